From an optimization exercise on the open Yosys and OpenROAD flow, aimed at small area, a short achievable clock period and few clock cycles; shortcuts taken in it are not production practice. In this exercise RTL edits were held to simulation tests only and were not proved equivalent to the original. Runs are listed by start time; runs that overlapped did not see each other's results, and the first one shown may already differ from the original design. Not every run is shown, and edits may drop behaviour that the tests do not exercise. Power and IR drop assume default switching activity.

[design/flow/config.mk]
export PLATFORM = sky130hd
export DESIGN_NAME = ysyx_040066_Div
export DESIGN_NICKNAME = ysyx_040066_Div
export VERILOG_FILES = /design/flow/design.v
export SDC_FILE = /design/flow/constraint.sdc
export NUM_CORES = 4
export LEC_CHECK = 0
export CAP_MARGIN = 20
export CORE_MARGIN = 2
export CORE_UTILIZATION = 45
export SLEW_MARGIN = 20
[design/flow/constraint.sdc]
create_clock -name core_clock -period 7.5 [get_ports {clk}]
set_input_delay 1.5000 -clock core_clock [delete_from_list [all_inputs] [get_ports {clk}]]
set_output_delay 1.5000 -clock core_clock [all_outputs]
set_load 0.01 [all_outputs]
[design/flow/design.v]
module ysyx_040066_Div(
    input clk,rst,
    input [63:0] src1_in,
    input [63:0] src2_in,
    input is_w,
    input [1:0] ALUctr_in,
    input in_valid,
    output reg in_ready,
    output out_valid,
    output [63:0] result
);
    wire [63:0] src1,src2,x_abs,y_abs;
    wire div_signed,x_sign,y_sign;
    assign div_signed=~ALUctr_in[0];
    assign src1={is_w?{32{src1_in[31]&&div_signed}}:src1_in[63:32],src1_in[31:0]};
    assign src2={is_w?{32{src2_in[31]&&div_signed}}:src2_in[63:32],src2_in[31:0]};
    assign x_sign=src1[63]&&div_signed;
    assign y_sign=src2[63]&&div_signed;
    assign x_abs=x_sign?(~src1+64'b1):src1;
    assign y_abs=y_sign?(~src2+64'b1):src2;
    reg doing;
    reg [5:0] count; 
    assign out_valid = doing && in_ready;
    wire ready_to_doing;
    assign ready_to_doing = in_ready&&in_valid;
    always @(posedge clk) begin
        if(rst||(&count)) in_ready<=1;
        else if(ready_to_doing) in_ready<=0;
    end
    always @(posedge clk) begin
        if(rst) doing<=0;
        else if(ready_to_doing) doing<=1;
        else if(out_valid) doing<=0;
    end
    always @(posedge clk) begin
        if(rst||ready_to_doing) count<=6'b0;
        else if(doing) count<=count+6'b1;
    end
    reg dividend_s,divisor_s,aluctr;
    always @(posedge clk) if(ready_to_doing) begin
        dividend_s<=x_sign;
        divisor_s<=y_sign;
        aluctr<=ALUctr_in[1];
    end
    reg [127:0] dividend;
    reg [63:0] divisor;
    wire sub_cout;
    wire [63:0] sub_result;
    assign {sub_cout,sub_result}=dividend[127:63]-{1'b0,divisor};
    always @(posedge clk) begin
        if(ready_to_doing) begin
            dividend <= {64'b0,x_abs};
            divisor <= y_abs;
        end else if(doing) begin
            dividend <= {sub_cout?dividend[126:63]:sub_result[63:0],dividend[62:0],~sub_cout};
        end
    end
    wire [63:0] qutient,remain,qutient_real,remain_real;
    assign {remain,qutient}=dividend;
    assign qutient_real=(dividend_s^divisor_s)?-qutient:qutient;
    assign remain_real=dividend_s?-remain:remain;
    assign result=aluctr?remain_real:qutient_real;
endmodule
[design/flow/run.sh]
#!/bin/bash
# synth_recipe.tcl (not shown) runs the flow's synth.tcl, then flattens the netlist and writes it again
# the make line also repeats each setting of config.mk as NAME=value (left out here)
make -C /OpenROAD-flow-scripts/flow DESIGN_CONFIG=/design/flow/config.mk WORK_HOME=/design/flow/orfs CLKGATE_MAP_FILE= SYNTH_SCRIPT=/design/flow/synth_recipe.tcl finish
==> metrics.md, run 1 <==
| Metric | Value |
|---|---|
| Status | timing/DRC/antenna clean |
| Max Cap Viol | 0 |
| Avg Cell Area, Syn | 7.61 um2 |
| Die Height | a little over 200 um |
| Synth Warn # | 1 |
| Global-route met2 utilization | a little under 50% |
| Post-layout min period | between 6000 and 7000 ps |
| Inst Count DP | 3016 |
| Final nets | 2721 |
| Most frequent cells in the layout | 298 x nand2_1, 247 x a21oi_1, 239 x o21ai_0 |
| Starting Density | 45.8% |
| Power density cells | approximately 200 mW/mm2 |
| Clock Skews | 8.91 ps |
| Setup Buffers After CTS | 0 |
| CTS clk-pin slew, worst paths | about 60 ps |
| Fmax | around 150 MHz |
| Die width | around 210 um |
| Layout cells sized above 1 | between 3 and 4% |
| Placer Congestion | about 0.95 |
| Starting DRT DRC Count | 1329 |
| Post-CTS Resized | 0 |
| Multi-input gate area | approximately 0.012 mm2 |
| CTS Buf Count | 24 |
| Final setup violation count | 0 |
| Core Rows | between 70 and 80 |
| Worst path arrival time | slightly below 5000 ps |
| Grt peak-use layer | met2 |
| Area of the core | 0.0399 mm2 |
| Max H-tree Level | 1 |
| Critical path startpoint category | register |
| Post-synth top flop | edfxtp_1 |
| Post-DP HPWL | approximately 46000 um |
| Tightest Pin Transition | 1080 ps |
| Worst path slowest cell | clkdlybuf4s50_1 |
| Avg WL per Cell | around 19 um |
| Port bufs | between 150 and 200 |
| Fin cells | between 3000 and 4000 |
| Critical path cell sequence | or3_1 -> or4_1 -> nor4b_1 -> nand4_1 -> or3_1 -> nand2b_1 -> or4_1 -> o21ai_0 -> xor2_1 -> mux2i_1 -> clkdlybuf4s50_1 |
| DIE AREA | 0.0423 mm2 |
| Fin Hold WS | ~500 ps |
| Syn_nets | ~2600 |
| Worst slew margin | 28.2% |
| M3 GR Usage | under 10% |
| Clock sink total | approximately 200 |
| Critical Path Fanout Max | 7 |
| Commonest non-fill, non-tap cell in the layout | nand2_1 |
| Synthesized instance count | roughly 2400 |
| Worst slack at placement | around 1700 ps |
| Slew Limit Fails | 0 |
| Synth unique cells | 73 |
| DR vias/cell | 5.94 |
| Pin count of the biggest net entering global routing | 120 |
| Tcrit/Tclk final | a little under nine tenths |
| TNS Setup | 0 ps |
| Crit. End Element | primary output |
| EDFF count, synth | about 130 |
| Fin. Hold Viols | 0 |
| Leakage power | slightly above 8 nW |
| Async set-reset flop share out of synthesis | 0% |
| Worst path required time | ~6000 ps |
| Routed Antenna Nets | 0 |
| Hold_buf cts | 0 |
| GRT met1 Usage | 33.9% |
| RSZ-0062 raised after global routing | no |
| Final WL | a little under 60000 um |
| Sequential area share after synthesis | between 20% and 30% |
| Initial antenna violation count | 1 |
| TritonCTS clock tree | yes |
| GR Util All Layers | 27.3% |
| Drt pass-1 iters | 6 |
| Synth Cell Area | between 0.015 and 0.02 mm2 |
| Area growth, synth to finish | 17.1% |
| Via count | ~18000 |
| Critical path's largest stage delay | between 500 and 600 ps |
| Register area | ~0.0054 mm2 |
| Top-level I/O count | 200 |
| Fillers | slightly below 4000 |
| Worst Hold Class | reg2reg |
| Critical path class | reg2out |
| Setup ws final | about 1000 ps |
| Ant. Diodes | 0 |
| Clock root cell | clkbuf_16 |
| Number of remaining DRC errors | 0 |
| Global route overflow | 0 |
| First-pass GRT wire length | about 92000 um |
| Vias in the first global route | 17025 |
| Skew-Pair Late Insertion Delay | ~540 ps |
| Yosys reg bits | 203 |
| Clock Tree Buf Depth | 3 |
| VDD IR-drop max | approximately 190 uV |
logic make-up after synthesis:
group	count (synthesis)	synth area share [%]
xor gates and xnor gates	288	13.8
DFF	203	29.4
and+or+nand+nor	823	21.3
AOI/OAI and AO/OA	765	24.8
muxes	17	0.930
adders and majority gates	70	4.83
buffers and inverters	240	4.93
flip-flops by register name, summed over array words and instances, names as in the netlist:
name        flops
divisor        64
count           6
dividend      128
dividend_s      1
doing           1
in_ready        1
aluctr          1
divisor_s       1
worst max-delay path: cells and delay by family (launching register included):
kind / cells / cell delay (ps)
DFF: 1 / 370
buffers and inverters: 1 / 570
AOI/OAI and AO/OA: 1 / 250
muxes: 1 / 140
and+or+nand+nor: 7 / 2940
xor gates and xnor gates: 1 / 120
per-layer routing:
layer  share of wire, %  vias up
met3                4.9       86
li1                   -     8935
met2                 50      514
met1                 42     8629
met5                  0        -
met4                3.3        0
worst paths after layout:
kind           startpoint           to  slack, ps  cells after the start
max          dividend[92]   result[58]       1040                     11
min              count[5]     count[5]        500                      2
max reg2reg  dividend[63]  dividend[0]       2590                     13
min reg2reg      count[5]     count[5]        500                      2
layout make-up:
type / instances / share of cell area [%]
clock inverters: 13 / 0.596
inverters: 106 / 1.86
flip-flops and latches: 203 / 25.1
repair buffers: 219 / 9.99
clock buffers: 31 / 3.03
multi-input cells: 1963 / 56.4
well taps: 525 / 3.07
synth_stat cells, drive strengths merged (5+ instances only):
cell,number,share of area (%)
clkbuf,128,2.6
nor4,31,1.1
nand4,35,1.2
nand2b,19,0.65
a21oi,247,6.8
xnor2,152,7.3
o21ai,240,6.6
or2,10,0.36
o31ai,61,2.5
xor2,136,6.5
nand3b,5,0.21
ha,69,4.7
o21bai,11,0.45
mux2i,17,0.93
edfxtp,131,21
o41ai,19,0.95
nor2b,16,0.55
dfxtp,72,7.9
a21o,34,1.4
and2,12,0.41
and3,9,0.31
nor2,204,4.2
o211ai,7,0.29
o31a,5,0.24
nor3,55,1.5
a21boi,5,0.21
buf,6,0.13
nor3b,9,0.43
nand2,299,6.1
or3,32,1.1
o311ai,5,0.24
a211oi,10,0.41
or4,25,1.1
a221oi,5,0.24
nand3,46,1.3
inv,105,2.2
a31oi,66,2.3
o21a,8,0.33
a32oi,8,0.38
through the flow:
stage | utilization [%] | instance area [um2] | total power [mW]
2_1_floorplan | - | 18300 | 2.50
3_3_place_gp | 51.7 | 20600 | 3.09
3_5_place_dp | 51.7 | 20600 | 3.10
4_1_cts | 53.7 | 21400 | 4.28
5_1_grt | 53.7 | 21400 | 4.50
6_report | 53.7 | 21400 | 4.26
where the power goes:
part | total, mW | internal, mW | switching [mW]
Clock | 1.17 | 0.681 | 0.493
Combinational | 1.61 | 0.674 | 0.935
Sequential | 1.48 | 1.33 | 0.152
Total | 4.26 | 2.68 | 1.58
Testbench counts, summed over its fixed seeds: cycles 156,000.
==> inputs of run 2 (changes only) <==
==> design/flow/design.v (replaced) <==
module ysyx_040066_Div(
    input clk,rst,
    input [63:0] src1_in,
    input [63:0] src2_in,
    input is_w,
    input [1:0] ALUctr_in,
    input in_valid,
    output reg in_ready,
    output reg out_valid,
    output [63:0] result
);
    localparam S_IDLE=3'd0, S_CLZ=3'd1, S_SHIFT=3'd2, S_ITER=3'd3, S_POST=3'd4;
    wire div_signed = ~ALUctr_in[0];
    wire [63:0] src1 = {is_w ? {32{src1_in[31] & div_signed}} : src1_in[63:32], src1_in[31:0]};
    wire [63:0] src2 = {is_w ? {32{src2_in[31] & div_signed}} : src2_in[63:32], src2_in[31:0]};
    reg [2:0] state;
    reg [63:0] R;       
    reg [63:0] Q;       
    reg [64:0] D;       
    reg [6:0] count;
    reg xs, ys, aluctr;
    wire accept = in_ready & in_valid;
    function [6:0] bitlen;
        input [63:0] v;
        integer k;
        begin
            bitlen = 7'd0;
            for (k = 0; k < 64; k = k + 1)
                if (v[k]) bitlen = k + 1;
        end
    endfunction
    wire [6:0] la = bitlen(R ^ {64{xs}});
    wire [6:0] lb = bitlen(D[63:0] ^ {64{ys}});
    wire [6:0] la_est = la + {6'b0, xs};         
    wire d_zero = ~ys & (lb == 7'd0);
    wire [7:0] s_diff = {1'b0, la_est} - {1'b0, lb};    
    wire [63:0] neg_in = (state == S_POST && !aluctr) ? Q : R;
    wire [63:0] neg_out = -neg_in;
    wire [64:0] d_sh = {ys, D[63:0]} << count;
    wire [65:0] sum = {2'b00, R} + {D[64], D} + {65'b0, ~ys};
    wire qbit = ~sum[65];
    wire [63:0] sel = aluctr ? R : Q;
    wire do_neg = aluctr ? xs : (xs ^ ys);
    reg [2:0] nstate;
    always @(*) begin
        nstate = state;
        case (state)
            S_IDLE, S_POST: nstate = accept ? S_CLZ : S_IDLE;
            S_CLZ: nstate = (d_zero | ~s_diff[7]) ? S_SHIFT : S_POST;
            S_SHIFT: nstate = S_ITER;
            S_ITER: nstate = (count == 7'd0) ? S_POST : S_ITER;
            default: nstate = S_IDLE;
        endcase
    end
    always @(posedge clk) begin
        if (rst) begin
            state <= S_IDLE;
            in_ready <= 1'b1;
            out_valid <= 1'b0;
        end else begin
            state <= nstate;
            in_ready <= (nstate == S_IDLE) | (nstate == S_POST);
            out_valid <= (state == S_POST);
        end
    end
    always @(posedge clk) begin
        if (accept) begin
            R <= src1;
            D <= {1'b0, src2};
            xs <= src1[63] & div_signed;
            ys <= src2[63] & div_signed;
            aluctr <= ALUctr_in[1];
        end else if (state == S_CLZ) begin
            if (xs) R <= neg_out;
            count <= d_zero ? 7'd63 : s_diff[6:0];
        end else if (state == S_SHIFT) begin
            D <= d_sh ^ {65{~ys}};
        end else if (state == S_ITER) begin
            if (qbit) R <= sum[63:0];
            D <= {1'b1, D[64:1]};
            count <= count - 7'd1;
        end
    end
    always @(posedge clk) begin
        if (state == S_CLZ) Q <= 64'b0;
        else if (state == S_ITER) Q <= {Q[62:0], qbit};
        else if (state == S_POST) Q <= do_neg ? neg_out : sel;
    end
    assign result = Q;
endmodule
==> run 2 against run 1 <==
  * Non-clock buffer count up 21
  * Synthesized area up 38%
  * Critical path depth up 15
  * Global-route usage up 6.7 points
  * Die area up 37%
  * Register-to-register slack worse by 1500 ps
  * Count of clock-buffer cells in the layout up 4
  * Cell count up 40%
  * Hold slack better by 9.2 ps
  * Critical endpoint is now state[2]
  * Highest routed layer unchanged
==> metrics.md, run 2 <==
| Metric | Value |
|---|---|
| Commonest non-fill, non-tap cell in the layout | a21oi_1 |
| Vias in the first global route | 25067 |
| Number of flip-flops in the largest register | 65 |
| Synth area leaders | edfxtp_1 16%, a21oi_1 9.6%, nor2_1 6.8%, nand2_1 6.1%, dfxtp_1 5.6% |
| Routed Antenna Nets | 0 |
| Port bufs | 199 |
| Critical path class | reg2reg |
| DIE AREA | 0.0579 mm2 |
| Syn_nets | between 3000 and 4000 |
| Most common cell in the netlist | a21oi_1 |
| Tightest Pin Transition | about 1000 ps |
| Clock root cell | clkbuf_16 |
| Inst Count DP | roughly 4200 |
| Critical path's largest stage delay | between 600 and 700 ps |
| EDFF count, synth | around 140 |
| Avg Cell Area, Syn | between 7 and 8 um2 |
| Sequential area share after synthesis | about 22% |
| Synth Warn # | 1 |
| Core Rows | 86 |
| Critical Path Fanout Max | 67 |
| TNS Setup | 0 ps |
| Max Cap Viol | 0 |
| Post-DP HPWL | roughly 74000 um |
| Reg with most FFs | D |
| Fin. Hold Viols | 0 |
| CTS Buf Count | 29 |
| Clock Skews | 17.9 ps |
| Initial antenna violation count | 2 |
| Status | timing/DRC/antenna clean |
| Crit. End Element | register |
| Area growth, synth to finish | 11.8% |
| Final setup violation count | 0 |
| Clock Tree Buf Depth | 3 |
| Synth cell count leaders | 482 x a21oi_1, 460 x nor2_1, 409 x nand2_1 |
| Starting DRT DRC Count | ~3000 |
| Crit path buffers/inverters | 1 |
| RSZ-0062 raised after global routing | no |
| Final WL | 102000 um |
| Worst path arrival time | 6870 ps |
| Final nets | ~3700 |
| Post-synth top flop | edfxtp_1 |
| Hold_buf cts | 0 |
| Cell family with most CP delay | compound AO/OA/AOI/OAI gates |
| Via count | ~27000 |
| Worst slew margin | around a third |
| Die width | 241 um |
| First-pass GRT wire length | 152000 um |
| Critical path's most frequent cell | a21oi_1 |
| Die Height | ~240 um |
| Synth unique cells | 95 |
| Async set-reset flop share out of synthesis | 0% |
| Global route overflow | 0 |
| Number of remaining DRC errors | 0 |
| Starting Density | 45.7% |
| Top-level I/O count | 200 |
| Slew Limit Fails | 0 |
| DR vias/cell | 6.38 |
| TritonCTS clock tree | yes |
| Worst R2R Setup Slack | roughly 1100 ps |
| Regs by FF count | D x65, Q x64, R x64 |
| Worst path required time | around 8000 ps |
| Max H-tree Level | 1 |
| Fin cells | between 4000 and 5000 |
| Worst Hold Class | reg2reg |
| Clock sink total | approximately 210 |
| Final core occ | 51.0% |
| Synth Cell Area | between 0.02 and 0.03 mm2 |
| Setup Buffers After CTS | 0 |
| GR Util All Layers | about a third |
| Layout cells sized above 1 | 5.68% |
| Placer Congestion | between 0.9 and 1 |
| Yosys reg bits | about 210 |
| Synth top area share | roughly 16% |
| Pin count of the biggest net entering global routing | ~110 |
| Avg WL per Cell | about 24 um |
| Post-CTS Resized | 0 |
| Yosys top cell by area | edfxtp_1 |
| CTS clk-pin slew, worst paths | ~60 ps |
| Fmax | roughly 160 MHz |
| Tcrit/Tclk final | ~85% |
| Most frequent cells in the layout | 482 x a21oi_1, 456 x nor2_1, 407 x nand2_1 |
| Area of the core | around 0.055 mm2 |
| Post-layout min period | around 6400 ps |
| Worst path slowest cell | buf_4 |
| Skew-Pair Late Insertion Delay | ~600 ps |
| Drt pass-1 iters | 8 |
| Critical path startpoint category | register |
| Synthesized instance count | about 3600 |
-- run 2: cell type report --
type | count | area (um2)
multi-input cells | 2981 | 18200
repair buffers | 240 | 2320
flip-flops and latches | 208 | 5550
clock buffers | 35 | 782
clock inverters | 17 | 121
fillers | 5604 | 27000
well taps | 748 | 936
inverters | 60 | 226
diodes | 1 | 2.50
-- run 2: worst min-delay path, cell delays in order (launching register included) --
cell,delay [ps]
dfxtp_1,330
nand3_1,70
o21ai_0,60
-- run 2: cells by family after synthesis --
| kind of cell | synth area share (%) |
|---|---|
| simple gates | 24.7 |
| flops | 22.0 |
| buf+inv | 6.01 |
| compound gates | 28.8 |
| fa+ha+maj | 3.91 |
| mux | 8.21 |
| xor+xnor | 6.39 |
-- run 2: final timing paths --
kind	endpoint	from	depth (start not counted)
worst min register to register	Q[58]	Q[57]	2
worst max register to register	state[2]	xs	26
worst max-delay path	state[2]	xs	26
worst min-delay path	Q[58]	Q[57]	2
-- run 2: layer usage --
layer | track usage, % | vias up | routed length [um]
met5 | 0 | - | 0
met3 | 4.96 | 184 | 8240
li1 | - | 12886 | -
met4 | 12.8 | 0 | 3920
met2 | 54.8 | 1266 | 46400
met1 | 46.0 | 13054 | 43200
-- run 2: through the flow --
stage	hold WS (ps)	area (um2)	worst slack [ps]
2_1_floorplan	503	25200	731
3_3_place_gp	504	27300	1490
3_5_place_dp	506	27300	1420
4_1_cts	514	28200	1340
5_1_grt	564	28200	658
6_report	512	28200	1130
Testbench counts for the RTL of run 2, summed over its fixed seeds: cycles 43,191.
Power of run 2 is not shown: the default activity estimate is doubtful for this run.
==> inputs of run 3 (changes only) <==
==> design/flow/design.v (replaced) <==
module lzc64(input [63:0] x, output [6:0] z);
    wire [31:0] v1, p1;
    wire [15:0] v2; wire [31:0] p2;
    wire [7:0]  v3; wire [23:0] p3;
    wire [3:0]  v4; wire [15:0] p4;
    wire [1:0]  v5; wire [9:0]  p5;
    wire v6; wire [5:0] p6;
    genvar j;
    generate
        for (j = 0; j < 32; j = j + 1) begin : l1
            assign v1[j] = x[2*j+1] | x[2*j];
            assign p1[j] = ~x[2*j+1];
        end
        for (j = 0; j < 16; j = j + 1) begin : l2
            assign v2[j] = v1[2*j+1] | v1[2*j];
            assign p2[2*j+1:2*j] = v1[2*j+1] ? {1'b0, p1[2*j+1]} : {1'b1, p1[2*j]};
        end
        for (j = 0; j < 8; j = j + 1) begin : l3
            assign v3[j] = v2[2*j+1] | v2[2*j];
            assign p3[3*j+2:3*j] = v2[2*j+1] ? {1'b0, p2[4*j+3:4*j+2]} : {1'b1, p2[4*j+1:4*j]};
        end
        for (j = 0; j < 4; j = j + 1) begin : l4
            assign v4[j] = v3[2*j+1] | v3[2*j];
            assign p4[4*j+3:4*j] = v3[2*j+1] ? {1'b0, p3[6*j+5:6*j+3]} : {1'b1, p3[6*j+2:6*j]};
        end
        for (j = 0; j < 2; j = j + 1) begin : l5
            assign v5[j] = v4[2*j+1] | v4[2*j];
            assign p5[5*j+4:5*j] = v4[2*j+1] ? {1'b0, p4[8*j+7:8*j+4]} : {1'b1, p4[8*j+3:8*j]};
        end
    endgenerate
    assign v6 = v5[1] | v5[0];
    assign p6 = v5[1] ? {1'b0, p5[9:5]} : {1'b1, p5[4:0]};
    assign z = v6 ? {1'b0, p6} : 7'd64;
endmodule
module ks64(input [63:0] a, input [63:0] b, input cin, output [63:0] s, output cout);
    wire [64:0] g0 = {a & b, cin};
    wire [64:0] p0 = {a ^ b, 1'b0};
    wire [64:0] g1, p1, g2, p2, g3, p3, g4, p4, g5, p5, g6, p6, g7;
    genvar i;
    generate
        for (i = 0; i < 65; i = i + 1) begin : lv
            if (i >= 1) begin : a1 assign g1[i] = g0[i] | p0[i] & g0[i-1]; assign p1[i] = p0[i] & p0[i-1]; end
            else begin : b1 assign g1[i] = g0[i]; assign p1[i] = p0[i]; end
            if (i >= 2) begin : a2 assign g2[i] = g1[i] | p1[i] & g1[i-2]; assign p2[i] = p1[i] & p1[i-2]; end
            else begin : b2 assign g2[i] = g1[i]; assign p2[i] = p1[i]; end
            if (i >= 4) begin : a3 assign g3[i] = g2[i] | p2[i] & g2[i-4]; assign p3[i] = p2[i] & p2[i-4]; end
            else begin : b3 assign g3[i] = g2[i]; assign p3[i] = p2[i]; end
            if (i >= 8) begin : a4 assign g4[i] = g3[i] | p3[i] & g3[i-8]; assign p4[i] = p3[i] & p3[i-8]; end
            else begin : b4 assign g4[i] = g3[i]; assign p4[i] = p3[i]; end
            if (i >= 16) begin : a5 assign g5[i] = g4[i] | p4[i] & g4[i-16]; assign p5[i] = p4[i] & p4[i-16]; end
            else begin : b5 assign g5[i] = g4[i]; assign p5[i] = p4[i]; end
            if (i >= 32) begin : a6 assign g6[i] = g5[i] | p5[i] & g5[i-32]; assign p6[i] = p5[i] & p5[i-32]; end
            else begin : b6 assign g6[i] = g5[i]; assign p6[i] = p5[i]; end
            if (i >= 64) begin : a7 assign g7[i] = g6[i] | p6[i] & g6[i-64]; end
            else begin : b7 assign g7[i] = g6[i]; end
        end
    endgenerate
    assign s = p0[64:1] ^ g7[63:0];
    assign cout = g7[64];
endmodule
module ysyx_040066_Div(
    input clk,rst,
    input [63:0] src1_in,
    input [63:0] src2_in,
    input is_w,
    input [1:0] ALUctr_in,
    input in_valid,
    output reg in_ready,
    output reg out_valid,
    output [63:0] result
);
    wire div_signed = ~ALUctr_in[0];
    wire [63:0] src1 = {is_w ? {32{src1_in[31] & div_signed}} : src1_in[63:32], src1_in[31:0]};
    wire [63:0] src2 = {is_w ? {32{src2_in[31] & div_signed}} : src2_in[63:32], src2_in[31:0]};
    wire sx = src1[63] & div_signed;
    wire sy = src2[63] & div_signed;
    reg st_clz, st_shift, st_iter, st_post;
    reg [63:0] R;       
    reg [63:0] Q;       
    reg [63:0] D;       
    reg [5:0] count;
    reg xs, ys, aluctr;
    wire accept = in_ready & in_valid;
    wire [6:0] za, zb;
    lzc64 u_lza(.x(R), .z(za));
    lzc64 u_lzb(.x(D), .z(zb));
    wire [7:0] s_diff = {1'b0, zb} - {1'b0, za} + {7'b0, xs};
    wire b_zero = zb[6] & ~ys;            
    wire q_zero = s_diff[7];              
    wire do_neg = aluctr ? xs : (xs ^ ys);
    wire [63:0] inc_in = ((st_post & ~aluctr) ? Q : R) ^ {64{st_post & do_neg}};
    wire inc_c = st_post ? do_neg : xs;
    wire [63:0] inc_out = inc_in + {63'b0, inc_c};
    wire [63:0] d_sh = ~((D << count) | ({64{ys}} >> (7'd64 - {1'b0, count})));
    wire [63:0] sum;
    wire qbit;
    ks64 u_add(.a(R), .b(D), .cin(~ys), .s(sum), .cout(qbit));
    wire last = st_iter & (count == 6'd0);
    wire to_post = (st_clz & q_zero) | last;
    always @(posedge clk) begin
        if (rst) begin
            st_clz <= 1'b0; st_shift <= 1'b0; st_iter <= 1'b0; st_post <= 1'b0;
            in_ready <= 1'b1;
            out_valid <= 1'b0;
        end else begin
            st_clz <= accept;
            st_shift <= st_clz & ~q_zero;
            st_iter <= st_shift | (st_iter & ~last);
            st_post <= to_post;
            in_ready <= to_post | (in_ready & ~in_valid);
            out_valid <= st_post;
        end
    end
    always @(posedge clk) begin
        if (accept) begin
            R <= src1 ^ {64{sx}};
            D <= src2 ^ {64{sy}};
            xs <= sx;
            ys <= sy;
            aluctr <= ALUctr_in[1];
        end else begin
            if (st_clz) R <= inc_out;
            if (st_iter & qbit) R <= sum;
            if (st_shift) D <= d_sh;
            if (st_iter) D <= {1'b1, D[63:1]};
        end
        if (st_clz) count <= (b_zero | s_diff[6]) ? 6'd63 : s_diff[5:0];
        if (st_iter) count <= count - 6'd1;
    end
    always @(posedge clk) begin
        if (st_clz) Q <= 64'b0;
        if (st_iter) Q <= {Q[62:0], qbit};
        if (st_post) Q <= inc_out;
    end
    assign result = Q;
endmodule
--- a/design/flow/config.mk
+++ b/design/flow/config.mk
@@ -8,4 +8,5 @@
 export CAP_MARGIN = 20
 export CORE_MARGIN = 2
 export CORE_UTILIZATION = 45
+export SETUP_SLACK_MARGIN = 4
 export SLEW_MARGIN = 20
==> run 3 against run 2 <==
  * Die area fell by 6.2%
  * Still clean on timing, DRC and antenna
  * First-iteration DRC count increased by 31%
  * Worst setup slack improved by 2000 ps
  * Critical endpoint is now count[3]
  * Core utilization grew 14 points
==> metrics.md, run 3 <==
| Metric | Value |
|---|---|
| Worst R2R Setup Slack | roughly 3100 ps |
| Via count | roughly 28000 |
| Routed Antenna Nets | 0 |
| Die width | around 230 um |
| TritonCTS clock tree | yes |
| First-pass GRT wire length | 171000 um |
| Fin. Hold Viols | 0 |
| Cell family with most CP delay | compound AO/OA/AOI/OAI gates |
| Multi-input gate area | a little under 0.02 mm2 |
| TNS Setup | 0 ps |
| Avg Cell Area, Syn | a little over 8 um2 |
| Tcrit/Tclk final | approximately 58% |
| Die Height | ~230 um |
| Synth cell count leaders | 318 x nor2_1, 311 x nand2_1, 236 x a21oi_1 |
| Fillers | 4125 |
| Worst Hold Class | reg2reg |
| Leakage power | 12.7 nW |
| Core Rows | 83 |
| Commonest non-fill, non-tap cell in the layout | buf_4 |
| CP Depth | 20 |
| Port bufs | between 150 and 200 |
| Clock Tree Buf Depth | 3 |
| Tightest Pin Transition | between 1000 and 1500 ps |
| Post-layout min period | 4370 ps |
| Fin Hold WS | 629 ps |
| Critical path's largest stage delay | 560 ps |
| Starting Density | between 40% and 50% |
| Most common cell in the netlist | nor2_1 |
| DIE AREA | approximately 0.054 mm2 |
| Critical path startpoint category | register |
| Yosys reg bits | 207 |
| Regs by FF count | D x64, Q x64, R x64 |
| Post-synth top flop | edfxtp_1 |
| Critical path cell sequence | nor2_1 -> nand2_1 -> or4b_4 -> o311a_1 -> nor3_2 -> o21ai_1 -> ha_1 -> inv_1 -> ha_2 -> inv_2 -> fa_2 -> inv_1 -> a21oi_1 -> o21bai_1 -> a21o_1 -> a21oi_2 -> xnor2_1 -> a211oi_2 -> buf_4 -> a22oi_1 |
| Synth unique cells | 83 |
| Synth area leaders | edfxtp_1 26%, xnor2_1 7.8%, mux4_2 5.2%, nor2_1 5.1%, a21oi_1 5.0% |
| Worst slew margin | 17.3% |
| Clock root cell | clkbuf_16 |
| Worst reg-to-reg path cell count | 20 |
| Vias in the first global route | around 26000 |
| Synth Warn # | 1 |
| Final nets | roughly 3600 |
| FF-to-FF Start | D[44] |
| Clock Skews | around 47 ps |
| Design Area, Final | approximately 0.033 mm2 |
| Clock sink total | 207 |
| Global route overflow | 0 |
| Synthesized instance count | between 2000 and 3000 |
| Layout cells sized above 1 | between 20% and 30% |
| GR Util All Layers | 42.3% |
| CTS Buf Count | 26 |
| End point of the critical path | count[3] |
| Skew-Pair Late Insertion Delay | between 600 and 700 ps |
| DR vias/cell | between 6 and 7 |
| Power density cells | approximately 460 mW/mm2 |
| Sequential area share after synthesis | between 20% and 30% |
| VDD IR-drop max | between 200 and 250 uV |
| Most frequent cells in the layout | 298 x buf_4, 288 x nor2_1, 284 x nand2_1 |
| Avg WL per Cell | a little over 30 um |
| Critical Path Fanout Max | 6 |
| Async set-reset flop share out of synthesis | 0% |
| EDFF count, synth | roughly 200 |
| Top-level I/O count | 200 |
| Status | timing/DRC/antenna clean |
| Register area | a little over 0.006 mm2 |
| Final setup violation count | 0 |
| Final WL | 122000 um |
| Worst path required time | between 7000 and 8000 ps |
| Worst path arrival time | between 4000 and 5000 ps |
| Post-DP HPWL | 77700 um |
| Number of remaining DRC errors | 0 |
| Crit. End Element | register |
| Crit. Startpoint | D[44] |
| Drt pass-1 iters | 7 |
| RSZ-0062 raised after global routing | yes |
| Fmax | 229 MHz |
| Hold_buf cts | 0 |
| Max H-tree Level | 1 |
| Worst path slowest cell | or4b_4 |
| Critical path class | reg2reg |
| Area growth, synth to finish | 41.4% |
| Slew Limit Fails | 0 |
| Critical path's most frequent cell | inv_1 |
| Yosys top cell by area | edfxtp_1 |
| Area of the core | 0.0516 mm2 |
| Syn_nets | about 3100 |
| Placer Congestion | between 1 and 1.5 |
| Starting DRT DRC Count | 3923 |
| Crit path buffers/inverters | 4 |
| Placed instance area | approximately 0.026 mm2 |
| Synth top area share | approximately 26% |
| Initial antenna violation count | 5 |
| Max Cap Viol | 0 |
| RR Endpoint | count[3] |
| Synth Cell Area | 0.0236 mm2 |
| Pin count of the biggest net entering global routing | 74 |
| Total Power | roughly 15 mW |
| CTS clk-pin slew, worst paths | about 60 ps |
-- run 3: how the worst min path moves through the flow --
| stage | start | endpoint | slack (ps) | depth (start not counted) |
|---|---|---|---|---|
| floorplan | st_shift | st_iter | 430 | 2 |
| global placement | st_shift | st_iter | 470 | 2 |
| detailed placement | st_shift | st_iter | 460 | 2 |
| CTS | Q[12] | Q[13] | 630 | 1 |
| global route | Q[9] | Q[10] | 660 | 1 |
| finish | Q[8] | Q[9] | 630 | 1 |
-- run 3: worst reg2reg max path, delay by kind of cell, from the launching register on --
family | cells | cell delay (ps)
flip-flops | 1 | 510
XOR/XNOR | 1 | 130
adder cells (fa/ha/maj) | 3 | 810
AO/OA/AOI/OAI | 8 | 1160
AND/OR/NAND/NOR | 4 | 1130
buffers and inverters | 4 | 340
-- run 3: through the flow --
stage          setup slack, ps  util (%)  std cells
2_1_floorplan             3500         -       2916
3_3_place_gp              2530      50.7       3614
4_1_cts                   3220      60.6       3918
5_1_grt                   3020      64.7       4037
3_5_place_dp              2410      50.7       3614
6_report                  3130      64.7       4038
-- run 3: cells by family (layout without fill, tap and decap cells) --
group	after synthesis	after routing	synth area share (%)
simple gates	993	1002	19.1
compound gates	881	881	24.4
xor+xnor	323	323	12.1
buf+inv	282	714	4.70
flops	207	207	26.1
mux	147	147	9.21
fa+ha+maj	83	83	4.46
other cells	0	1	0
-- run 3: area by class of cell --
cell class / count / share of cell area (%)
antenna: 1 / 0.00749
clock buffer: 30 / 1.99
clock inverter: 18 / 0.570
inverter: 58 / 0.719
multi-input combinational: 2436 / 57.9
sequential: 207 / 18.5
tap: 680 / 2.55
timing repair buffer: 608 / 17.8
-- run 3: power breakdown --
part | switching (mW) | internal, mW | total [mW]
registers | 0.720 | 1.88 | 2.60
clock network | 0.597 | 0.745 | 1.34
logic | 6.88 | 4.48 | 11.4
total | 8.20 | 7.10 | 15.3
-- run 3: layer usage --
| metal | part of all wire [%] | up-vias | GRT usage (%) |
|---|---|---|---|
| met1 | 36 | 13423 | 54.4 |
| met2 | 43 | 2332 | 64.7 |
| met4 | 7.9 | 4 | 24.5 |
| met5 | 0.018 | - | 0 |
| li1 | - | 11826 | - |
| met3 | 12 | 638 | 10.0 |
-- run 3: what timing repair did --
action	CTS	global route
resized for setup	415	236
pin swaps	169	152
setup endpoints to repair	286	243
setup buffers	240	114
gates cloned	16	5
Testbench counts for the RTL of run 3, summed over its fixed seeds: cycles 43,191.
==> inputs of run 4 (changes only) <==
--- a/design/flow/config.mk
+++ b/design/flow/config.mk
@@ -7,6 +7,6 @@
 export LEC_CHECK = 0
 export CAP_MARGIN = 20
 export CORE_MARGIN = 2
-export CORE_UTILIZATION = 45
-export SETUP_SLACK_MARGIN = 4
+export CORE_UTILIZATION = 55
+export SETUP_SLACK_MARGIN = 5
 export SLEW_MARGIN = 20
==> run 4 against run 3 <==
  * The flow now stops in global routing (5_1_grt)
  * Synthesized area unchanged
  * Synthesized cell count unchanged
==> metrics.md, run 4 <==
| Metric | Value |
|---|---|
| WEP type | register data pin |
| XOR/XNOR share of the synthesized area | 12.1% |
| Synth Warn # | 1 |
| Most common cell in the netlist | nor2_1 |
| Adder-Cell Fraction of Synth Area | around 4.5% |
| Pin count of the biggest net entering global routing | between 90 and 100 |
| GRT repair_timing worst endpoint | st_post$_SDFF_PP0_/D |
| Largest family of logic cells by synthesized area | compound AO/OA/AOI/OAI gates |
| Die width | around 210 um |
| Synth Cell Area | about 0.024 mm2 |
| Clock sink total | 207 |
| Placer Congestion | 1.05 |
| Max H-tree Level | 1 |
| Sequential area share after synthesis | a little over a quarter |
| Post-synth top flop | edfxtp_1 |
| Synth top area share | approximately 26% |
| Port bufs | roughly 200 |
| Synth area leaders | edfxtp_1 26%, xnor2_1 7.8%, mux4_2 5.2%, nor2_1 5.1%, a21oi_1 5.0% |
| Syn_nets | 3133 |
| Post-Synth Simple-Gate Area | a little under a fifth |
| Synth unique cells | between 80 and 90 |
| Async set-reset flop share out of synthesis | 0% |
| Yosys top cell by area | edfxtp_1 |
| Die Height | about 210 um |
| Synth Area in Compound Gates | 24.4% |
| EDFF count, synth | 201 |
| Post-DP HPWL | between 70000 and 80000 um |
| Clock Tree Buf Depth | 3 |
| CTS Buf Count | 26 |
| Core Rows | 75 |
| GR Util All Layers | about nine tenths |
| Avg Cell Area, Syn | about 8.1 um2 |
| Yosys reg bits | just over 200 |
| Top-level I/O count | 200 |
| Err | [ERROR GRT-0232] Routing congestion too high. Check the congestion heatmap in the GUI. |
| Synthesized instance count | 2916 |
| Starting Density | 56.1% |
| Synth cell count leaders | 318 x nor2_1, 311 x nand2_1, 236 x a21oi_1 |
| Failed at | global routing (5_1_grt) |
| Clock root cell | clkbuf_16 |
| Global route overflow | roughly 650 |
| Mux cell area share after synthesis | under 10% |
| Status | stopped before the end |
-- run 4: cell counts after synthesis --
No cell type changed its count.
-- run 4: metal layers --
metal | GRT overflow | global-route usage [%]
met4 | 238 | 92.2
met5 | 3 | 54.5
met1 | 21 | 86.3
met3 | 46 | 79.3
met2 | 340 | 100
-- run 4: cell families after synthesis --
logic type / after synthesis
simple gates: 993
compound gates: 881
xor+xnor: 323
buf+inv: 282
flops: 207
mux: 147
fa+ha+maj: 83
-- run 4: stage by stage --
stage	setup slack, ps	cell area (um2)	util, %	instances
floorplan	3500	25000	-	2916
global placement	2180	26600	63.0	3464
detailed placement	2060	26600	63.0	3464
CTS	3200	35100	83.3	3953
-- run 4: how the worst max path moves through the flow --
stage | slack (ps) | depth (start not counted) | endpoint
floorplan | 3500 | 14 | R[57]
detailed placement | 2060 | 12 | R[56]
global placement | 2180 | 12 | R[56]
CTS | 3200 | 20 | count[2]
-- run 4: repair_timing --
| item | 4_1_cts |
|---|---|
| gates resized for setup | 1108 |
| hold buffers | 0 |
| pin swaps | 234 |
| gates cloned | 34 |
| buffers inserted | 408 |
| hold endpoints to repair | 0 |
| endpoints found under the setup margin | 400 |
==> inputs of run 5 (changes only) <==
--- a/design/flow/design.v
+++ b/design/flow/design.v
@@ -92,10 +92,21 @@
     wire inc_c = st_post ? do_neg : xs;
     wire [63:0] inc_out = inc_in + {63'b0, inc_c};
     wire [63:0] d_sh = ~((D << count) | ({64{ys}} >> (7'd64 - {1'b0, count})));
-    wire [63:0] sum;
-    wire qbit;
-    ks64 u_add(.a(R), .b(D), .cin(~ys), .s(sum), .cout(qbit));
-    wire last = st_iter & (count == 6'd0);
+    wire [63:0] Dh = {1'b1, D[63:1]};
+    wire [63:0] t1, t2, t3;
+    wire c1, c2, c3o;
+    ks64 u_add1(.a(R), .b(D), .cin(~ys), .s(t1), .cout(c1));
+    ks64 u_add2(.a(R), .b(Dh), .cin(~ys), .s(t2), .cout(c2));
+    wire [63:0] cs_s = R ^ D ^ Dh;
+    wire [64:0] cs_c = {(R & D) | (R & Dh) | (D & Dh), ~ys};
+    ks64 u_add3(.a(cs_s), .b(cs_c[63:0]), .cin(~ys), .s(t3), .cout(c3o));
+    wire c3 = cs_c[64] & c3o;
+    wire q1 = c1;
+    wire q0 = c1 ? c3 : c2;
+    wire last = st_iter & (count[5:1] == 5'd0);
+    wire single = last & ~count[0];
+    wire [63:0] r_next = single ? (c1 ? t1 : R) :
+                         q1 ? (q0 ? t3 : t1) : (q0 ? t2 : R);
     wire to_post = (st_clz & q_zero) | last;
     always @(posedge clk) begin
         if (rst) begin
@@ -120,16 +131,16 @@
             aluctr <= ALUctr_in[1];
         end else begin
             if (st_clz) R <= inc_out;
-            if (st_iter & qbit) R <= sum;
+            if (st_iter) R <= r_next;
             if (st_shift) D <= d_sh;
-            if (st_iter) D <= {1'b1, D[63:1]};
+            if (st_iter) D <= {2'b11, D[63:2]};
         end
         if (st_clz) count <= (b_zero | s_diff[6]) ? 6'd63 : s_diff[5:0];
-        if (st_iter) count <= count - 6'd1;
+        if (st_iter) count <= count - 6'd2;
     end
     always @(posedge clk) begin
         if (st_clz) Q <= 64'b0;
-        if (st_iter) Q <= {Q[62:0], qbit};
+        if (st_iter) Q <= single ? {Q[62:0], c1} : {Q[61:0], q1, q0};
         if (st_post) Q <= inc_out;
     end
     assign result = Q;
--- a/design/flow/config.mk
+++ b/design/flow/config.mk
@@ -7,6 +7,6 @@
 export LEC_CHECK = 0
 export CAP_MARGIN = 20
 export CORE_MARGIN = 2
-export CORE_UTILIZATION = 55
-export SETUP_SLACK_MARGIN = 5
+export CORE_UTILIZATION = 45
+export SETUP_SLACK_MARGIN = 4
 export SLEW_MARGIN = 20
==> run 5 against run 4 <==
  * The run now finishes clean
  * Synthesized area grew 47%
  * Synthesized cell count grew 56%
==> metrics.md, run 5 <==
| Metric | Value |
|---|---|
| Status | timing/DRC/antenna clean |
| Hold_buf cts | 0 |
| Critical Path Fanout Max | 6 |
| Clock root cell | clkbuf_16 |
| TritonCTS clock tree | yes |
| Drt pass-1 iters | 8 |
| Placed instance area | 0.0383 mm2 |
| Register area | 0.00616 mm2 |
| Design Area, Final | 0.0493 mm2 |
| Die width | around 280 um |
| Final setup violation count | 0 |
| EDFF count, synth | 201 |
| Worst path arrival time | just under 5000 ps |
| Async set-reset flop share out of synthesis | 0% |
| Tightest Pin Transition | around 1200 ps |
| Regs by FF count | D x64, Q x64, R x64 |
| Fmax | 216 MHz |
| Number of remaining DRC errors | 0 |
| RSZ-0062 raised after global routing | yes |
| Synth Warn # | 1 |
| Worst path slowest cell | edfxtp_1 |
| Most frequent cells in the layout | 488 x nand2_1, 445 x buf_4, 362 x a21oi_1 |
| Final WL | between 200000 and 250000 um |
| Starting DRT DRC Count | roughly 7000 |
| Setup ws final | 2880 ps |
| DIE AREA | between 0.07 and 0.08 mm2 |
| Synth Cell Area | 0.0347 mm2 |
| Avg WL per Cell | about 34 um |
| Critical path cell sequence | buf_4 -> nor4_1 -> nor2b_2 -> nand2_2 -> nor3_4 -> nand2_2 -> nor4_4 -> nor2_1 -> ha_1 -> inv_2 -> fa_2 -> inv_1 -> a21oi_1 -> o21bai_1 -> a21o_1 -> a21oi_2 -> xor2_2 -> o21ai_4 -> nor3b_2 -> a21oi_1 |
| Initial antenna violation count | 9 |
| Fillers | approximately 6500 |
| CTS Buf Count | 34 |
| Port bufs | between 150 and 200 |
| Crit. End Element | register |
| Critical path startpoint category | register |
| Slew Limit Fails | 0 |
| TNS Setup | 0 ps |
| Worst path required time | about 7800 ps |
| Hold depth | 2 |
| Critical path's largest stage delay | 560 ps |
| RR Endpoint | count[1] |
| Critical hold path startpoint | st_shift |
| Layout cells sized above 1 | a little over a quarter |
| Starting Density | between 40% and 50% |
| Clock Tree Buf Depth | 3 |
| Avg Cell Area, Syn | between 7 and 8 um2 |
| Post-layout min period | between 4000 and 5000 ps |
| Yosys top cell by area | edfxtp_1 |
| CTS clk-pin slew, worst paths | around 70 ps |
| Clock Skews | 25.2 ps |
| Syn_nets | about 5000 |
| Worst slack at placement | between 1500 and 2000 ps |
| Synth top area share | ~17% |
| Area growth, synth to finish | 41.8% |
| Synthesized instance count | 4552 |
| End point of the critical path | count[1] |
| FF-to-FF Start | R[57] |
| Worst slew margin | 16.7% |
| First-pass GRT wire length | ~290000 um |
| GR Util All Layers | 50.2% |
| Tcrit/Tclk final | between 60% and 70% |
| Via count | approximately 44000 |
| DR vias/cell | between 7 and 8 |
| Routed Antenna Nets | 0 |
| Die Height | between 200 and 300 um |
| Worst reg-to-reg path cell count | 20 |
| Clock sink total | 207 |
| Synth area leaders | edfxtp_1 17%, ha_1 7.6%, xnor2_1 7.2%, a21oi_1 6.1%, o21ai_0 6.1% |
| Fin cells | between 6000 and 7000 |
| Crit. Startpoint | R[57] |
| Synth unique cells | 93 |
| Post-synth top flop | edfxtp_1 |
| Synth cell count leaders | 524 x nand2_1, 425 x a21oi_1, 423 x o21ai_0 |
| Sequential area share after synthesis | between 10% and 20% |
| Placer Congestion | 1.07 |
| Critical path class | reg2reg |
| Most common cell in the netlist | nand2_1 |
| Max Cap Viol | 0 |
| Final nets | between 5000 and 6000 |
| Worst Hold Class | reg2reg |
| Yosys reg bits | slightly above 200 |
| Vias in the first global route | around 40000 |
| Commonest non-fill, non-tap cell in the layout | nand2_1 |
| Core Rows | 101 |
| Skew-Pair Late Insertion Delay | around 580 ps |
| Multi-input gate area | ~0.032 mm2 |
| Post-DP HPWL | between 100000 and 150000 um |
| Global route overflow | 0 |
| Area of the core | between 0.07 and 0.08 mm2 |
| Fin. Hold Viols | 0 |
| Pin count of the biggest net entering global routing | 73 |
| Max H-tree Level | 2 |
| Worst R2R Setup Slack | between 2000 and 3000 ps |
| Inst Count DP | 5618 |
| Top-level I/O count | 200 |
-- run 5: worst min path at each step --
stage and endpoint:
2_1_floorplan st_iter, 3_3_place_gp st_iter, 3_5_place_dp st_iter, 4_1_cts st_iter, 5_1_grt st_iter, 6_report st_iter
-- run 5: stage by stage --
stage | util (%) | hold WS (ps)
final | 64.6 | 476
after global routing | 64.6 | 494
after CTS | 60.5 | 472
after detailed placement | 50.3 | 444
after global placement | 50.3 | 440
after floorplan | - | 431
-- run 5: area by class of cell --
class,instances,share of cell area (%)
Clock inverter,23,0.549
Multi-Input combinational cell,3963,64.9
Inverter,121,0.958
Timing Repair Buffer,827,16.6
Clock buffer,39,1.81
Antenna cell,12,0.0610
Sequential cell,207,12.5
Tap cell,1030,2.62
-- run 5: logic make-up (layout without fill, tap and decap cells) --
kind of cell,after synthesis,count (layout),share of synthesized area [%]
AO/OA/AOI/OAI,1580,1581,28.7
AND/OR/NAND/NOR,1461,1474,19.4
XOR/XNOR,437,437,11.1
buffers and inverters,396,1010,4.45
adder cells (fa/ha/maj),278,278,11.4
flip-flops,207,207,17.7
multiplexers,193,193,7.23
other,0,12,0
-- run 5: metal layers --
metal | wire (um) | global-route usage (%)
met5 | 207 | 0
met4 | 21500 | 38.7
met3 | 32500 | 18.7
met2 | 83900 | 71.8
met1 | 73200 | 60.8
-- run 5: what timing repair did --
action,4_1_cts,5_1_grt
pin swaps,167,206
gates resized for setup,640,394
buffers inserted,368,136
hold endpoints to repair,0,0
setup endpoints to repair,327,246
gates cloned,17,9
-- run 5: critical path, delay by kind of cell, from the launching register on --
family / cells / cell delay (ps)
buf+inv: 3 / 340
simple gates: 8 / 1830
fa+ha+maj: 2 / 730
compound gates: 6 / 660
flops: 1 / 560
xor+xnor: 1 / 190
Testbench counts for the RTL of run 5, summed over its fixed seeds: cycles 25,698.
Power of run 5 is not shown: default switching activity piles up to over one toggle a cycle in this logic, so the estimate is an artifact.
==> inputs of run 6 (changes only) <==
--- a/design/flow/design.v
+++ b/design/flow/design.v
@@ -74,24 +74,28 @@
     wire [63:0] src2 = {is_w ? {32{src2_in[31] & div_signed}} : src2_in[63:32], src2_in[31:0]};
     wire sx = src1[63] & div_signed;
     wire sy = src2[63] & div_signed;
-    reg st_clz, st_shift, st_iter, st_post;
+    reg [63:0] Ain;     
+    reg [63:0] Bin;     
+    reg xs_i, ys_i, al_i;
+    reg iv;             
+    reg sv;             
+    reg [5:0] cnt_i;    
+    reg qz_i;           
+    wire [6:0] za, zb;
+    lzc64 u_lza(.x(Ain), .z(za));
+    lzc64 u_lzb(.x(Bin), .z(zb));
+    wire [7:0] s_diff = {1'b0, zb} - {1'b0, za} + {7'b0, xs_i};
+    wire b_zero = zb[6] & ~ys_i;          
+    reg st_iter, st_post, first;
     reg [63:0] R;       
     reg [63:0] Q;       
     reg [63:0] D;       
     reg [5:0] count;
-    reg xs, ys, aluctr;
+    reg xs, ys, aluctr, qz;
+    wire handoff = iv & sv & ~st_iter;
     wire accept = in_ready & in_valid;
-    wire [6:0] za, zb;
-    lzc64 u_lza(.x(R), .z(za));
-    lzc64 u_lzb(.x(D), .z(zb));
-    wire [7:0] s_diff = {1'b0, zb} - {1'b0, za} + {7'b0, xs};
-    wire b_zero = zb[6] & ~ys;            
-    wire q_zero = s_diff[7];              
-    wire do_neg = aluctr ? xs : (xs ^ ys);
-    wire [63:0] inc_in = ((st_post & ~aluctr) ? Q : R) ^ {64{st_post & do_neg}};
-    wire inc_c = st_post ? do_neg : xs;
-    wire [63:0] inc_out = inc_in + {63'b0, inc_c};
-    wire [63:0] d_sh = ~((D << count) | ({64{ys}} >> (7'd64 - {1'b0, count})));
+    wire [63:0] a_abs = Ain + {63'b0, xs_i};
+    wire [63:0] d_sh = ~((Bin << cnt_i) | ({64{ys_i}} >> (7'd64 - {1'b0, cnt_i})));
     wire [63:0] Dh = {1'b1, D[63:1]};
     wire [63:0] t1, t2, t3;
     wire c1, c2, c3o;
@@ -107,41 +111,57 @@
     wire single = last & ~count[0];
     wire [63:0] r_next = single ? (c1 ? t1 : R) :
                          q1 ? (q0 ? t3 : t1) : (q0 ? t2 : R);
-    wire to_post = (st_clz & q_zero) | last;
+    wire [63:0] q_base = first ? 64'b0 : Q;
+    wire [63:0] q_next = single ? {q_base[62:0], c1} : {q_base[61:0], q1, q0};
+    wire do_neg = aluctr ? xs : (xs ^ ys);
+    wire [63:0] sel = aluctr ? R : (Q & {64{~qz}});
+    wire [63:0] res = (sel ^ {64{do_neg}}) + {63'b0, do_neg};
+    wire iv_n = accept | (iv & ~handoff);
+    wire sv_n = iv & ~handoff;
+    wire st_iter_n = (st_iter & ~last) | (handoff & ~qz_i);
+    wire st_post_n = last | (handoff & qz_i);
     always @(posedge clk) begin
         if (rst) begin
-            st_clz <= 1'b0; st_shift <= 1'b0; st_iter <= 1'b0; st_post <= 1'b0;
+            iv <= 1'b0; sv <= 1'b0;
+            st_iter <= 1'b0; st_post <= 1'b0;
             in_ready <= 1'b1;
             out_valid <= 1'b0;
         end else begin
-            st_clz <= accept;
-            st_shift <= st_clz & ~q_zero;
-            st_iter <= st_shift | (st_iter & ~last);
-            st_post <= to_post;
-            in_ready <= to_post | (in_ready & ~in_valid);
+            iv <= iv_n; sv <= sv_n;
+            st_iter <= st_iter_n; st_post <= st_post_n;
+            in_ready <= ~iv_n | (sv_n & ~st_iter_n);
             out_valid <= st_post;
         end
     end
     always @(posedge clk) begin
         if (accept) begin
-            R <= src1 ^ {64{sx}};
-            D <= src2 ^ {64{sy}};
-            xs <= sx;
-            ys <= sy;
-            aluctr <= ALUctr_in[1];
-        end else begin
-            if (st_clz) R <= inc_out;
-            if (st_iter) R <= r_next;
-            if (st_shift) D <= d_sh;
-            if (st_iter) D <= {2'b11, D[63:2]};
+            Ain <= src1 ^ {64{sx}};
+            Bin <= src2 ^ {64{sy}};
+            xs_i <= sx;
+            ys_i <= sy;
+            al_i <= ALUctr_in[1];
         end
-        if (st_clz) count <= (b_zero | s_diff[6]) ? 6'd63 : s_diff[5:0];
-        if (st_iter) count <= count - 6'd2;
-    end
-    always @(posedge clk) begin
-        if (st_clz) Q <= 64'b0;
-        if (st_iter) Q <= single ? {Q[62:0], c1} : {Q[61:0], q1, q0};
-        if (st_post) Q <= inc_out;
+        if (iv & ~sv) begin
+            cnt_i <= (b_zero | s_diff[6]) ? 6'd63 : s_diff[5:0];
+            qz_i <= s_diff[7];
+        end
+        if (handoff) begin
+            R <= a_abs;
+            D <= d_sh;
+            count <= cnt_i;
+            xs <= xs_i;
+            ys <= ys_i;
+            aluctr <= al_i;
+            qz <= qz_i;
+            first <= 1'b1;
+        end else if (st_iter) begin
+            R <= r_next;
+            D <= {2'b11, D[63:2]};
+            count <= count - 6'd2;
+            first <= 1'b0;
+        end
+        if (st_iter) Q <= q_next;
+        else if (st_post) Q <= res;
     end
     assign result = Q;
 endmodule
==> run 6 against run 5 <==
  * Synthesized area is 11% higher
  * Worst setup slack better by 350 ps
  * Cell count is 0.23% lower
  * Count of clock-buffer cells in the layout up 9
  * Critical path depth is 2 lower
  * Hold slack lost 37 ps
  * Still clean
  * First-iteration DRC count is 48% lower
  * Wire length decreased by 25%
==> metrics.md, run 6 <==
| Metric | Value |
|---|---|
| Status | timing/DRC/antenna clean |
| Slew Limit Fails | 0 |
| Worst Hold Class | reg2reg |
| Via count | 38601 |
| Max H-tree Level | 2 |
| Synth cell count leaders | 543 x nand2_1, 395 x nor2_1, 383 x a21oi_1 |
| Final nets | roughly 5400 |
| Critical Path Fanout Max | 8 |
| Seq pwr share | about a quarter |
| Starting DRT DRC Count | about 3700 |
| Die width | around 300 um |
| Ant. Diodes | 0 |
| Most common cell in the netlist | nand2_1 |
| Async set-reset flop share out of synthesis | 0% |
| Worst reg-to-reg path cell count | 18 |
| Fillers | 7646 |
| Critical path's largest stage delay | ~530 ps |
| Top-level I/O count | 200 |
| Layout cells sized above 1 | between 20% and 30% |
| Synth top area share | a little over a quarter |
| Critical path cell sequence | fa_1 -> buf_4 -> ha_4 -> nor2_1 -> a21oi_4 -> o2111ai_4 -> nand4b_1 -> a31oi_4 -> o21bai_4 -> a21o_4 -> a22oi_4 -> a31o_4 -> buf_12 -> buf_16 -> buf_6 -> mux2i_1 -> a21oi_1 -> a21oi_1 |
| EDFF count, synth | 340 |
| Commonest non-fill, non-tap cell in the layout | nand2_1 |
| Final WL | 158000 um |
| CP Depth | 18 |
| Skew-Pair Late Insertion Delay | around 630 ps |
| Power density cells | between 150 and 200 mW/mm2 |
| Drt pass-1 iters | 7 |
| Total Power | around 9.7 mW |
| Clock root cell | clkbuf_16 |
| Area of the core | approximately 0.085 mm2 |
| Inst Count DP | 5715 |
| Sequential area share after synthesis | 26.8% |
| Synth Cell Area | roughly 0.039 mm2 |
| Die Height | 297 um |
| Register area | approximately 0.010 mm2 |
| Number of remaining DRC errors | 0 |
| GR Util All Layers | between 30 and 40% |
| Worst path required time | between 7000 and 8000 ps |
| Yosys top cell by area | edfxtp_1 |
| Hold_buf cts | 0 |
| VDD IR-drop max | a little under 200 uV |
| Fin cells | slightly above 6000 |
| Area growth, synth to finish | 30.0% |
| Critical path's most frequent cell | a21oi_1 |
| CTS Buf Count | 44 |
| Syn_nets | ~5000 |
| Worst path arrival time | between 4000 and 5000 ps |
| Fin. Hold Viols | 0 |
| Post-DP HPWL | around 120000 um |
| Yosys reg bits | 347 |
| Vias in the first global route | roughly 36000 |
| RSZ-0062 raised after global routing | yes |
| Sw Ratio | around two fifths |
| Synth Warn # | 1 |
| Clk pwr share | 23.6% |
| Synth unique cells | between 100 and 150 |
| Max Cap Viol | 0 |
| Pin count of the biggest net entering global routing | approximately 160 |
| CTS clk-pin slew, worst paths | around 60 ps |
| DIE AREA | roughly 0.088 mm2 |
| Crit. End Element | register |
| Core Rows | ~110 |
| Fmax | between 200 and 250 MHz |
| Comb pwr share | between 40 and 50% |
| TNS Setup | 0 ps |
| Global route overflow | 0 |
| TritonCTS clock tree | yes |
| Sw Pwr | approximately 4 mW |
| Multi-input gate area | 0.0297 mm2 |
| DR vias/cell | between 6 and 7 |
| Routed Antenna Nets | 0 |
| Critical path class | reg2reg |
| Synth area leaders | edfxtp_1 26%, xnor2_1 7.9%, ha_1 6.9%, nand2_1 5.3%, a21oi_1 5.0% |
| Post-layout min period | approximately 4300 ps |
| Cell family with most CP delay | compound AO/OA/AOI/OAI gates |
| First-pass GRT wire length | 230000 um |
| Post-synth top flop | edfxtp_1 |
| Tightest Pin Transition | between 1000 and 1500 ps |
| Initial antenna violation count | 1 |
| Final setup violation count | 0 |
| Leakage power | 18.9 nW |
| Int Pwr | approximately 5.7 mW |
| Placer Congestion | between 1 and 1.5 |
| Worst slew margin | approximately a quarter |
| Critical path startpoint category | register |
| Clock Skews | between 30 and 40 ps |
| Starting Density | between 40% and 50% |
| Clock Tree Buf Depth | 3 |
| Crit path buffers/inverters | 4 |
| Tcrit/Tclk final | between 50 and 60% |
| Most frequent cells in the layout | 522 x nand2_1, 360 x nor2_1, 340 x edfxtp_1 |
| Worst path slowest cell | fa_1 |
| Avg Cell Area, Syn | about 8.4 um2 |
| Avg WL per Cell | 25.4 um |
| Clock sink total | 347 |
| Port bufs | slightly below 200 |
| Synthesized instance count | around 4600 |
| Hold depth | 0 |
run 6: logic make-up (layout without fill, tap and decap cells):
| kind of cell | Yosys count | in the layout | synth area share (%) |
|---|---|---|---|
| AO/OA/AOI/OAI | 1412 | 1413 | 23.1 |
| XOR/XNOR | 545 | 545 | 12.4 |
| adder cells (fa/ha/maj) | 279 | 279 | 10.3 |
| buffers and inverters | 420 | 874 | 4.47 |
| flip-flops | 347 | 347 | 26.8 |
| multiplexers | 147 | 147 | 5.43 |
| AND/OR/NAND/NOR | 1458 | 1459 | 17.4 |
run 6: path summary, 6_finish.rpt:
path              slack, ps      to  from
hold / removal          440  aluctr  al_i
hold reg to reg         440  aluctr  al_i
setup reg to reg       3240   R[13]  D[1]
setup / recovery       3240   R[13]  D[1]
run 6: power by group through the flow:
| stage | Sequential (mW) | Clock (mW) | Combinational, mW |
|---|---|---|---|
| after CTS | 2.57 | 2.32 | 4.41 |
| after global routing | 2.59 | 2.38 | 5.11 |
| final | 2.57 | 2.29 | 4.81 |
| after floorplan | 2.53 | 0 | 2.70 |
| after global placement | 2.64 | 0 | 3.82 |
| after detailed placement | 2.65 | 0 | 3.79 |
run 6: cell type report:
class | instances | area share [%]
Multi-Input combinational cell | 3843 | 59.2
Sequential cell | 347 | 20.6
Timing Repair Buffer | 663 | 13.3
Tap cell | 1144 | 2.85
Clock buffer | 48 | 2.22
Inverter | 132 | 1.01
Clock inverter | 31 | 0.800
run 6: layer usage:
layer / GRT usage, % / part of all wire (%) / up-vias / wire, um
met4: 15.4 / 5.4 / 2 / 8540
met5: 0 / 0.0089 / - / 14
li1: - / - / 17802 / -
met3: 4.98 / 8.3 / 302 / 13100
met2: 54.0 / 45 / 1777 / 70800
met1: 46.1 / 41 / 18718 / 65300
run 6: timing repair:
| item | in CTS | in global routing |
|---|---|---|
| gates cloned | 17 | 3 |
| resized for setup | 436 | 280 |
| pin swaps | 161 | 165 |
| endpoints found under the setup margin | 223 | 235 |
| setup buffers | 279 | 114 |
run 6: stage by stage:
step	area, um2	utilization [%]	setup WS, ps	hold WS, ps
2_1_floorplan	39100	-	2860	400
3_3_place_gp	41700	48.9	2240	403
3_5_place_dp	41700	48.9	2200	426
4_1_cts	47900	56.2	3170	441
5_1_grt	50200	58.9	3140	451
6_report	50200	58.9	3240	438
run 6: worst reg2reg max path: cells and delay by family (launching register included):
| kind | cells | cell delay [ps] |
|---|---|---|
| flip-flops | 1 | 490 |
| multiplexers | 1 | 60 |
| AND/OR/NAND/NOR | 2 | 450 |
| adder cells (fa/ha/maj) | 2 | 690 |
| AO/OA/AOI/OAI | 9 | 1710 |
| buffers and inverters | 4 | 570 |
Testbench counts for the RTL of run 6, summed over its fixed seeds: cycles 21,173.
==> inputs of run 7 (changes only) <==
--- a/design/flow/design.v
+++ b/design/flow/design.v
@@ -80,7 +80,6 @@
     reg iv;             
     reg sv;             
     reg [5:0] cnt_i;    
-    reg qz_i;           
     wire [6:0] za, zb;
     lzc64 u_lza(.x(Ain), .z(za));
     lzc64 u_lzb(.x(Bin), .z(zb));
@@ -90,9 +89,12 @@
     reg [63:0] R;       
     reg [63:0] Q;       
     reg [63:0] D;       
+    reg [63:0] OUT;     
     reg [5:0] count;
-    reg xs, ys, aluctr, qz;
-    wire handoff = iv & sv & ~st_iter;
+    reg xs, ys, aluctr, neg_f;
+    wire last = st_iter & (count[5:1] == 5'd0);
+    wire single = last & ~count[0];
+    wire handoff = iv & sv & (~st_iter | last);
     wire accept = in_ready & in_valid;
     wire [63:0] a_abs = Ain + {63'b0, xs_i};
     wire [63:0] d_sh = ~((Bin << cnt_i) | ({64{ys_i}} >> (7'd64 - {1'b0, cnt_i})));
@@ -107,19 +109,17 @@
     wire c3 = cs_c[64] & c3o;
     wire q1 = c1;
     wire q0 = c1 ? c3 : c2;
-    wire last = st_iter & (count[5:1] == 5'd0);
-    wire single = last & ~count[0];
     wire [63:0] r_next = single ? (c1 ? t1 : R) :
                          q1 ? (q0 ? t3 : t1) : (q0 ? t2 : R);
     wire [63:0] q_base = first ? 64'b0 : Q;
     wire [63:0] q_next = single ? {q_base[62:0], c1} : {q_base[61:0], q1, q0};
     wire do_neg = aluctr ? xs : (xs ^ ys);
-    wire [63:0] sel = aluctr ? R : (Q & {64{~qz}});
-    wire [63:0] res = (sel ^ {64{do_neg}}) + {63'b0, do_neg};
+    wire [63:0] res = (Q ^ {64{neg_f}}) + {63'b0, neg_f};
     wire iv_n = accept | (iv & ~handoff);
     wire sv_n = iv & ~handoff;
-    wire st_iter_n = (st_iter & ~last) | (handoff & ~qz_i);
-    wire st_post_n = last | (handoff & qz_i);
+    wire st_iter_n = (st_iter & ~last) | handoff;
+    wire [5:0] count_n = handoff ? cnt_i : count - 6'd2;
+    wire last_n = st_iter_n & (count_n[5:1] == 5'd0);
     always @(posedge clk) begin
         if (rst) begin
             iv <= 1'b0; sv <= 1'b0;
@@ -128,8 +128,8 @@
             out_valid <= 1'b0;
         end else begin
             iv <= iv_n; sv <= sv_n;
-            st_iter <= st_iter_n; st_post <= st_post_n;
-            in_ready <= ~iv_n | (sv_n & ~st_iter_n);
+            st_iter <= st_iter_n; st_post <= last;
+            in_ready <= ~iv_n | (sv_n & (~st_iter_n | last_n));
             out_valid <= st_post;
         end
     end
@@ -141,27 +141,21 @@
             ys_i <= sy;
             al_i <= ALUctr_in[1];
         end
-        if (iv & ~sv) begin
-            cnt_i <= (b_zero | s_diff[6]) ? 6'd63 : s_diff[5:0];
-            qz_i <= s_diff[7];
-        end
+        if (iv & ~sv) cnt_i <= (s_diff[7] & ~b_zero) ? 6'd0 : (b_zero | s_diff[6]) ? 6'd63 : s_diff[5:0];
         if (handoff) begin
-            R <= a_abs;
-            D <= d_sh;
-            count <= cnt_i;
             xs <= xs_i;
             ys <= ys_i;
             aluctr <= al_i;
-            qz <= qz_i;
-            first <= 1'b1;
-        end else if (st_iter) begin
-            R <= r_next;
-            D <= {2'b11, D[63:2]};
-            count <= count - 6'd2;
-            first <= 1'b0;
         end
-        if (st_iter) Q <= q_next;
-        else if (st_post) Q <= res;
+        if (last) neg_f <= do_neg;
     end
-    assign result = Q;
+    always @(posedge clk) begin
+        R <= handoff ? a_abs : r_next;
+        D <= handoff ? d_sh : {2'b11, D[63:2]};
+        count <= count_n;
+        first <= handoff;
+        Q <= (last & aluctr) ? r_next : q_next;
+        OUT <= res;
+    end
+    assign result = OUT;
 endmodule
==> run 7 against run 6 <==
  * Sequential share of layout area down 0.84 points
  * Count of clock-buffer cells in the layout is 13 higher
  * Non-clock buffer count down 190
  * Via count up 4.0%
  * Still clean
  * Core utilization fell by 1.5 points
  * Cell count increased by 1.1%
  * Critical endpoint is now R[57]
  * Critical path type unchanged
  * Synthesized area rose by 1.4%
==> metrics.md, run 7 <==
| Metric | Value |
|---|---|
| Status | timing/DRC/antenna clean |
| Worst path slowest cell | fa_1 |
| Die Height | approximately 300 um |
| EDFF count, synth | approximately 140 |
| DIE AREA | 0.0894 mm2 |
| Synth top area share | 13.7% |
| Clock Tree Buf Depth | 3 |
| Initial antenna violation count | 10 |
| Inst Count DP | around 6000 |
| Core Rows | 108 |
| Post-synth top flop | dfxtp_1 |
| Pin count of the biggest net entering global routing | between 80 and 90 |
| Fmax | between 200 and 250 MHz |
| Starting Density | 45.3% |
| Number of remaining DRC errors | 0 |
| Yosys top cell by area | dfxtp_1 |
| Tcrit/Tclk final | just under 60% |
| Vias in the first global route | between 30000 and 40000 |
| Grt peak-use layer | met2 |
| CTS Buf Count | 49 |
| Final WL | 173000 um |
| TNS Setup | 0 ps |
| First-pass GRT wire length | 252000 um |
| Clock Skews | ~40 ps |
| Critical Path Fanout Max | 6 |
| Tightest Pin Transition | 1210 ps |
| Final setup violation count | 0 |
| Worst path arrival time | roughly 4900 ps |
| Critical path startpoint category | register |
| Post-layout min period | roughly 4300 ps |
| Most frequent cells in the layout | 544 x nand2_1, 496 x nor2_1, 305 x a21oi_1 |
| Synth Area in Compound Gates | around a fifth |
| Fin Hold WS | 425 ps |
| Final nets | 5492 |
| Fin cells | ~6300 |
| Worst path required time | ~8100 ps |
| Worst slew margin | 19.5% |
| Yosys reg bits | ~400 |
| Area of the core | around 0.086 mm2 |
| Avg Cell Area, Syn | 8.06 um2 |
| Async set-reset flop share out of synthesis | 0% |
| Worst slack at placement | 1190 ps |
| Syn_nets | roughly 5300 |
| Crit. End Element | register |
| Post-DP HPWL | 131000 um |
| Clock sink total | a little over 400 |
| Commonest non-fill, non-tap cell in the layout | nand2_1 |
| Skew-Pair Late Insertion Delay | roughly 650 ps |
| Drt pass-1 iters | 6 |
| Critical path's largest stage delay | approximately 580 ps |
| Largest family of logic cells by synthesized area | compound AO/OA/AOI/OAI gates |
| Worst Hold Class | reg2reg |
| Placer Congestion | around 1.0 |
| Top-level I/O count | 200 |
| Synthesized instance count | 4857 |
| Global-route met2 utilization | 59.2% |
| Synth Cell Area | 0.0392 mm2 |
| TritonCTS clock tree | yes |
| Synth cell count leaders | 554 x nand2_1, 522 x nor2_1, 349 x a21oi_1 |
| Post-Synth Simple-Gate Area | about a fifth |
| Most common cell in the netlist | nand2_1 |
| Sequential area share after synthesis | 24.6% |
| DR vias/cell | 6.40 |
| CTS clk-pin slew, worst paths | ~70 ps |
| Fin. Hold Viols | 0 |
| XOR/XNOR share of the synthesized area | about a tenth |
| Area growth, synth to finish | 26.9% |
| Max Cap Viol | 0 |
| Hold_buf cts | 0 |
| Via count | approximately 40000 |
| RSZ-0062 raised after global routing | yes |
| Synth area leaders | dfxtp_1 14%, edfxtp_1 11%, ha_1 6.8%, xnor2_1 6.0%, mux2i_1 5.9% |
| GRT met1 Usage | 46.4% |
| Critical path class | reg2reg |
| Critical path cell sequence | inv_2 -> fa_1 -> inv_2 -> ha_4 -> a21oi_2 -> o21ai_2 -> a32oi_2 -> a21oi_2 -> o211ai_1 -> buf_4 -> a21oi_4 -> a41oi_4 -> buf_4 -> buf_6 -> buf_6 -> a21o_4 -> a311o_1 -> a32o_2 -> o21ai_4 |
| Starting DRT DRC Count | around 4000 |
| M3 GR Usage | under 10% |
| Max H-tree Level | 2 |
| Port bufs | between 150 and 200 |
| Synth unique cells | 93 |
| Clock root cell | clkbuf_16 |
| Synth Warn # | 1 |
| Setup ws final | 3170 ps |
| Layout cells sized above 1 | approximately 20% |
| Avg WL per Cell | between 20 and 30 um |
| Die width | roughly 300 um |
| Mux cell area share after synthesis | 10.5% |
| Routed Antenna Nets | 0 |
| Global route overflow | 0 |
| Slew Limit Fails | 0 |
| GR Util All Layers | a little under two fifths |
| Adder-Cell Fraction of Synth Area | roughly 10% |
run 7: area by class of cell:
type                    count  area (um2)
fillers                  7858       36800
multi-input cells        4020       31100
flip-flops and latches    410        9830
repair buffers            473        5080
well taps                1155        1450
clock buffers              61        1310
inverters                 125         484
clock inverters            28         418
diodes                      4        10.0
run 7: through the flow:
step / utilization (%) / cell area (um2)
after floorplan: - / 39700
after global placement: 48.7 / 42100
after detailed placement: 48.7 / 42100
after CTS: 55.9 / 48400
after global routing: 57.4 / 49700
final: 57.4 / 49700
run 7: per-layer routing:
layer	routed length [um]	vias up
met4	14500	4
met2	76800	2062
li1	-	18162
met3	14700	582
met1	67300	19337
met5	28	-
run 7: cell families after synthesis:
group           Yosys count
mux                     341
fa+ha+maj               279
simple gates           1677
buf+inv                 432
flops                   410
xor+xnor                458
compound gates         1260
run 7: path summary, 6_finish.rpt:
kind	from	to	slack, ps	cells past startpoint
worst min register to register	al_i	aluctr	430	0
worst min-delay path	al_i	aluctr	430	0
worst max-delay path	D[10]	R[57]	3170	19
worst max register to register	D[10]	R[57]	3170	19
run 7: what timing repair did:
action,4_1_cts,5_1_grt
endpoints found under the setup margin,198,159
resized for setup,620,178
pin swaps,136,82
setup buffers,162,52
gates cloned,25,1
run 7: critical path, delay by kind of cell, from the launching register on:
| family | cells | cell delay, ps |
|---|---|---|
| compound gates | 11 | 2260 |
| fa+ha+maj | 2 | 880 |
| flops | 1 | 380 |
| buf+inv | 6 | 700 |
Testbench counts for the RTL of run 7, summed over its fixed seeds: cycles 19,182.
Power of run 7 is not shown: default switching activity piles up to over one toggle a cycle in this logic, so the estimate is an artifact.
==> inputs of run 8 (changes only) <==
--- a/design/flow/design.v
+++ b/design/flow/design.v
@@ -35,28 +35,52 @@
 module ks64(input [63:0] a, input [63:0] b, input cin, output [63:0] s, output cout);
     wire [64:0] g0 = {a & b, cin};
     wire [64:0] p0 = {a ^ b, 1'b0};
-    wire [64:0] g1, p1, g2, p2, g3, p3, g4, p4, g5, p5, g6, p6, g7;
-    genvar i;
+    wire [64:0] g [0:7];
+    wire [64:0] p [0:7];
+    assign g[0] = g0; assign p[0] = p0;
+    genvar l, i;
     generate
-        for (i = 0; i < 65; i = i + 1) begin : lv
-            if (i >= 1) begin : a1 assign g1[i] = g0[i] | p0[i] & g0[i-1]; assign p1[i] = p0[i] & p0[i-1]; end
-            else begin : b1 assign g1[i] = g0[i]; assign p1[i] = p0[i]; end
-            if (i >= 2) begin : a2 assign g2[i] = g1[i] | p1[i] & g1[i-2]; assign p2[i] = p1[i] & p1[i-2]; end
-            else begin : b2 assign g2[i] = g1[i]; assign p2[i] = p1[i]; end
-            if (i >= 4) begin : a3 assign g3[i] = g2[i] | p2[i] & g2[i-4]; assign p3[i] = p2[i] & p2[i-4]; end
-            else begin : b3 assign g3[i] = g2[i]; assign p3[i] = p2[i]; end
-            if (i >= 8) begin : a4 assign g4[i] = g3[i] | p3[i] & g3[i-8]; assign p4[i] = p3[i] & p3[i-8]; end
-            else begin : b4 assign g4[i] = g3[i]; assign p4[i] = p3[i]; end
-            if (i >= 16) begin : a5 assign g5[i] = g4[i] | p4[i] & g4[i-16]; assign p5[i] = p4[i] & p4[i-16]; end
-            else begin : b5 assign g5[i] = g4[i]; assign p5[i] = p4[i]; end
-            if (i >= 32) begin : a6 assign g6[i] = g5[i] | p5[i] & g5[i-32]; assign p6[i] = p5[i] & p5[i-32]; end
-            else begin : b6 assign g6[i] = g5[i]; assign p6[i] = p5[i]; end
-            if (i >= 64) begin : a7 assign g7[i] = g6[i] | p6[i] & g6[i-64]; end
-            else begin : b7 assign g7[i] = g6[i]; end
+        for (l = 0; l < 7; l = l + 1) begin : lv
+            for (i = 0; i < 65; i = i + 1) begin : bt
+                if ((i >> l) & 1) begin : m
+                    assign g[l+1][i] = g[l][i] | p[l][i] & g[l][((i >> l) << l) - 1];
+                    assign p[l+1][i] = p[l][i] & p[l][((i >> l) << l) - 1];
+                end else begin : n
+                    assign g[l+1][i] = g[l][i];
+                    assign p[l+1][i] = p[l][i];
+                end
+            end
         end
     endgenerate
-    assign s = p0[64:1] ^ g7[63:0];
-    assign cout = g7[64];
+    assign s = p0[64:1] ^ g[7][63:0];
+    wire [63:0] tg0 = a & b, tp0 = a ^ b;
+    wire [31:0] tg1, tp1; wire [15:0] tg2, tp2; wire [7:0] tg3, tp3;
+    wire [3:0] tg4, tp4; wire [1:0] tg5, tp5; wire tg6, tp6;
+    generate
+        for (i = 0; i < 32; i = i + 1) begin : c1
+            assign tg1[i] = tg0[2*i+1] | tp0[2*i+1] & tg0[2*i];
+            assign tp1[i] = tp0[2*i+1] & tp0[2*i];
+        end
+        for (i = 0; i < 16; i = i + 1) begin : c2
+            assign tg2[i] = tg1[2*i+1] | tp1[2*i+1] & tg1[2*i];
+            assign tp2[i] = tp1[2*i+1] & tp1[2*i];
+        end
+        for (i = 0; i < 8; i = i + 1) begin : c3
+            assign tg3[i] = tg2[2*i+1] | tp2[2*i+1] & tg2[2*i];
+            assign tp3[i] = tp2[2*i+1] & tp2[2*i];
+        end
+        for (i = 0; i < 4; i = i + 1) begin : c4
+            assign tg4[i] = tg3[2*i+1] | tp3[2*i+1] & tg3[2*i];
+            assign tp4[i] = tp3[2*i+1] & tp3[2*i];
+        end
+        for (i = 0; i < 2; i = i + 1) begin : c5
+            assign tg5[i] = tg4[2*i+1] | tp4[2*i+1] & tg4[2*i];
+            assign tp5[i] = tp4[2*i+1] & tp4[2*i];
+        end
+    endgenerate
+    assign tg6 = tg5[1] | tp5[1] & tg5[0];
+    assign tp6 = tp5[1] & tp5[0];
+    assign cout = tg6 | tp6 & cin;
 endmodule
 module ysyx_040066_Div(
     input clk,rst,
@@ -80,9 +104,12 @@
     reg iv;             
     reg sv;             
     reg [5:0] cnt_i;    
-    wire [6:0] za, zb;
-    lzc64 u_lza(.x(Ain), .z(za));
-    lzc64 u_lzb(.x(Bin), .z(zb));
+    wire [63:0] a_x = src1 ^ {64{sx}};
+    wire [63:0] b_x = src2 ^ {64{sy}};
+    wire [6:0] za_w, zb_w;
+    lzc64 u_lza(.x(a_x), .z(za_w));
+    lzc64 u_lzb(.x(b_x), .z(zb_w));
+    reg [6:0] za, zb;
     wire [7:0] s_diff = {1'b0, zb} - {1'b0, za} + {7'b0, xs_i};
     wire b_zero = zb[6] & ~ys_i;          
     reg st_iter, st_post, first;
@@ -135,8 +162,10 @@
     end
     always @(posedge clk) begin
         if (accept) begin
-            Ain <= src1 ^ {64{sx}};
-            Bin <= src2 ^ {64{sy}};
+            Ain <= a_x;
+            Bin <= b_x;
+            za <= za_w;
+            zb <= zb_w;
             xs_i <= sx;
             ys_i <= sy;
             al_i <= ALUctr_in[1];
==> run 8 against run 7 <==
  * Critical path type unchanged
  * Still clean on timing, DRC and antenna
  * Final area down 4.6%
  * Critical path depth is 4 lower
  * Count of clock-buffer cells in the layout up 7
==> metrics.md, run 8 <==
| Metric | Value |
|---|---|
| FF-to-FF Start | D[55] |
| Die width | just under 300 um |
| Fmax | around 240 MHz |
| TritonCTS clock tree | yes |
| Drt pass-1 iters | 6 |
| Fillers | 7350 |
| Worst R2R Setup Slack | roughly 3400 ps |
| Tcrit/Tclk final | ~55% |
| Synth top area share | about 14% |
| Sequential area share after synthesis | a little over a quarter |
| Layout cells sized above 1 | 20.2% |
| Starting DRT DRC Count | roughly 3600 |
| Worst slew margin | between 20% and 30% |
| Slew Limit Fails | 0 |
| Clock root cell | clkbuf_16 |
| Critical hold path startpoint | st_post |
| TNS Setup | 0 ps |
| Post-layout min period | just over 4000 ps |
| Vias in the first global route | ~34000 |
| DIE AREA | 0.0852 mm2 |
| Core Rows | 105 |
| Avg Cell Area, Syn | 8.28 um2 |
| Starting Density | around 45% |
| Port bufs | 199 |
| GR Util All Layers | 32.0% |
| Clock Skews | ~36 ps |
| Initial antenna violation count | 9 |
| Critical Path Fanout Max | 6 |
| Crit. End Element | register |
| Final setup violation count | 0 |
| Synth area leaders | dfxtp_1 14%, edfxtp_1 13%, ha_1 7.1%, xnor2_1 6.6%, nand2_1 5.4% |
| Placer Congestion | between 1 and 1.5 |
| Area of the core | roughly 0.08 mm2 |
| RSZ-0062 raised after global routing | yes |
| Clock sink total | approximately 420 |
| Top-level I/O count | 200 |
| Yosys top cell by area | dfxtp_1 |
| CTS Buf Count | between 50 and 60 |
| Routed Antenna Nets | 0 |
| Area growth, synth to finish | 27.1% |
| Skew-Pair Late Insertion Delay | 640 ps |
| Die Height | roughly 290 um |
| Clock Tree Buf Depth | 3 |
| Number of remaining DRC errors | 0 |
| Post-synth top flop | dfxtp_1 |
| Synth Warn # | 2 |
| First-pass GRT wire length | between 200000 and 250000 um |
| Synth cell count leaders | 540 x nand2_1, 441 x nor2_1, 363 x a21oi_1 |
| Hold Crit Endpoint | out_valid |
| Worst reg-to-reg path cell count | 15 |
| Worst path required time | approximately 8000 ps |
| CTS clk-pin slew, worst paths | ~60 ps |
| Commonest non-fill, non-tap cell in the layout | nand2_1 |
| Worst Hold Class | reg2reg |
| Max H-tree Level | 2 |
| Async set-reset flop share out of synthesis | 0% |
| RR Endpoint | Q[56] |
| Via count | ~36000 |
| Most common cell in the netlist | nand2_1 |
| Avg WL per Cell | approximately 24 um |
| Status | timing/DRC/antenna clean |
| Syn_nets | roughly 5000 |
| Final WL | about 140000 um |
| Pin count of the biggest net entering global routing | 90 |
| Critical path startpoint category | register |
| Post-DP HPWL | ~100000 um |
| Tightest Pin Transition | about 1100 ps |
| Critical path class | reg2reg |
| Fin. Hold Viols | 0 |
| EDFF count, synth | roughly 160 |
| Yosys reg bits | 424 |
| Final nets | approximately 5200 |
| Worst path arrival time | about 4600 ps |
| Hold depth | 1 |
| Synth Cell Area | approximately 0.037 mm2 |
| Synth unique cells | 98 |
| Most frequent cells in the layout | 520 x nand2_1, 425 x nor2_1, 317 x a21oi_1 |
| Synthesized instance count | roughly 4500 |
| DR vias/cell | just over 6 |
| Global route overflow | 0 |
| Max Cap Viol | 0 |
run 8: cell types whose count changed after synthesis, moves of 32 or more:
cell | previous run | this run
mux2i_1 | 229 | 163
nor3_1 | 129 | 94
nor2_1 | 522 | 441
nand4_1 | 98 | 61
clkbuf_1 | 237 | 170
mux2_2 | 61 | 29
a21o_1 | 99 | 57
xor2_1 | 191 | 141
run 8: timing repair:
action | in CTS | in global routing
hold buffers | 0 | 0
endpoints found under the setup margin | 202 | 163
cloned | 23 | 5
buffers inserted | 117 | 77
pin swaps | 129 | 126
resized for setup | 500 | 299
run 8: area by class of cell:
| type | instances | area (um2) | area share (%) |
|---|---|---|---|
| multi-input cells | 3712 | 28800 | 60.8 |
| flip-flops and latches | 424 | 10200 | 21.6 |
| repair buffers | 446 | 4800 | 10.1 |
| clock buffers | 68 | 1420 | 3.00 |
| well taps | 1070 | 1340 | 2.83 |
| inverters | 138 | 542 | 1.14 |
| clock inverters | 27 | 229 | 0.483 |
| diodes | 3 | 7.51 | 0.0158 |
run 8: routing by layer:
layer  wire length (um)  global-route usage, %  up-vias
met4               7230                   13.8        6
met5                 37                      0        -
li1                   -                      -    16991
met1              60000                   43.1    17267
met2              62700                   49.7     1710
met3              13300                   6.71      329
run 8: critical path, cell delays in order, from the launching register on:
cell       delay (ps)
dfxtp_4           360
fa_1              580
ha_4              220
and3_4            190
a221o_1           350
a211oi_2          300
o32ai_4           180
a2111oi_2         250
buf_4             180
a31oi_4            90
nand2b_4          220
and2_4            240
buf_12            160
mux2_2            290
mux2i_4           230
o22ai_2           110
run 8: worst max-delay path by stage:
stage	cells after the start	end	from
finish	15	Q[56]	D[55]
global route	15	R[37]	R[17]
CTS	15	Q[37]	D[13]
detailed placement	13	za[0]	is_w
global placement	12	zb[2]	ALUctr_in[0]
floorplan	10	za[0]	is_w
run 8: cells by family after synthesis:
group,share of synthesized area (%)
AO/OA/AOI/OAI,20.8
multiplexers,8.15
adder cells (fa/ha/maj),11.5
XOR/XNOR,9.89
buffers and inverters,4.13
flip-flops,27.0
AND/OR/NAND/NOR,18.6
run 8: metrics by stage:
stage	cells	area [um2]	hold slack (ps)	worst slack (ps)	util (%)
after floorplan	4504	37800	400	3650	-
after global placement	5568	40300	464	2110	49.1
after detailed placement	5568	40300	421	2070	49.1
after CTS	5803	45300	461	3400	55.2
after global routing	5886	47400	486	3370	57.7
final	5888	47400	466	3400	57.7
Testbench counts for the RTL of run 8, summed over its fixed seeds: cycles 19,182.
Power of run 8 is not shown: the default activity estimate is doubtful for this run.
==> inputs of run 9 (changes only) <==
--- a/design/flow/design.v
+++ b/design/flow/design.v
@@ -136,8 +136,10 @@
     wire c3 = cs_c[64] & c3o;
     wire q1 = c1;
     wire q0 = c1 ? c3 : c2;
-    wire [63:0] r_next = single ? (c1 ? t1 : R) :
-                         q1 ? (q0 ? t3 : t1) : (q0 ? t2 : R);
+    wire q0e = q0 & ~single;
+    wire sel3 = q1 & q0e, sel1 = q1 & ~q0e, sel2 = ~q1 & q0e, selr = ~q1 & ~q0e;
+    wire [63:0] r_next = ({64{sel3}} & t3) | ({64{sel1}} & t1) | ({64{sel2}} & t2) | ({64{selr}} & R);
+    wire lastA = last & aluctr;
     wire [63:0] q_base = first ? 64'b0 : Q;
     wire [63:0] q_next = single ? {q_base[62:0], c1} : {q_base[61:0], q1, q0};
     wire do_neg = aluctr ? xs : (xs ^ ys);
@@ -179,11 +181,13 @@
         if (last) neg_f <= do_neg;
     end
     always @(posedge clk) begin
-        R <= handoff ? a_abs : r_next;
+        R <= ({64{handoff}} & a_abs) | ({64{~handoff & sel3}} & t3) | ({64{~handoff & sel1}} & t1) |
+             ({64{~handoff & sel2}} & t2) | ({64{~handoff & selr}} & R);
         D <= handoff ? d_sh : {2'b11, D[63:2]};
         count <= count_n;
         first <= handoff;
-        Q <= (last & aluctr) ? r_next : q_next;
+        Q <= ({64{~lastA}} & q_next) | ({64{lastA & sel3}} & t3) | ({64{lastA & sel1}} & t1) |
+             ({64{lastA & sel2}} & t2) | ({64{lastA & selr}} & R);
         OUT <= res;
     end
     assign result = OUT;
==> run 9 against run 8 <==
  * Still clean on timing, DRC and antenna
  * Fmax up 4.8%
  * Hold slack worse by 28 ps
  * First-iteration DRC count up 16%
  * Sequential share of layout area down 0.26 points
  * Via count up 2.9%
  * Non-clock buffer count up 30
  * Cell count up 1.0%
  * Die area up 1.9%
  * Synthesized area up 1.9%
  * Critical path type unchanged
==> metrics.md, run 9 <==
| Metric | Value |
|---|---|
| Fin Hold WS | 438 ps |
| Worst path slowest cell | o211ai_1 |
| RSZ-0062 raised after global routing | yes |
| Avg Cell Area, Syn | 8.51 um2 |
| Synth area leaders | dfxtp_1 14%, edfxtp_1 12%, xnor2_1 7.4%, ha_1 7.0%, nand2_1 5.3% |
| Via count | about 37000 |
| Crit. Startpoint | R[18] |
| Routed Antenna Nets | 0 |
| Synth top area share | between 10% and 20% |
| Port bufs | just under 200 |
| Avg WL per Cell | between 20 and 30 um |
| Final nets | a little over 5000 |
| Synth unique cells | between 100 and 150 |
| Final core occ | 57.9% |
| Worst path required time | roughly 8000 ps |
| Starting Density | a little under half |
| Synth cell count leaders | 541 x nand2_1, 353 x nor2_1, 351 x a21oi_1 |
| Max H-tree Level | 2 |
| Drt pass-1 iters | 9 |
| Starting DRT DRC Count | a little over 4000 |
| Clock Skews | approximately 42 ps |
| Clock Tree Buf Depth | 3 |
| Tcrit/Tclk final | 52.2% |
| Cell family with most CP delay | compound AO/OA/AOI/OAI gates |
| GR Util All Layers | 34.0% |
| First-pass GRT wire length | between 200000 and 250000 um |
| Core Rows | 106 |
| Top-level I/O count | 200 |
| Crit. End Element | register |
| Critical path's largest stage delay | 530 ps |
| Synth Warn # | 2 |
| Layout cells sized above 1 | between 20 and 25% |
| FF-to-FF Start | R[18] |
| Critical Path Fanout Max | 6 |
| Clock root cell | clkbuf_16 |
| Worst slack at placement | around 2000 ps |
| Fin. Hold Viols | 0 |
| EDFF count, synth | 156 |
| Critical path class | reg2reg |
| Most frequent cells in the layout | 519 x nand2_1, 331 x nor2_1, 321 x a21oi_1 |
| Critical path's most frequent cell | o211ai_1 |
| Slew Limit Fails | 0 |
| Commonest non-fill, non-tap cell in the layout | nand2_1 |
| Vias in the first global route | about 35000 |
| Clock sink total | ~420 |
| CP Depth | 15 |
| Fmax | ~260 MHz |
| Worst reg-to-reg path cell count | 15 |
| TritonCTS clock tree | yes |
| Number of remaining DRC errors | 0 |
| Pin count of the biggest net entering global routing | 94 |
| CTS clk-pin slew, worst paths | ~60 ps |
| Post-layout min period | between 3000 and 4000 ps |
| DIE AREA | between 0.08 and 0.09 mm2 |
| Max Cap Viol | 0 |
| Synth Cell Area | roughly 0.038 mm2 |
| Placer Congestion | 1.05 |
| Post-synth top flop | dfxtp_1 |
| CTS Buf Count | ~50 |
| Worst Hold Class | reg2reg |
| Synthesized instance count | about 4500 |
| Die width | approximately 290 um |
| Final setup violation count | 0 |
| Syn_nets | 4892 |
| Yosys top cell by area | dfxtp_1 |
| Post-DP HPWL | about 110000 um |
| Hold_buf cts | 0 |
| Initial antenna violation count | 7 |
| Global route overflow | 0 |
| Worst R2R Setup Slack | 3590 ps |
| Crit path buffers/inverters | 3 |
| Tightest Pin Transition | 1020 ps |
| Sequential area share after synthesis | 26.4% |
| RR Endpoint | R[62] |
| TNS Setup | 0 ps |
| Setup ws final | about 3600 ps |
| Yosys reg bits | ~420 |
| Critical path cell sequence | fa_1 -> ha_1 -> nand2_1 -> o21ai_1 -> a21oi_2 -> o211ai_1 -> o211ai_1 -> buf_4 -> a21boi_4 -> buf_6 -> buf_6 -> a41oi_2 -> xnor2_2 -> a22oi_1 -> o211ai_1 |
| Worst slew margin | between 30% and 40% |
| Die Height | ~290 um |
| DR vias/cell | 6.28 |
| Area growth, synth to finish | 27.4% |
| Worst path arrival time | ~4400 ps |
| Async set-reset flop share out of synthesis | 0% |
| Skew-Pair Late Insertion Delay | roughly 640 ps |
| Critical path startpoint category | register |
| Area of the core | about 0.084 mm2 |
| Status | timing/DRC/antenna clean |
| Most common cell in the netlist | nand2_1 |
| Final WL | 154000 um |
| End point of the critical path | R[62] |
==> run 9: changes by cell type after synthesis, moves of 40 or more <==
cell	previous run	this run
o21ai_0	285	243
nor2_1	441	353
o22ai_1	93	36
clkbuf_1	170	129
a221oi_1	15	60
xnor2_1	280	320
mux2i_1	163	107
==> run 9: logic make-up (layout without fill, tap and decap cells) <==
group,count (synthesis),in the layout,synth area share (%)
buffers and inverters,375,708,4.32
AND/OR/NAND/NOR,1439,1451,18.3
multiplexers,197,197,6.82
AO/OA/AOI/OAI,1292,1292,22.7
other,0,4,0
adder cells (fa/ha/maj),294,294,11.3
XOR/XNOR,443,443,10.2
flip-flops,424,424,26.4
==> run 9: stage by stage <==
step	area, um2	instances
3_5_place_dp	40900	5605
6_report	48400	5947
4_1_cts	46500	5869
2_1_floorplan	38200	4464
3_3_place_gp	40900	5605
5_1_grt	48400	5943
==> run 9: routing by layer <==
layer,share of wire (%),GRT usage [%]
met1,41,45.5
met2,43,52.6
met3,10,6.70
met4,5.8,15.9
met5,0.0084,0
==> run 9: how the worst min path moves through the flow <==
stage                     startpoint      to  slack [ps]  depth (start not counted)
final                           al_i  aluctr         440                          0
after CTS                       al_i  aluctr         440                          0
after global routing            al_i  aluctr         450                          0
after detailed placement        al_i  aluctr         430                          0
after global placement          al_i  aluctr         430                          0
after floorplan                 al_i  aluctr         400                          0
==> run 9: what timing repair did <==
action	CTS	global route
cloned	19	7
setup buffers	153	67
setup endpoints to repair	198	180
pin swaps	140	175
resized for setup	582	256
==> run 9: cell type report <==
type / count / area [um2]
clock inverter: 26 / 278
antenna: 4 / 10.0
sequential: 424 / 10300
multi-input combinational: 3677 / 29400
fill: 7437 / 35300
clock buffer: 66 / 1420
timing repair buffer: 476 / 5050
tap: 1134 / 1420
inverter: 140 / 544
==> run 9: worst register-to-register path: cells and delay by family (launching register included) <==
family / cells / cell delay [ps]
adders and majority gates: 2 / 890
AOI/OAI and AO/OA: 8 / 1730
buffers and inverters: 3 / 450
DFF: 1 / 460
and+or+nand+nor: 1 / 70
xor gates and xnor gates: 1 / 210
Testbench counts for the RTL of run 9, summed over its fixed seeds: cycles 19,182.
Power of run 9 is not shown: the default activity estimate is doubtful for this run.
==> inputs of run 10 (changes only) <==
--- a/design/flow/config.mk
+++ b/design/flow/config.mk
@@ -5,6 +5,7 @@
 export SDC_FILE = /design/flow/constraint.sdc
 export NUM_CORES = 4
 export LEC_CHECK = 0
+export ABC_AREA = 1
 export CAP_MARGIN = 20
 export CORE_MARGIN = 2
 export CORE_UTILIZATION = 45
==> run 10 against run 9 <==
  * Final area rose by 3.8%
  * Hold slack improved by 37 ps
  * Register-to-register slack improved by 440 ps
  * Die area rose by 13%
==> metrics.md, run 10 <==
| Metric | Value |
|---|---|
| Setup ws final | 4030 ps |
| Clock sink total | between 400 and 500 |
| Core Rows | 113 |
| Sequential area share after synthesis | between 20% and 30% |
| Skew-Pair Late Insertion Delay | between 600 and 700 ps |
| Synth area leaders | nand2_1 15%, dfxtp_1 12%, edfxtp_1 11%, nand3_1 7.8%, nor2_1 7.0% |
| Clock Skews | approximately 25 ps |
| Number of remaining DRC errors | 0 |
| Clock Tree Buf Depth | 3 |
| Die width | around 310 um |
| Synth unique cells | 65 |
| Syn_nets | ~7200 |
| Most common cell in the netlist | nand2_1 |
| Worst slack at placement | 1830 ps |
| Fillers | just under 10000 |
| TNS Setup | 0 ps |
| Post-synth top flop | dfxtp_1 |
| Max H-tree Level | 2 |
| First-pass GRT wire length | roughly 260000 um |
| Yosys top cell by area | nand2_1 |
| Worst path arrival time | approximately 4100 ps |
| Most frequent cells in the layout | 1680 x nand2_1, 769 x nor2_1, 727 x inv_1 |
| Layout cells sized above 1 | under 10% |
| Clock root cell | clkbuf_16 |
| Critical Path Fanout Max | 20 |
| Critical path startpoint category | register |
| DR vias/cell | ~5.7 |
| Avg WL per Cell | 21.2 um |
| Fmax | between 200 and 300 MHz |
| Die Height | approximately 310 um |
| CTS clk-pin slew, worst paths | 70 ps |
| Final core occ | roughly 53% |
| DIE AREA | 0.0982 mm2 |
| Synthesized instance count | slightly below 7000 |
| Drt pass-1 iters | 9 |
| RSZ-0062 raised after global routing | yes |
| EDFF count, synth | ~160 |
| Worst path required time | 8090 ps |
| Area growth, synth to finish | 16.7% |
| Post-DP HPWL | between 100000 and 150000 um |
| Placer Congestion | around 1 |
| Crit. End Element | register |
| Top-level I/O count | 200 |
| CTS Buf Count | 53 |
| Post-layout min period | between 3000 and 4000 ps |
| Routed Antenna Nets | 0 |
| Register area | slightly above 0.01 mm2 |
| Avg Cell Area, Syn | roughly 6.3 um2 |
| Global route overflow | 0 |
| Commonest non-fill, non-tap cell in the layout | nand2_1 |
| Synth Cell Area | between 0.04 and 0.05 mm2 |
| TritonCTS clock tree | yes |
| Yosys reg bits | approximately 420 |
| Starting Density | roughly 45% |
| Area of the core | 0.0949 mm2 |
| Synth Warn # | 2 |
| Final setup violation count | 0 |
| Critical path class | reg2reg |
| Worst slew margin | about a quarter |
| Via count | about 47000 |
| GR Util All Layers | between 30% and 40% |
| Status | timing/DRC/antenna clean |
| Tcrit/Tclk final | 46.2% |
| Synth top area share | between 10% and 20% |
| Max Cap Viol | 0 |
| Worst Hold Class | reg2reg |
| Worst R2R Setup Slack | roughly 4000 ps |
| Port bufs | roughly 200 |
| Final WL | about 170000 um |
| Initial antenna violation count | 5 |
| Design Area, Final | 0.0502 mm2 |
| Synth cell count leaders | 1718 x nand2_1, 808 x nor2_1, 743 x inv_1 |
| Pin count of the biggest net entering global routing | 90 |
| Fin. Hold Viols | 0 |
| Tightest Pin Transition | around 1100 ps |
| Starting DRT DRC Count | approximately 5500 |
| Multi-input gate area | approximately 0.030 mm2 |
| Final nets | approximately 7400 |
| Placed instance area | roughly 0.046 mm2 |
| Async set-reset flop share out of synthesis | 0% |
| Slew Limit Fails | 0 |
| Vias in the first global route | ~43000 |
[run 10: cell types whose count changed after synthesis, moves of 52 or more]
| cell | delta |
|---|---|
| inv_1 | +607 |
| nand2_1 | +1177 |
| mux2i_1 | -64 |
| a221oi_1 | -56 |
| xnor2_1 | -113 |
| and3_1 | -52 |
| o21ai_0 | +274 |
| nor2_1 | +455 |
| nand4_1 | +148 |
| nand3_1 | +568 |
[run 10: cell families after synthesis]
logic type                 count (synthesis)  share of synthesized area, %
muxes                                     43                         0.999
xor gates and xnor gates                 335                          6.87
adders and majority gates                294                          9.95
AOI/OAI and AO/OA                       1032                          13.0
buffers and inverters                   1031                          9.53
DFF                                      424                          23.3
and+or+nand+nor                         3644                          36.3
[run 10: metal layers]
layer  vias up  GRT usage, %  wire [um]
li1      22763             -          -
met1     21721          46.9      74600
met2      2176          52.8      75600
met3       317          6.34      16600
met4         2          12.7       7700
met5         -             0         16
[run 10: area by class of cell]
class | instances | share of cell area (%)
Antenna cell | 3 | 0.0149
Clock buffer | 59 | 2.70
Clock inverter | 38 | 0.819
Inverter | 760 | 5.77
Multi-Input combinational cell | 5358 | 59.9
Sequential cell | 424 | 20.5
Tap cell | 1265 | 3.15
Timing Repair Buffer | 339 | 7.13
Timing Repair inverter | 1 | 0.0174
[run 10: stage by stage]
step / hold WS (ps) / cells
2_1_floorplan: 388 / 6803
3_3_place_gp: 475 / 8046
3_5_place_dp: 468 / 8046
4_1_cts: 481 / 8182
5_1_grt: 523 / 8244
6_report: 475 / 8247
[run 10: worst paths after layout]
check             startpoint   endpoint  cells past startpoint
setup / recovery       D[60]      R[35]                     17
hold reg to reg      st_post  out_valid                      2
hold / removal       st_post  out_valid                      2
setup reg to reg       D[60]      R[35]                     17
[run 10: repair_timing]
item                       CTS  global route
gates cloned                13             8
hold buffers                 0             0
pin swaps                   20            50
setup endpoints to repair  278           186
resized for setup          220           253
buffers inserted            26            54
[run 10: worst max-delay path, stage by stage, from the launching register on]
cell and delay [ps]:
dfxtp_4 410, ha_1 440, nand2_1 140, a21oi_1 50, o21ai_0 150, nand2_1 180
a21oi_1 250, nand2_1 100, nor2_2 210, nand2_1 210, inv_2 180, nor2_4 70
buf_4 150, nor2_4 190, buf_4 220, buf_12 200, nand4_1 130, nand3_1 120
Power of run 10 is not shown: the default activity estimate is doubtful for this run.
==> inputs of run 11 (changes only) <==
--- a/design/flow/design.v
+++ b/design/flow/design.v
@@ -124,7 +124,7 @@
     wire handoff = iv & sv & (~st_iter | last);
     wire accept = in_ready & in_valid;
     wire [63:0] a_abs = Ain + {63'b0, xs_i};
-    wire [63:0] d_sh = ~((Bin << cnt_i) | ({64{ys_i}} >> (7'd64 - {1'b0, cnt_i})));
+    wire [63:0] d_sh = (Bin << cnt_i) ^ {64{~ys_i}};
     wire [63:0] Dh = {1'b1, D[63:1]};
     wire [63:0] t1, t2, t3;
     wire c1, c2, c3o;
@@ -165,7 +165,7 @@
     always @(posedge clk) begin
         if (accept) begin
             Ain <= a_x;
-            Bin <= b_x;
+            Bin <= src2;
             za <= za_w;
             zb <= zb_w;
             xs_i <= sx;
==> run 11 against run 10 <==
  * Still clean on timing, DRC and antenna
  * Synthesized cell count up 2.8%
  * Sequential share of layout area about the same
  * Core utilization down 0.92 points
  * Wire length about the same
  * Die area up 0.98%
  * Cell count up 2.1%
  * Flip-flop and latch count unchanged
  * First-iteration DRC count down 11%
  * Via count down 0.38%
  * Largest cell class unchanged
==> metrics.md, run 11 <==
| Metric | Value |
|---|---|
| Clock Skews | 55.5 ps |
| Top-level I/O count | 200 |
| Synthesized instance count | roughly 7000 |
| TNS Setup | 0 ps |
| Avg Cell Area, Syn | 6.22 um2 |
| Synth top area share | 18.3% |
| Global-route met2 utilization | 52.7% |
| Post-Synth Simple-Gate Area | between 30% and 40% |
| Yosys top cell by area | nand2_1 |
| Global route overflow | 0 |
| Critical path class | reg2reg |
| Sequential area share after synthesis | a little under a quarter |
| Ant. Diodes | 0 |
| Fin. Hold Viols | 0 |
| Hold_buf cts | 0 |
| Register area | 0.0103 mm2 |
| Worst slew margin | around 13% |
| Routed Antenna Nets | 0 |
| Tcrit/Tclk final | 47.2% |
| Synth Warn # | 2 |
| Tightest Pin Transition | ~1300 ps |
| Pin count of the biggest net entering global routing | approximately 150 |
| Synth unique cells | 69 |
| Area growth, synth to finish | 15.2% |
| DIE AREA | slightly below 0.1 mm2 |
| Post-synth top flop | dfxtp_1 |
| Syn_nets | between 7000 and 8000 |
| Port bufs | ~200 |
| Inst Count DP | just over 8000 |
| Final nets | roughly 7500 |
| Fillers | roughly 10000 |
| Synth Cell Area | between 0.04 and 0.05 mm2 |
| Multi-input gate area | just over 0.03 mm2 |
| Largest family of logic cells by synthesized area | simple AND/OR/NAND/NOR gates |
| Via count | ~47000 |
| Adder-Cell Fraction of Synth Area | 9.83% |
| EDFF count, synth | 156 |
| Placer Congestion | around 1 |
| Critical path startpoint category | register |
| Fmax | ~280 MHz |
| Most frequent cells in the layout | 2097 x nand2_1, 782 x nor2_1, 759 x nand3_1 |
| DR vias/cell | ~5.6 |
| Starting DRT DRC Count | ~5000 |
| Layout cells sized above 1 | under 10% |
| Mux cell area share after synthesis | less than 1% |
| CTS clk-pin slew, worst paths | around 60 ps |
| Core Rows | between 100 and 150 |
| Worst path arrival time | between 4000 and 5000 ps |
| Async set-reset flop share out of synthesis | 0% |
| Fin Hold WS | 420 ps |
| Max Cap Viol | 0 |
| Worst Hold Class | reg2reg |
| Clock sink total | around 420 |
| Commonest non-fill, non-tap cell in the layout | nand2_1 |
| Final setup violation count | 0 |
| Max H-tree Level | 2 |
| Die Height | between 300 and 400 um |
| Starting Density | around 45% |
| XOR/XNOR share of the synthesized area | 6.43% |
| Slew Limit Fails | 0 |
| Area of the core | 0.0963 mm2 |
| Post-layout min period | 3540 ps |
| Status | timing/DRC/antenna clean |
| Die width | 315 um |
| First-pass GRT wire length | 259000 um |
| Worst path required time | about 8100 ps |
| Crit. End Element | register |
| Final WL | between 150000 and 200000 um |
| Initial antenna violation count | 6 |
| Clock Tree Buf Depth | 3 |
| RSZ-0062 raised after global routing | yes |
| CTS Buf Count | 53 |
| Grt peak-use layer | met2 |
| Drt pass-1 iters | 6 |
| Number of remaining DRC errors | 0 |
| M3 GR Usage | about 6% |
| Vias in the first global route | 42502 |
| TritonCTS clock tree | yes |
| GRT met1 Usage | between 40% and 50% |
| Synth cell count leaders | 2121 x nand2_1, 808 x nor2_1, 762 x nand3_1 |
| Clock root cell | clkbuf_16 |
| Post-DP HPWL | around 140000 um |
| Most common cell in the netlist | nand2_1 |
| Yosys reg bits | around 420 |
| Synth Area in Compound Gates | roughly an eighth |
| GR Util All Layers | approximately a third |
| Synth area leaders | nand2_1 18%, dfxtp_1 12%, edfxtp_1 11%, nand3_1 8.8%, nor2_1 7.0% |
| Critical Path Fanout Max | 29 |
| Skew-Pair Late Insertion Delay | approximately 700 ps |
| Fin cells | roughly 8400 |
| Avg WL per Cell | a little over 20 um |
==> run 11: changes by cell type after synthesis, moves of 36 or more <==
cell      before   now
nand2_1     1718  2121
nand3b_1      17    59
o21ai_0      517   433
nand4_1      193    65
inv_1        743   707
nand3_1      673   762
xnor2_1      207   155
==> run 11: critical path, cell delays in order, from the launching register on <==
cell and delay, ps:
dfxtp_2 470, ha_1 330, nand2_1 140, nor2_1 60, nand3_1 180, inv_1 80, nand2_1 130, nor2_2 90
nand2_1 70, nand3_1 70, nor2_1 310, nand3_2 270, nor2_4 190, buf_12 140, nand2_1 60, buf_6 220
inv_4 310, nand2_1 140, nand3_1 170
==> run 11: repair_timing <==
item                                    CTS  global route
setup buffers                            29            15
gates resized for setup                 160           197
pin swaps                                16            25
cloned                                   13             8
endpoints found under the setup margin  178           158
==> run 11: cell type report <==
class                   instances  share of cell area [%]
inverters                     733                    5.58
clock buffers                  64                    2.79
multi-input cells            5590                    60.4
flip-flops and latches        424                    20.5
repair buffers                299                    6.54
well taps                    1276                    3.19
clock inverters                35                    1.05
==> run 11: logic make-up (layout without fill, tap and decap cells) <==
group           after synthesis  after routing
mux                           9              9
buf+inv                     990           1131
xor+xnor                    304            304
simple gates               4034           4044
compound gates              939            940
fa+ha+maj                   293            293
flops                       424            424
==> run 11: path summary, 6_finish.rpt <==
path           start        end  slack (ps)  cells past startpoint
max            D[10]      Q[56]        3960                     18
min          st_post  out_valid         420                      2
max reg2reg    D[10]      Q[56]        3960                     18
min reg2reg  st_post  out_valid         420                      2
==> run 11: stage by stage <==
step	setup WS (ps)	utilization, %	cell area (um2)
finish	3960	52.0	50100
global route	3930	52.0	50100
floorplan	3430	-	43500
CTS	3970	51.0	49100
detailed placement	2360	48.0	46300
global placement	2430	48.0	46300
==> run 11: layer usage <==
metal	up-vias	part of all wire [%]
met4	10	4.2
met1	21504	44
met2	1994	43
met5	-	0.048
li1	23001	-
met3	292	8.7
Testbench counts for the RTL of run 11, summed over its fixed seeds: cycles 19,182.
Power of run 11 is not shown: the default activity estimate is doubtful for this run.
==> inputs of run 12 (changes only) <==
--- a/design/flow/design.v
+++ b/design/flow/design.v
@@ -124,7 +124,7 @@
     wire handoff = iv & sv & (~st_iter | last);
     wire accept = in_ready & in_valid;
     wire [63:0] a_abs = Ain + {63'b0, xs_i};
-    wire [63:0] d_sh = (Bin << cnt_i) ^ {64{~ys_i}};
+    wire [63:0] d_sh = ~((Bin << cnt_i) | ({64{ys_i}} >> (7'd64 - {1'b0, cnt_i})));
     wire [63:0] Dh = {1'b1, D[63:1]};
     wire [63:0] t1, t2, t3;
     wire c1, c2, c3o;
@@ -165,7 +165,7 @@
     always @(posedge clk) begin
         if (accept) begin
             Ain <= a_x;
-            Bin <= src2;
+            Bin <= b_x;
             za <= za_w;
             zb <= zb_w;
             xs_i <= sx;
--- a/design/flow/config.mk
+++ b/design/flow/config.mk
@@ -9,5 +9,6 @@
 export CAP_MARGIN = 20
 export CORE_MARGIN = 2
 export CORE_UTILIZATION = 45
+export PLACE_DENSITY = 0.72
 export SETUP_SLACK_MARGIN = 4
 export SLEW_MARGIN = 20
==> run 12 against run 11 <==
  * Flip-flop and latch count did not move
  * Synthesized cell count decreased by 2.7%
  * Non-clock buffer count up 70
  * Cell count decreased by 1.8%
  * Fmax grew 1.4%
  * Register-to-register slack gained 50 ps
  * Sequential share of layout area shrank 0.30 points
  * First-iteration DRC count increased by 29%
  * Die area is 0.97% lower
  * Synthesized area fell by 0.98%
  * Still clean
==> metrics.md, run 12 <==
| Metric | Value |
|---|---|
| Status | timing/DRC/antenna clean |
| Fmax | ~290 MHz |
| Vias in the first global route | roughly 43000 |
| Max Cap Viol | 0 |
| Worst R2R Setup Slack | approximately 4000 ps |
| Largest family of logic cells by synthesized area | simple AND/OR/NAND/NOR gates |
| Yosys top cell by area | nand2_1 |
| Worst Hold Class | reg2reg |
| Worst path arrival time | roughly 4000 ps |
| Post-synth top flop | dfxtp_1 |
| Synth Warn # | 2 |
| Synth area leaders | nand2_1 15%, dfxtp_1 12%, edfxtp_1 11%, nand3_1 7.8%, nor2_1 7.0% |
| Synth cell count leaders | 1718 x nand2_1, 808 x nor2_1, 743 x inv_1 |
| Synth top area share | between 10% and 20% |
| Top-level I/O count | 200 |
| Most frequent cells in the layout | 1683 x nand2_1, 758 x nor2_1, 731 x inv_1 |
| Area growth, synth to finish | 18.0% |
| Clock root cell | clkbuf_16 |
| Critical path startpoint category | register |
| Clock Skews | 51.6 ps |
| Starting DRT DRC Count | roughly 6300 |
| Fin. Hold Viols | 0 |
| Crit. End Element | register |
| Routed Antenna Nets | 0 |
| Fillers | approximately 9400 |
| TritonCTS clock tree | yes |
| Skew-Pair Late Insertion Delay | about 660 ps |
| Port bufs | 199 |
| Slew Limit Fails | 0 |
| Core Rows | 113 |
| DIE AREA | between 0.09 and 0.1 mm2 |
| Adder-Cell Fraction of Synth Area | around 10% |
| Max H-tree Level | 2 |
| Tcrit/Tclk final | between 40% and 50% |
| Critical path class | reg2reg |
| Post-Synth Simple-Gate Area | 36.3% |
| Yosys reg bits | 424 |
| Final setup violation count | 0 |
| Placer Congestion | about 1.0 |
| TNS Setup | 0 ps |
| XOR/XNOR share of the synthesized area | between 6 and 7% |
| DR vias/cell | approximately 5.8 |
| Async set-reset flop share out of synthesis | 0% |
| RSZ-0062 raised after global routing | yes |
| Starting Density | a little under half |
| Mux cell area share after synthesis | less than 1% |
| Commonest non-fill, non-tap cell in the layout | nand2_1 |
| CTS clk-pin slew, worst paths | 70 ps |
| EDFF count, synth | around 160 |
| Tightest Pin Transition | between 1000 and 1500 ps |
| Die Height | around 310 um |
| Avg Cell Area, Syn | between 6 and 7 um2 |
| Worst path required time | around 8000 ps |
| Clock Tree Buf Depth | 3 |
| Most common cell in the netlist | nand2_1 |
| Drt pass-1 iters | 9 |
| Avg WL per Cell | about 20 um |
| Clock sink total | roughly 420 |
| Critical Path Fanout Max | 18 |
| Synth unique cells | between 60 and 70 |
| Initial antenna violation count | 11 |
| Number of remaining DRC errors | 0 |
| GR Util All Layers | roughly 33% |
| Die width | ~310 um |
| CTS Buf Count | 49 |
| Pin count of the biggest net entering global routing | 122 |
| Post-layout min period | between 3000 and 4000 ps |
| Ant. Diodes | 0 |
| Global route overflow | 0 |
| Worst slew margin | between 10% and 20% |
| Layout cells sized above 1 | roughly a tenth |
| Final nets | around 7400 |
| Via count | 47628 |
| Syn_nets | approximately 7200 |
| Synth Area in Compound Gates | a little over an eighth |
| Final core occ | 53.5% |
| Synth Cell Area | approximately 0.043 mm2 |
| First-pass GRT wire length | ~250000 um |
| Sequential area share after synthesis | between 20% and 30% |
| Post-DP HPWL | roughly 130000 um |
| Synthesized instance count | 6803 |
| Area of the core | around 0.095 mm2 |
| Final WL | ~170000 um |
[run 12: cell count changes after synthesis, moves of 22 or more]
cell	delta
inv_1	+36
nand3b_1	-42
a21oi_1	+32
mux2i_1	+35
clkbuf_1	+34
or2_2	+30
nand3_1	-89
xnor2_1	+52
o21ai_0	+84
nand2_1	-403
nor3_1	+22
nand4_1	+128
[run 12: critical path, cell delays in order, from the launching register on]
cell and delay, ps:
dfxtp_2 480, fa_1 440, ha_1 350, nand2_1 80, nand2_1 40, nand2_1 80, nand2_1 80, nand2_1 110
nand3_4 120, a21oi_4 240, nand4_1 230, nand4_1 180, buf_4 250, buf_12 210, nor2_1 70, nor2_1 240
nand3_1 110
[run 12: what timing repair did]
item,CTS,global route
endpoints found under the setup margin,264,195
gates resized for setup,229,273
pin swaps,19,55
gates cloned,15,9
buffers inserted,47,65
hold buffers,0,0
[run 12: per-layer routing]
metal / vias up / GRT usage, % / wire length, um
li1: 22766 / - / -
met1: 21837 / 44.9 / 70100
met2: 2612 / 50.3 / 72700
met3: 401 / 6.82 / 18400
met4: 12 / 12.5 / 7270
met5: - / 0 / 138
[run 12: worst paths after layout]
check | from | to | cells past startpoint
min reg2reg | st_post | out_valid | 2
min | st_post | out_valid | 2
max reg2reg | D[57] | R[58] | 16
max | D[57] | R[58] | 16
[run 12: stage by stage]
| stage | setup slack (ps) | hold slack (ps) | area [um2] | instances |
|---|---|---|---|---|
| 3_5_place_dp | 2020 | 500 | 45800 | 8039 |
| 6_report | 4010 | 490 | 50800 | 8267 |
| 3_3_place_gp | 2060 | 499 | 45800 | 8039 |
| 2_1_floorplan | 3430 | 388 | 43100 | 6803 |
| 5_1_grt | 3930 | 501 | 50800 | 8267 |
| 4_1_cts | 3970 | 487 | 49100 | 8193 |
[run 12: cell type report]
type / count / area, um2 / area share, %
inverter: 760 / 2920 / 5.74
multi-input combinational: 5357 / 30300 / 59.7
timing repair buffer: 369 / 3940 / 7.76
clock inverter: 37 / 528 / 1.04
tap: 1265 / 1580 / 3.12
clock buffer: 55 / 1280 / 2.52
sequential: 424 / 10200 / 20.2
[run 12: cell families (layout without fill, tap and decap cells)]
group / count (synthesis) / count (layout)
simple gates: 3644 / 3653
buf+inv: 1031 / 1221
compound gates: 1032 / 1032
mux: 43 / 43
xor+xnor: 335 / 335
fa+ha+maj: 294 / 294
flops: 424 / 424
Testbench counts for the RTL of run 12, summed over its fixed seeds: cycles 19,182.
Power of run 12 is not shown: the default activity estimate is doubtful for this run.

## re-timing with driven ports
How much do the figures lean on ideal ports? The routed layouts below were timed once more, with nothing changed but the port constraints. Step 1 assumes that a clkbuf_16 drives the clock port and a buf_2 every other input. Step 2, shift: input delay + t, output delay - t, t = (earliest + latest rising clock arrival at the registers) / 2. This alone moves slack from input paths to output paths. Three values: ideal ports, drivers, drivers and shift; two values: the first two.
run | t, ns | slack for setup (ns) | hold WS [ns] | worst register clock-pin slew, ns | pins driven straight from the clock port
run 1 | 0.599 | 1.044 / 0.985 / 1.584 | 0.503 / 0.503 / 0.503 | 0.06 / 0.06 | 1
run 2 | 0.658 | 1.133 / 1.133 / 1.133 | 0.512 / 0.512 / 0.512 | 0.07 / 0.07 | 1
run 3 | 0.647 | 3.131 / 3.131 / 3.131 | 0.629 / 0.629 / 0.629 | 0.07 / 0.07 | 1
run 5 | 0.637 | 2.881 / 2.881 / 2.881 | 0.476 / 0.476 / 0.476 | 0.07 / 0.07 | 1
run 6 | 0.690 | 3.235 / 3.235 / 3.235 | 0.438 / 0.438 / 0.438 | 0.07 / 0.07 | 1
run 7 | 0.704 | 3.172 / 3.172 / 3.172 | 0.425 / 0.425 / 0.425 | 0.07 / 0.07 | 1
run 8 | 0.702 | 3.400 / 3.400 / 3.349 | 0.466 / 0.466 / 0.466 | 0.07 / 0.07 | 1
run 9 | 0.693 | 3.588 / 3.588 / 3.396 | 0.438 / 0.438 / 0.438 | 0.07 / 0.07 | 1
run 10 | 0.719 | 4.032 / 4.032 / 3.431 | 0.475 / 0.475 / 0.475 | 0.07 / 0.07 | 1
run 11 | 0.746 | 3.963 / 3.963 / 3.413 | 0.420 / 0.420 / 0.420 | 0.07 / 0.07 | 1
run 12 | 0.708 | 4.011 / 4.011 / 3.421 | 0.490 / 0.490 / 0.490 | 0.07 / 0.07 | 1
After both steps setup and hold are still met in every run listed. The setup slack of run 10, which loses most, moves by 0.000 ns with the drivers and by -0.601 ns with both steps.
